This is an optimization exercise on Yosys and OpenROAD, whose aim is small area, not a production implementation. At most, simulation tests tie the RTL to the original design; equivalence was not proved. Order is by start time. A run may have started before the one above it ended, and the first run may already hold edits. Some runs may be left out. An edit can pass the tests and still lose a function that they never use. Function not checked in run 2: the RTL went through the layout flow alone. Power figures rest on the tool's default switching activity, not on a simulated workload.

### flow/config.mk
export PLATFORM = sky130hd
export DESIGN_NAME = vdo_format_detect
export DESIGN_NICKNAME = vdo_format_detect
export VERILOG_FILES = /design/flow/design.v
export SDC_FILE = /design/flow/constraint.sdc
export NUM_CORES = 4
export LEC_CHECK = 0
export CAP_MARGIN = 20
export CORE_MARGIN = 2
export CORE_UTILIZATION = 40
export SLEW_MARGIN = 20
### flow/constraint.sdc
create_clock -name core_clock -period 5.0 [get_ports {aclk}]
set_input_delay 1.0000 -clock core_clock [delete_from_list [all_inputs] [get_ports {aclk}]]
set_output_delay 1.0000 -clock core_clock [all_outputs]
set_load 0.01 [all_outputs]
### flow/design.v
`timescale 1ns / 1ps
module vdo_format_detect (
  input         aclk,
  input         aresetn,
  input         s_axis_video_tlast,  
  input         s_axis_video_tuser,  
  input         s_axis_video_tvalid,
  output logic [11:0] pxlCnt,
  output logic [11:0] latchPxlCnt,
  output logic [11:0] lnCnt,
  output logic [11:0] latchLnCnt,
	output logic        oneSecPulse,
  output logic [5:0]  frameCnt,
	output logic [12:0] avgPxlCnt,
	output logic [12:0] avgLnCnt,
	output logic [1:0]  frameFormat  
);
enum bit [1:0] {NOVIDEO=2'd0,P60AT1080=2'd1,P30AT4K=2'd2,P60AT4K=2'd3} frameReslRate;
logic        rst;
logic [4:0]  primaryCnt;  
logic [12:0] secondaryCnt;
logic [02:0] secondsCnt;
assign rst = !aresetn;
always_ff @(posedge aclk) begin
  if(rst) begin
    pxlCnt <= 0;
    latchPxlCnt <= 0;
  end else if(s_axis_video_tlast & s_axis_video_tvalid) begin
    pxlCnt <= 0;
    latchPxlCnt <= pxlCnt;
  end else if(s_axis_video_tvalid) begin	
	  pxlCnt <= pxlCnt + 11'd1;
    latchPxlCnt <= latchPxlCnt;
  end
end
always_ff @(posedge aclk) begin
  if(rst) begin
    lnCnt <= 0;
    latchLnCnt <= 0;
  end else if(s_axis_video_tuser & s_axis_video_tvalid) begin
    lnCnt <= 0;
    latchLnCnt <= lnCnt;
  end else if(s_axis_video_tlast & s_axis_video_tvalid) begin	
	  lnCnt <= lnCnt + 11'd1;
    latchLnCnt <= latchLnCnt;
  end
end
always_ff @(posedge aclk) begin
  if(rst) begin
    primaryCnt <= 0;
  end else begin
	  primaryCnt <= primaryCnt + 5'd1;
  end
end
always_ff @(posedge aclk) begin
  if(rst) begin
    secondaryCnt <= 0;
  end else if(oneSecPulse) begin
    secondaryCnt <= 0;
  end else if(primaryCnt==5'h1f) begin
	  secondaryCnt <= secondaryCnt + 13'd1;
  end
end
always_ff @(posedge aclk) begin
  if(rst) begin
    oneSecPulse <= 0;
  end else if((secondaryCnt==13'd4578) & (!oneSecPulse)) begin
    oneSecPulse <= 1;
  end else begin
	  oneSecPulse <= 0;
  end
end
always_ff @(posedge aclk) begin
  if(rst) begin
    secondsCnt <= 0;
  end else if(oneSecPulse) begin
    secondsCnt <= secondsCnt + 3'd1;
  end
end
always_ff @(posedge aclk) begin
  if(rst) begin
    frameCnt <= 0;
	end else if(oneSecPulse) begin
    frameCnt <= 0;
  end else if(s_axis_video_tuser & s_axis_video_tvalid & (frameCnt<6'd63)) begin
	  frameCnt <= frameCnt + 6'd1;
  end
end
always_ff @(posedge aclk) begin
  if(rst) begin
    avgPxlCnt <= 0;
  end else if(lnCnt>11'd2) begin
    if(s_axis_video_tlast & s_axis_video_tvalid) begin	
	    avgPxlCnt <= (pxlCnt + latchPxlCnt)>>1;
		end
  end
end
always_ff @(posedge aclk) begin
  if(rst) begin
    avgLnCnt <= 0;
  end else if(frameCnt>6'd2) begin
    if(s_axis_video_tuser & s_axis_video_tvalid) begin	
	    avgLnCnt <= (lnCnt + latchLnCnt)>>1;
		end
  end
end
always_ff @(posedge aclk) begin
  if(rst) begin
    frameReslRate <= NOVIDEO;
  end else if(oneSecPulse & (secondsCnt>3'd1)) begin
    if((avgPxlCnt==13'd0) | (avgLnCnt==13'd0)) begin
      frameReslRate <= NOVIDEO;
		end else if((avgPxlCnt<=13'd1280) & (avgLnCnt<=13'd1600)) begin
	    frameReslRate <= P60AT1080;
		end else if((avgPxlCnt>13'd1900) & (avgLnCnt>13'd1600)) begin
	      frameReslRate <= P60AT4K;
		end else begin
	    frameReslRate <= frameReslRate;
		end
  end
end
assign frameFormat = frameReslRate;
endmodule
### flow/run.sh
#!/bin/bash
# synth_recipe.tcl (not shown) runs the flow's synth.tcl, then flattens the netlist and writes it again
# the make line also repeats each setting of config.mk as NAME=value (left out here)
make -C /OpenROAD-flow-scripts/flow DESIGN_CONFIG=/design/flow/config.mk WORK_HOME=/design/flow/orfs CLKGATE_MAP_FILE= SYNTH_SCRIPT=/design/flow/synth_recipe.tcl finish
==> results of run 1 <==
==> state kept, by name, indices dropped and copies added, names as in the netlist <==
name,count
avgLnCnt,12
avgPxlCnt,12
frameCnt,6
frameReslRate,2
latchLnCnt,12
latchPxlCnt,12
lnCnt,12
oneSecPulse,1
primaryCnt,5
pxlCnt,12
secondaryCnt,13
secondsCnt,3
==> how the worst max path moves through the flow <==
stage                                             to  depth (start not counted)
final                       avgLnCnt[8]$_SDFFE_PN0P_                          6
after global routing        avgLnCnt[8]$_SDFFE_PN0P_                          6
after CTS                 avgPxlCnt[10]$_SDFFE_PN0P_                          6
after detailed placement  avgPxlCnt[10]$_SDFFE_PN0P_                          6
after global placement    avgPxlCnt[10]$_SDFFE_PN0P_                          6
after floorplan               lnCnt[11]$_SDFFE_PP0P_                          7
==> cells by family after synthesis <==
logic type,synth area share [%]
other,0.0721
flip-flops,39.3
AO/OA/AOI/OAI,17.8
adder cells (fa/ha/maj),8.47
multiplexers,0.385
buffers and inverters,3.08
XOR/XNOR,6.91
AND/OR/NAND/NOR,24.0
==> power by group through the flow <==
stage | Combinational (mW) | Clock (mW) | Sequential (mW)
floorplan | 0.0454 | 0 | 0.848
finish | 0.0702 | 0.786 | 0.830
global placement | 0.0687 | 0 | 0.848
CTS | 0.0707 | 0.797 | 0.830
global route | 0.0773 | 0.833 | 0.831
detailed placement | 0.0706 | 0 | 0.849
==> through the flow <==
stage	cells	hold WS (ns)
finish	871	0.445
global route	871	0.466
CTS	871	0.452
detailed placement	855	0.440
global placement	855	0.427
floorplan	621	0.418
==> cells in the final DEF (no fill, tap or decap), types with 8 or more instances in the layout <==
| master | count |
|---|---|
| nand4_1 | 13 |
| and2_1 | 9 |
| and3_1 | 14 |
| a21oi_1 | 58 |
| xor2_1 | 28 |
| o211ai_1 | 8 |
| a211oi_1 | 8 |
| ha_1 | 32 |
| dfxtp_1 | 102 |
| nand2_1 | 90 |
| nand3_1 | 33 |
| o21ai_0 | 21 |
| clkdlybuf4s50_1 | 85 |
| nor2_1 | 58 |
| nor4_1 | 9 |
| inv_1 | 10 |
| xnor2_1 | 13 |
| or3_1 | 12 |
| clkbuf_16 | 9 |
==> final cells by class <==
| class | count | area [sq um] | area share (%) |
|---|---|---|---|
| multi-input cells | 483 | 3010 | 46.2 |
| flip-flops and latches | 102 | 2040 | 31.4 |
| repair buffers | 88 | 873 | 13.4 |
| clock buffers | 13 | 270 | 4.15 |
| well taps | 172 | 215 | 3.30 |
| clock inverters | 3 | 65.1 | 0.999 |
| inverters | 10 | 37.5 | 0.576 |
==> metal layers <==
layer / vias up / GRT usage [%] / share of wire [%] / wire [microns]
met5: - / 0 / 0 / 0
met1: 2250 / 24.4 / 45 / 6210
met3: 26 / 4.26 / 4.5 / 621
met4: 0 / 7.53 / 2.4 / 327
li1: 2362 / - / - / -
met2: 125 / 34.3 / 48 / 6600
==> qor.yml, run 1 <==
period_needed_ns: 3.03
ys_seq_area_share_pct: 39.3
yosysTopAreaCell: "dfxtp_1"
boundaryPins: 88
grt_usage_pct: 20.0
yosysWarningCount: 1
hpwl_microns: 10000
fillers: 1221
switchingPower_uw: 363
critPathBufInv: 1
path_max_fanout: 18
cts_setup_buffers: 0
drt_wl_total_microns: 13800
cp_data_required_time_ns: 5.25
synth-seq-cells: 102
fin_skew_ns: 0.00964
synth.most_common_cell: "dfxtp_1"
antenna_found_initial: 0
dieArea_sq_mm: 0.0139
placed_area_sq_mm: 0.00617
fin_ws_ns: 1.97
portBuffers: 85
cpLargestDelayFamily: "simple AND/OR/NAND/NOR gates"
htreeDepth: 3
coreArea_sq_mm: 0.0127
synth_edf_count: 0
setup_viol: 0
wire_per_inst_microns: 15.8
syn-mean-instance-area_sq_um: 8.39
startpoint_type: "primary input"
ant_nets: 0
place_ws_ns: 1.46
syn2layout_area_growth_pct: 25.2
drt_iter0_drc: 253
p_clk_share_pct: 46.6
peakVddDrop_mv: 0.141
cts_tree: "built"
period_share_pct: 60.5
path_class: "primary input to flop"
min_to: "primaryCnt[0]$_SDFF_PN0_"
holdBufCountCts: 0
cell_internal_pwr_mw: 1.32
slew_headroom_pct: 50.2
synth_cell_types: 61
num_rows: 41
initial_core_util_pct: 41.0
ff2ff_setup_slack_ns: 2.45
tightest_slew_ns: 0.747
critical_path.endpoint_type: "flop"
cts_sinks: 102
netlist_instances: 620
cts-root-buf: "clkbuf_16"
status: "finished clean"
cts_buffer_depth: 2
seqPwrFrac_pct: 49.2
gp_congestion: 0.814
die_w_microns: 118
clock_latency_ns: 0.36
holdCritStartpoint: "primaryCnt[0]$_SDFF_PN0_"
r2r_end: "avgLnCnt[11]$_SDFFE_PN0P_"
critPathLaunch: "s_axis_video_tvalid"
grt_pass1_wl_microns: 22500
diodes: 0
grt_overflow: 0
fin_area_sq_mm: 0.00651
hold_path_depth: 1
setup_tns_ns: 0
total_power_mw: 1.69
fmax_ghz: 0.330
clk_pin_slew_worst_paths_ns: 0.07
drive_gt1_share_pct: 3.86
yosys-top-cells-count: "dfxtp_1, nand2_1, a21oi_1, nor2_1, nand3_1"
critPathSlowestCell: "clkdlybuf4s50_1"
p_per_area_mw_per_mm2: 259
firstDrtPassIters: 4
swShare_pct: 21.5
vias_per_cell: 5.47
cts_resized: 0
leakage_nw: 2.42
nNetsFinal: 733
regToRegStartpoint: "lnCnt[0]$_SDFFE_PP0P_"
combPwrFrac_pct: 4.2
synth.area.top_cells: "dfxtp_1, ha_1, nand2_1"
vias: 4763
die_y_microns: 118
rsz0062_at_grt: "false"
cp.arrival_ns: 3.28
hold_violations: 0
maxCapViolCount: 0
synthArstFlopShare_pct: 0
cts_buffers: 9
syn_area_sq_mm: 0.00520
hp-class: "flop to flop"
timing.final.max_slew_violations: 0
ff2ff_path_depth: 7
synthFlopType: "dfxtp_1"
crit_chain: "clkdlybuf4s50_1, and2_1, o21ai_4, or3_1, a211o_1, o311ai_0"
final_util_pct: 51.4
grt_pass1_vias: 4551
drc: 0
slowest_delay_ns: 0.67
grt_start_max_net_pins: 49
synth_top_area_share_pct: 39.3
==> run 2, diff against run 1 <==
==> flow/design.v (replaced) <==
`timescale 1ns / 1ps
module vdo_format_detect (
  input         aclk,
  input         aresetn,
  input         s_axis_video_tlast,
  input         s_axis_video_tuser,
  input         s_axis_video_tvalid,
  output logic [11:0] pxlCnt,
  output logic [11:0] latchPxlCnt,
  output logic [11:0] lnCnt,
  output logic [11:0] latchLnCnt,
  output logic        oneSecPulse,
  output logic [5:0]  frameCnt,
  output logic [12:0] avgPxlCnt,
  output logic [12:0] avgLnCnt,
  output logic [1:0]  frameFormat
);
logic        eol, sof;
logic [4:0]  primaryCnt;
logic [12:0] secondaryCnt;
logic [2:0]  secondsCnt;
logic [11:0] avgPxl, avgLn;
logic [12:0] pxlSum, lnSum;
assign eol = s_axis_video_tlast & s_axis_video_tvalid;
assign sof = s_axis_video_tuser & s_axis_video_tvalid;
logic [12:0] pc, lc;
assign pc[0] = 1'b0;
assign lc[0] = 1'b0;
genvar gi;
generate
  for (gi = 0; gi < 12; gi++) begin : g_rca
    assign pxlSum[gi] = pxlCnt[gi] ^ latchPxlCnt[gi] ^ pc[gi];
    assign pc[gi+1]   = (pxlCnt[gi] & latchPxlCnt[gi]) | (pc[gi] & (pxlCnt[gi] ^ latchPxlCnt[gi]));
    assign lnSum[gi]  = lnCnt[gi] ^ latchLnCnt[gi] ^ lc[gi];
    assign lc[gi+1]   = (lnCnt[gi] & latchLnCnt[gi]) | (lc[gi] & (lnCnt[gi] ^ latchLnCnt[gi]));
  end
endgenerate
assign pxlSum[12] = pc[12];
assign lnSum[12]  = lc[12];
always_ff @(posedge aclk) begin
  if (!aresetn) begin
    pxlCnt <= 0;
    latchPxlCnt <= 0;
  end else if (eol) begin
    pxlCnt <= 0;
    latchPxlCnt <= pxlCnt;
  end else if (s_axis_video_tvalid) begin
    pxlCnt <= pxlCnt + 12'd1;
  end
end
always_ff @(posedge aclk) begin
  if (!aresetn) begin
    lnCnt <= 0;
    latchLnCnt <= 0;
  end else if (sof) begin
    lnCnt <= 0;
    latchLnCnt <= lnCnt;
  end else if (eol) begin
    lnCnt <= lnCnt + 12'd1;
  end
end
always_ff @(posedge aclk) begin
  if (!aresetn) primaryCnt <= 0;
  else          primaryCnt <= primaryCnt + 5'd1;
end
always_ff @(posedge aclk) begin
  if (!aresetn)                secondaryCnt <= 0;
  else if (oneSecPulse)        secondaryCnt <= 0;
  else if (primaryCnt == 5'h1f) secondaryCnt <= secondaryCnt + 13'd1;
end
always_ff @(posedge aclk) begin
  if (!aresetn) oneSecPulse <= 0;
  else          oneSecPulse <= (secondaryCnt == 13'd4578) & !oneSecPulse;
end
always_ff @(posedge aclk) begin
  if (!aresetn)         secondsCnt <= 0;
  else if (oneSecPulse) secondsCnt <= secondsCnt + 3'd1;
end
always_ff @(posedge aclk) begin
  if (!aresetn)         frameCnt <= 0;
  else if (oneSecPulse) frameCnt <= 0;
  else if (sof & (frameCnt != 6'd63)) frameCnt <= frameCnt + 6'd1;
end
always_ff @(posedge aclk) begin
  if (!aresetn) avgPxl <= 0;
  else if (eol & ((|lnCnt[11:2]) | (&lnCnt[1:0]))) avgPxl <= pxlSum[12:1];
end
always_ff @(posedge aclk) begin
  if (!aresetn) avgLn <= 0;
  else if (sof & ((|frameCnt[5:2]) | (&frameCnt[1:0]))) avgLn <= lnSum[12:1];
end
assign avgPxlCnt = {1'b0, avgPxl};
assign avgLnCnt  = {1'b0, avgLn};
always_ff @(posedge aclk) begin
  if (!aresetn) frameFormat <= 2'd0;
  else if (oneSecPulse & (secondsCnt[2] | secondsCnt[1])) begin
    if ((avgPxl == 12'd0) | (avgLn == 12'd0))
      frameFormat <= 2'd0;
    else if ((avgPxl <= 12'd1280) & (avgLn <= 12'd1600))
      frameFormat <= 2'd1;
    else if ((avgPxl > 12'd1900) & (avgLn > 12'd1600))
      frameFormat <= 2'd3;
  end
end
endmodule
==> flow/flow/run.sh (new file) <==
#!/bin/bash
# Standard ORFS layout, with small port buffers and a clock tree without dummy loads.
set -euo pipefail
bash standard.sh \
  BUFFER_PORTS_ARGS="-buffer_cell sky130_fd_sc_hd__buf_1" \
  CTS_ARGS="-sink_clustering_enable -repair_clock_nets -dont_use_dummy_load" \
  finish > standard.log 2>&1
==> flow/standard.sh (new file) <==
#!/bin/bash
# synth_recipe.tcl (not shown) runs the flow's synth.tcl, then flattens the netlist and writes it again
# the make line also repeats each setting of config.mk as NAME=value (left out here)
make -C /OpenROAD-flow-scripts/flow DESIGN_CONFIG=/design/flow/config.mk WORK_HOME=/design/flow/orfs CLKGATE_MAP_FILE= SYNTH_SCRIPT=/design/flow/synth_recipe.tcl "${@:-finish}"
removed: flow/run.sh
==> qor.yml, run 2 <==
wire_per_inst_microns: 14.5  # was 15.8 microns
cts_sinks: 102  # unchanged
hold_violations: 0  # unchanged
synth-seq-cells: 102  # unchanged
p_per_area_mw_per_mm2: 268  # was 259 mW/mm^2
grt_pass1_vias: 3440  # was 4551
synth_edf_count: 0  # unchanged
cp.arrival_ns: 5.07  # was 3.28 ns
synth_top_area_share_pct: 43.0  # was 39.3%
fin_skew_ns: 0.0116  # was 0.00964 ns
leakage_nw: 1.99  # was 2.42 nW
yosysWarningCount: 1  # unchanged
antenna_found_initial: 0  # unchanged
synth.most_common_cell: "dfxtp_1"  # unchanged
num_rows: 39  # was 41
fin_area_sq_mm: 0.00545  # was 0.00651 sq mm
fillers: 1157  # was 1221
hpwl_microns: 7760  # was 10000 microns
grt_overflow: 0  # unchanged
dr_wl_met3_microns: 505  # was 621 microns
register_area_sq_mm: 0.00204  # unchanged
synthFlopType: "dfxtp_1"  # unchanged
regMostFlops: "secondaryCnt"  # unchanged
period_needed_ns: 4.78  # was 3.03 ns
grt_usage_pct: 17.3  # was 20.0%
netlist_instances: 499  # was 620
critical_path.endpoint_type: "flop"  # unchanged
cp_data_required_time_ns: 5.29  # was 5.25 ns
placed_area_sq_mm: 0.00520  # was 0.00617 sq mm
synth.area.top_cells: "dfxtp_1, fa_1, nand2_1"  # was dfxtp_1, ha_1, nand2_1
peakVddDrop_mv: 0.167  # was 0.141 mV
met1_length_microns: 4990  # was 6210 microns
cts_buffers: 9  # unchanged
maxUsedRoutingLayer: "met4"  # unchanged
drc: 0  # unchanged
gp_congestion: 0.818  # was 0.814
firstDrtPassIters: 20  # was 4
drive_gt1_share_pct: 5.70  # was 3.86%
vias: 3604  # was 4763
boundaryPins: 88  # unchanged
final_common_cell: "dfxtp_1"  # unchanged
vias_per_cell: 4.99  # was 5.47
startpoint_type: "flop"  # was primary input
portBuffers: 85  # unchanged
maxCapViolCount: 0  # unchanged
diodes: 0  # unchanged
largest_reg_flops: 13  # unchanged
multi_input_area_sq_mm: 0.00257  # was 0.00301 sq mm
cts-root-buf: "clkbuf_16"  # unchanged
tightest_slew_ns: 0.918  # was 0.747 ns
setup_tns_ns: 0  # unchanged
clk_pin_slew_worst_paths_ns: 0.06  # was 0.07 ns
fin_ws_ns: 0.218  # was 1.97 ns
path_class: "flop to flop"  # was primary input to flop
dieArea_sq_mm: 0.0128  # was 0.0139 sq mm
drt_iter0_drc: 145  # was 253
place_ws_ns: 0.0663  # was 1.46 ns
status: "finished clean"  # unchanged
nNetsFinal: 616  # was 733
period_share_pct: 95.6  # was 60.5%
syn2layout_area_growth_pct: 14.7  # was 25.2%
wl_met2_microns: 4880  # was 6600 microns
htreeDepth: 3  # unchanged
yosysTopAreaCell: "dfxtp_1"  # unchanged
syn_area_sq_mm: 0.00475  # was 0.00520 sq mm
ant_nets: 0  # unchanged
hp-class: "flop to flop"  # unchanged
setup_viol: 0  # unchanged
cts_tree: "built"  # unchanged
die_y_microns: 113  # was 118 microns
fmax_ghz: 0.209  # was 0.330 GHz
die_w_microns: 113  # was 118 microns
rsz0062_at_grt: "false"  # unchanged
ys_seq_area_share_pct: 43.0  # was 39.3%
initial_core_util_pct: 41.3  # was 41.0%
synthArstFlopShare_pct: 0  # unchanged
path_max_fanout: 3  # was 18
yosys-top-cells-count: "dfxtp_1, nand2_1, nor2_1, xor2_1, fa_1"  # was dfxtp_1, nand2_1, a21oi_1, nor2_1, nand3_1
grt_start_max_net_pins: 41  # was 49
clock_latency_ns: 0.34  # was 0.36 ns
coreArea_sq_mm: 0.0115  # was 0.0127 sq mm
grt_pass1_wl_microns: 17500  # was 22500 microns
final_cell_mix: "dfxtp_1, buf_1, nand2_1, nor2_1, xor2_1"  # was dfxtp_1, nand2_1, clkdlybuf4s50_1, a21oi_1, nor2_1
synth_cell_types: 43  # was 61
drt_wl_total_microns: 10500  # was 13800 microns
cts_buffer_depth: 2  # unchanged
syn-mean-instance-area_sq_um: 9.52  # was 8.39 sq um
cts_setup_buffers: 0  # unchanged
timing.final.max_slew_violations: 0  # unchanged
slew_headroom_pct: 38.8  # was 50.2%
run 2: changes by cell type in the layout (fill, tap and decap cells not counted), sizes merged, moves of 10 or more:
cell / delta
nor2b: +18
nand3: -23
mux2i: +19
nand2: -10
a21oi: -47
ha: -24
a21boi: +21
clkdlybuf4s50: -85
fa: +20
buf: +87
o21ai: -15
nor2: -18
run 2: path summary, 6_finish.rpt:
| check | start | end | cells past startpoint | slack, ns |
|---|---|---|---|---|
| worst max register to register | latchPxlCnt[0]$_SDFFE_PN0P_ | avgPxl[10]$_SDFFE_PN0P_ | 17 | 0.22 |
| worst max-delay path | latchPxlCnt[0]$_SDFFE_PN0P_ | avgPxl[10]$_SDFFE_PN0P_ | 17 | 0.22 |
| worst min register to register | primaryCnt[0]$_SDFF_PN0_ | primaryCnt[0]$_SDFF_PN0_ | 1 | 0.46 |
| worst min-delay path | primaryCnt[0]$_SDFF_PN0_ | primaryCnt[0]$_SDFF_PN0_ | 1 | 0.46 |
run 2: through the flow:
stage / hold slack (ns) / util [%] / power (mW) / instances
after CTS: 0.466 / 47.1 / 1.48 / 722
final: 0.461 / 47.3 / 1.46 / 722
after global placement: 0.434 / 45.2 / 0.893 / 713
after detailed placement: 0.458 / 45.2 / 0.894 / 713
after global routing: 0.488 / 47.3 / 1.52 / 722
after floorplan: 0.421 / - / 0.879 / 500
run 2: kinds of logic (layout without fill, tap and decap cells):
kind of cell,after synthesis,after routing,share of synthesized area [%]
multiplexers,21,21,4.42
AO/OA/AOI/OAI,58,58,9.22
AND/OR/NAND/NOR,211,211,21.6
buffers and inverters,39,118,3.48
XOR/XNOR,37,37,6.82
flip-flops,102,102,43.0
other,1,2,0.0789
adder cells (fa/ha/maj),30,30,11.4
run 2: report_power, final:
group,switching (mW),total (mW),internal [mW]
logic,0.0353,0.0528,0.0175
registers,0.00452,0.823,0.818
clock network,0.270,0.588,0.318
total,0.310,1.46,1.15
run 2: metal layers:
metal,up-vias,GRT usage (%)
met1,1711,23.4
li1,1817,-
met4,0,4.72
met3,6,5.09
met5,-,0
met2,70,27.2
run 2: final cells by class:
type | instances | area share, %
clock buffer | 9 | 4.13
inverter | 18 | 1.24
multi-input combinational | 359 | 47.2
sequential | 102 | 37.5
tap | 143 | 3.28
timing repair buffer | 91 | 6.70
run 2: critical path: stages (launching register included):
cell     delay [ns]
dfxtp_1        0.32
and2_1         0.17
fa_1           0.38
fa_1           0.39
fa_2           0.35
fa_2           0.35
fa_1           0.40
fa_2           0.35
fa_2           0.35
fa_1           0.36
inv_1          0.07
fa_1           0.16
inv_1          0.05
fa_1           0.36
inv_1          0.07
fa_1           0.40
nand2_1        0.06
o211a_1        0.14
run 2: repair_timing:
action                                  in CTS  in global routing
resized for setup                            0                  9
endpoints found under the setup margin       0                  2
hold buffers                                 0                  0
==> run 3, diff against run 2 <==
==> flow/design.v (replaced) <==
`timescale 1ns / 1ps
module vdo_format_detect (
  input         aclk,
  input         aresetn,
  input         s_axis_video_tlast,
  input         s_axis_video_tuser,
  input         s_axis_video_tvalid,
  output logic [11:0] pxlCnt,
  output logic [11:0] latchPxlCnt,
  output logic [11:0] lnCnt,
  output logic [11:0] latchLnCnt,
  output logic        oneSecPulse,
  output logic [5:0]  frameCnt,
  output logic [12:0] avgPxlCnt,
  output logic [12:0] avgLnCnt,
  output logic [1:0]  frameFormat
);
logic        eol, sof;
logic [2:0]  secondsCnt;
logic [11:0] avgPxl, avgLn;
logic [12:0] pxlSum, lnSum;
logic [12:0] pc, lc;       
logic [12:0] pic, lic;     
logic        pk, lk;       
logic        pe1, pe0, le1, le0, ae1, ae0, be1, be0;
assign eol = s_axis_video_tlast & s_axis_video_tvalid;
assign sof = s_axis_video_tuser & s_axis_video_tvalid;
assign pc[0] = 1'b0;
assign lc[0] = 1'b0;
assign pic[0] = s_axis_video_tvalid;
assign lic[0] = eol;
genvar gi;
generate
  for (gi = 0; gi < 12; gi++) begin : g_bit
    assign pxlSum[gi] = pxlCnt[gi] ^ latchPxlCnt[gi] ^ pc[gi];
    assign pc[gi+1]   = (pxlCnt[gi] & latchPxlCnt[gi]) | (pc[gi] & (pxlCnt[gi] ^ latchPxlCnt[gi]));
    assign lnSum[gi]  = lnCnt[gi] ^ latchLnCnt[gi] ^ lc[gi];
    assign lc[gi+1]   = (lnCnt[gi] & latchLnCnt[gi]) | (lc[gi] & (lnCnt[gi] ^ latchLnCnt[gi]));
    assign pic[gi+1]  = pic[gi] & pxlCnt[gi];
    assign lic[gi+1]  = lic[gi] & lnCnt[gi];
  end
endgenerate
assign pxlSum[12] = pc[12];
assign lnSum[12]  = lc[12];
assign pk  = aresetn & !eol;
assign pe1 = aresetn & eol;
assign pe0 = aresetn & !eol;
always_ff @(posedge aclk) begin
  pxlCnt      <= {12{pk}} & (pxlCnt ^ pic[11:0]);
  latchPxlCnt <= ({12{pe1}} & pxlCnt) | ({12{pe0}} & latchPxlCnt);
end
assign lk  = aresetn & !sof;
assign le1 = aresetn & sof;
assign le0 = aresetn & !sof;
always_ff @(posedge aclk) begin
  lnCnt      <= {12{lk}} & (lnCnt ^ lic[11:0]);
  latchLnCnt <= ({12{le1}} & lnCnt) | ({12{le0}} & latchLnCnt);
end
localparam logic [17:0] TB_M = 18'd137625;
localparam logic [17:0] TB_Q = 18'd144179;
logic [17:0] tbReg, tbX;
logic        tbFb;
assign tbX = tbReg ^ TB_M;
assign oneSecPulse = (tbX == TB_Q);
assign tbFb = tbX[17] ^ tbX[10] ^ oneSecPulse;
always_ff @(posedge aclk) begin
  tbReg <= {18{aresetn}} & ({tbX[16:0], tbFb} ^ TB_M);
end
always_ff @(posedge aclk) begin
  if (!aresetn)         secondsCnt <= 0;
  else if (oneSecPulse) secondsCnt <= secondsCnt + 3'd1;
end
always_ff @(posedge aclk) begin
  if (!aresetn)         frameCnt <= 0;
  else if (oneSecPulse) frameCnt <= 0;
  else if (sof & (frameCnt != 6'd63)) frameCnt <= frameCnt + 6'd1;
end
assign ae1 = aresetn & eol & ((|lnCnt[11:2]) | (&lnCnt[1:0]));
assign ae0 = aresetn & !(eol & ((|lnCnt[11:2]) | (&lnCnt[1:0])));
assign be1 = aresetn & sof & ((|frameCnt[5:2]) | (&frameCnt[1:0]));
assign be0 = aresetn & !(sof & ((|frameCnt[5:2]) | (&frameCnt[1:0])));
always_ff @(posedge aclk) begin
  avgPxl <= ({12{ae1}} & pxlSum[12:1]) | ({12{ae0}} & avgPxl);
  avgLn  <= ({12{be1}} & lnSum[12:1])  | ({12{be0}} & avgLn);
end
assign avgPxlCnt = {1'b0, avgPxl};
assign avgLnCnt  = {1'b0, avgLn};
always_ff @(posedge aclk) begin
  if (!aresetn) frameFormat <= 2'd0;
  else if (oneSecPulse & (secondsCnt[2] | secondsCnt[1])) begin
    if ((avgPxl == 12'd0) | (avgLn == 12'd0))
      frameFormat <= 2'd0;
    else if ((avgPxl <= 12'd1280) & (avgLn <= 12'd1600))
      frameFormat <= 2'd1;
    else if ((avgPxl > 12'd1900) & (avgLn > 12'd1600))
      frameFormat <= 2'd3;
  end
end
endmodule
==> flow/flow/run.sh (replaced) <==
#!/bin/bash
# Layout flow: the standard synthesis, then the combinational logic between the
# registers is mapped again by ABC with an area-oriented script (registers and their
# names are kept as the standard synthesis made them), then the standard ORFS layout
# with sky130_fd_sc_hd__buf_1 port buffers and a clock tree without dummy loads.
set -euo pipefail
WORK=$(pwd)
RES=$WORK/orfs/results/$FLOW_PLATFORM/vdo_format_detect/base
LIB=$FLOW_HOME/platforms/sky130hd/lib/sky130_fd_sc_hd__tt_025C_1v80.lib
YOSYS=$FLOW_HOME/../tools/install/yosys/bin/yosys

bash standard.sh synth > synth.log 2>&1

cp $RES/1_2_yosys.v $WORK/std_synth.v
sed 's/sky130_fd_sc_hd__dfxtp_1 /KEEPDFF /; s/sky130_fd_sc_hd__conb_1 /KEEPTIE /' \
  $WORK/std_synth.v > $WORK/resyn_in.v
DU=""
for c in $(sed -n '/^export DONT_USE_CELLS/,/^$/p' $FLOW_HOME/platforms/sky130hd/config.mk | tr -d '\\' | grep -o 'sky130_fd_sc_hd__[a-z0-9_]*'); do
  DU="$DU -dont_use $c"
done
cat > $WORK/resyn.ys <<EOT
read_liberty -wb -ignore_miss_func $LIB
read_verilog $WORK/flow/keep.v
read_verilog $WORK/resyn_in.v
hierarchy -top $FLOW_TOP
flatten -wb
delete A:scopeinfo
opt_clean
abc -script $WORK/flow/resyn.abc -liberty $LIB $DU
opt_clean -purge
setundef -zero
splitnets
opt_clean -purge
stat -liberty $LIB
write_verilog -noattr -noexpr -nohex -nodec $WORK/resyn_out.v
EOT
$YOSYS -s $WORK/resyn.ys > resyn.log 2>&1
sed 's/KEEPDFF /sky130_fd_sc_hd__dfxtp_1 /; s/KEEPTIE /sky130_fd_sc_hd__conb_1 /' $WORK/resyn_out.v \
  | awk '/^module KEEP/{skip=1} !skip{print} /^endmodule/{skip=0}' > $RES/1_2_yosys.v
rm -f $RES/1_synth.odb

bash standard.sh \
  BUFFER_PORTS_ARGS="-buffer_cell sky130_fd_sc_hd__buf_1" \
  CTS_ARGS="-sink_clustering_enable -repair_clock_nets -dont_use_dummy_load" \
  finish > standard.log 2>&1
==> flow/flow/keep.v (new file) <==
(* blackbox *)
module KEEPDFF(input CLK, input D, output Q);
endmodule
(* blackbox *)
module KEEPTIE(output HI, output LO);
endmodule
==> flow/flow/resyn.abc (new file) <==
strash
&get -n
&st
&syn2
&dch -f
&nf -a
&put
mfs2 -a
strash
&get -n
&dch -f
&nf -a
&put
topo
==> qor.yml, run 3 <==
status: "finished clean"  # unchanged
grt_pass1_vias: 3077  # was 3440
largest_reg_flops: 18  # was 13
startpoint_type: "flop"  # unchanged
wire_per_inst_microns: 13.5  # was 14.5 microns
fmax_ghz: 0.222  # was 0.209 GHz
critPathBufInv: 0  # was 3
critPathSlowestCell: "dfxtp_1"  # was fa_1
tightest_slew_ns: 1.04  # was 0.918 ns
grt_pass1_wl_microns: 15200  # was 17500 microns
crit_chain: "xor2_1, a31oi_1, maj3_1, maj3_1, maj3_1, maj3_1, maj3_1, maj3_1, maj3_1, maj3_1, xnor2_1, a21oi_1"  # was and2_1, fa_1, fa_1, fa_2, fa_2, fa_1, fa_2, fa_2, fa_1, inv_1, fa_1, inv_1, fa_1, inv_1, fa_1, nand2_1, o211a_1
htreeDepth: 3  # unchanged
drive_gt1_share_pct: 2.23  # was 5.70%
hpwl_microns: 6470  # was 7760 microns
regMostFlops: "tbReg"  # was secondaryCnt
drt_wl_total_microns: 9020  # was 10500 microns
cts_buffer_depth: 2  # unchanged
ant_nets: 0  # unchanged
netlist_instances: 440  # was 499
grt_start_max_net_pins: 65  # was 41
drc: 0  # unchanged
timing.final.max_slew_violations: 0  # unchanged
fin_skew_ns: 0.0283  # was 0.0116 ns
syn-mean-instance-area_sq_um: 9.18  # was 9.52 sq um
slew_headroom_pct: 29.8  # was 38.8%
diodes: 0  # unchanged
cpLargestDelayFamily: "adder cells"  # unchanged
clk_pin_slew_worst_paths_ns: 0.09  # was 0.06 ns
grt_usage_pct: 17.1  # was 17.3%
cts_resized: 0  # unchanged
syn_area_sq_mm: 0.00404  # was 0.00475 sq mm
yosysWarningCount: 1  # unchanged
crit_top_cell: "maj3_1"  # was fa_1
grt_overflow: 0  # unchanged
antenna_found_initial: 0  # unchanged
hp-class: "flop to flop"  # unchanged
final_common_cell: "dfxtp_1"  # unchanged
rsz0062_at_grt: "false"  # unchanged
cts_setup_buffers: 0  # unchanged
drt_iter0_drc: 119  # was 145
holdBufCountCts: 0  # unchanged
critical_path.endpoint_type: "flop"  # unchanged
period_needed_ns: 4.51  # was 4.78 ns
die_w_microns: 105  # was 113 microns
dieArea_sq_mm: 0.0109  # was 0.0128 sq mm
maxCapViolCount: 0  # unchanged
cp.arrival_ns: 4.73  # was 5.07 ns
cts-root-buf: "clkbuf_8"  # was clkbuf_16
cts_sinks: 101  # was 102
boundaryPins: 88  # unchanged
peakVddDrop_mv: 0.162  # was 0.167 mV
path_class: "flop to flop"  # unchanged
leakage_nw: 1.77  # was 1.99 nW
num_rows: 36  # was 39
portBuffers: 85  # unchanged
firstDrtPassIters: 4  # was 20
vias_per_cell: 5.00  # was 4.99
coreArea_sq_mm: 0.00977  # was 0.0115 sq mm
total_power_mw: 1.31  # was 1.46 mW
setup_viol: 0  # unchanged
syn2layout_area_growth_pct: 15.6  # was 14.7%
clock_latency_ns: 0.37  # was 0.34 ns
vias: 3348  # was 3604
slowest_delay_ns: 0.47  # was 0.40 ns
period_share_pct: 90.2  # was 95.6%
gp_congestion: 0.754  # was 0.818
initial_core_util_pct: 41.3  # about the same
final_cell_mix: "dfxtp_1, buf_1, nor2_1, o21ai_0, a21oi_1"  # was dfxtp_1, buf_1, nand2_1, nor2_1, xor2_1
cts_buffers: 9  # unchanged
cts_tree: "built"  # unchanged
hold_violations: 0  # unchanged
path_max_fanout: 9  # was 3
cp_data_required_time_ns: 5.22  # was 5.29 ns
nNetsFinal: 544  # was 616
setup_tns_ns: 0  # unchanged
p_per_area_mw_per_mm2: 282  # was 268 mW/mm^2
die_y_microns: 105  # was 113 microns
run 3: layout make-up:
type	instances	area, sq um
flip-flops and latches	101	2020
repair buffers	87	335
clock buffers	9	124
multi-input cells	338	2010
fillers	981	5100
well taps	133	166
inverters	2	7.51
run 3: metrics by stage:
| step | hold slack, ns | cells | worst slack (ns) | utilization (%) | cell area (sq um) |
|---|---|---|---|---|---|
| 2_1_floorplan | 0.385 | 441 | 0.643 | - | 4040 |
| 3_3_place_gp | 0.398 | 661 | 0.585 | 46.5 | 4550 |
| 3_5_place_dp | 0.402 | 661 | 0.500 | 46.5 | 4550 |
| 4_1_cts | 0.393 | 670 | 0.478 | 47.8 | 4670 |
| 5_1_grt | 0.415 | 670 | 0.325 | 47.8 | 4670 |
| 6_report | 0.391 | 670 | 0.492 | 47.8 | 4670 |
run 3: final timing paths:
check / startpoint / end / slack (ns) / cells past startpoint
worst max register to register: lnCnt[2]$_DFF_P_ / avgLn[10]$_DFF_P_ / 0.49 / 12
worst max-delay path: lnCnt[2]$_DFF_P_ / avgLn[10]$_DFF_P_ / 0.49 / 12
worst min-delay path: tbReg[8]$_DFF_P_ / tbReg[9]$_DFF_P_ / 0.39 / 1
worst min register to register: tbReg[8]$_DFF_P_ / tbReg[9]$_DFF_P_ / 0.39 / 1
run 3: routing by layer:
layer | wire [microns] | GRT usage, % | vias to the layer above
met3 | 603 | 6.39 | 10
li1 | - | - | 1766
met1 | 4270 | 22.1 | 1505
met4 | 86 | 4.05 | 0
met5 | 0 | 0 | -
met2 | 4060 | 27.0 | 67
run 3: where the power goes:
group / total (mW) / switching, mW / internal [mW] / leakage (nW)
Clock: 0.404 / 0.242 / 0.162 / 0.0647
Combinational: 0.0716 / 0.0454 / 0.0262 / 0.880
Sequential: 0.840 / 0.0173 / 0.822 / 0.821
Total: 1.31 / 0.304 / 1.01 / 1.77
==> run 4, diff against run 3 <==
--- a/flow/design.v
+++ b/flow/design.v
@@ -57,13 +57,15 @@
   latchLnCnt <= ({12{le1}} & lnCnt) | ({12{le0}} & latchLnCnt);
 end
-localparam logic [17:0] TB_M = 18'd137625;
+localparam logic [17:0] TB_P = 18'd174762;
+localparam logic [17:0] TB_R = 18'd45875;
 localparam logic [17:0] TB_Q = 18'd144179;
 logic [17:0] tbReg, tbX;
 logic        tbFb;
-assign tbX = tbReg ^ TB_M;
+assign tbX = tbReg ^ TB_P;
 assign oneSecPulse = (tbX == TB_Q);
 assign tbFb = tbX[17] ^ tbX[10] ^ oneSecPulse;
 always_ff @(posedge aclk) begin
-  tbReg <= {18{aresetn}} & ({tbX[16:0], tbFb} ^ TB_M);
+  if (!aresetn) tbReg <= TB_R;
+  else          tbReg <= {tbX[16:0], tbFb} ^ TB_P;
 end
 always_ff @(posedge aclk) begin
==> flow/flow/run.sh (replaced) <==
#!/bin/bash
# Layout flow: the standard synthesis first (its register names are kept), then
# gen_netlist.py writes the design's gate-level netlist (datapath as cells, control
# logic mapped by ABC with an area script), which replaces the synthesized netlist;
# then the standard ORFS layout with sky130_fd_sc_hd__buf_1 port buffers and a
# clock tree of small buffers without dummy loads.
set -euo pipefail
WORK=$(pwd)
RES=$WORK/orfs/results/$FLOW_PLATFORM/vdo_format_detect/base
LIB=$FLOW_HOME/platforms/sky130hd/lib/sky130_fd_sc_hd__tt_025C_1v80.lib
YOSYS=$FLOW_HOME/../tools/install/yosys/bin/yosys

bash standard.sh synth > synth.log 2>&1
cp $RES/1_2_yosys.v $WORK/std_synth.v

python3 $WORK/flow/gen_netlist.py $WORK/std_synth.v $WORK/gen_netlist.v > gen_netlist.log 2>&1

DU=""
for c in $(sed -n '/^export DONT_USE_CELLS/,/^$/p' $FLOW_HOME/platforms/sky130hd/config.mk | tr -d '\\' | grep -o 'sky130_fd_sc_hd__[a-z0-9_]*'); do
  DU="$DU -dont_use $c"
done
cat > $WORK/map.ys <<EOT
read_liberty -lib $LIB
read_verilog $WORK/gen_netlist.v
hierarchy -check -top $FLOW_TOP
proc
opt -full
techmap
opt -fast
abc -script $WORK/flow/resyn.abc -liberty $LIB $DU
opt_clean -purge
splitnets
opt_clean -purge
hilomap -singleton -hicell sky130_fd_sc_hd__conb_1 HI -locell sky130_fd_sc_hd__conb_1 LO
opt_clean -purge
check -assert -mapped
stat -liberty $LIB
write_verilog -noattr -noexpr -nohex -nodec $WORK/map_out.v
EOT
$YOSYS -s $WORK/map.ys > map.log 2>&1
cp $WORK/map_out.v $RES/1_2_yosys.v
rm -f $RES/1_synth.odb

bash standard.sh \
  BUFFER_PORTS_ARGS="-buffer_cell sky130_fd_sc_hd__buf_1" \
  CTS_ARGS="-sink_clustering_enable -repair_clock_nets -dont_use_dummy_load" \
  finish > standard.log 2>&1
==> flow/flow/gen_netlist.py (new file) <==
#!/usr/bin/env python3
"""Write the gate-level netlist of vdo_format_detect used by this flow.

usage: gen_netlist.py STD_NETLIST OUT.v

The regular datapath (counter carry chains, the two averaging adders and the
load/hold selection of the latched and averaged registers) is written as
sky130_fd_sc_hd cell instances; the remaining control logic is written as
assign statements for Yosys/ABC to map. Each register is a
sky130_fd_sc_hd__dfxtp_1 carrying the instance name that the standard synthesis
(STD_NETLIST) gave the register driving the same net, so the registers pair by
name with the standard synthesis.
"""
import re, sys

std = open(sys.argv[1]).read()
# register instance names of the standard synthesis, keyed by the net on Q
names = {}
for m in re.finditer(r'sky130_fd_sc_hd__dfxtp_\d+\s+(\\\S+|\S+)\s*\((.*?)\);', std, re.S):
    q = re.search(r'\.Q\(\s*(\\\S+\s|[^)\s]+)\s*\)', m.group(2)).group(1).strip()
    names[q.lstrip('\\')] = m.group(1)

L = []          # body lines
W = set()       # declared wires
n = [0]

def wire(name):
    W.add(name)
    return name

def cell(typ, **pins):
    n[0] += 1
    conns = ", ".join(f".{p}({v})" for p, v in pins.items())
    L.append(f"  sky130_fd_sc_hd__{typ} g{n[0]} ({conns});")

def assign(lhs, rhs):
    L.append(f"  assign {lhs} = {rhs};")

def b(v, i):
    return f"{v}[{i}]"

used = set()
def ff(q, d):
    key = q.replace(' ', '')
    if key not in names:
        sys.exit(f"no standard register drives {key}")
    used.add(key)
    L.append(f"  sky130_fd_sc_hd__dfxtp_1 {names[key]} (.CLK(aclk), .D({d}), .Q({q}));")

# ---------------- control
assign(wire("eol"), "s_axis_video_tlast & s_axis_video_tvalid")
assign(wire("sof"), "s_axis_video_tuser & s_axis_video_tvalid")

# ---------------- pixel counter: pxlCnt <= (reset | eol) ? 0 : pxlCnt + tvalid
assign(wire("pk"), "aresetn & ~eol")
c = "s_axis_video_tvalid"
for i in range(12):
    s = wire(f"pxs{i}")
    if i < 11:
        co = wire(f"pxc{i+1}")
        cell("ha_1", A=b("pxlCnt", i), B=c, SUM=s, COUT=co)
        c = co
    else:
        assign(s, f"pxlCnt[11] ^ {c}")
    d = wire(f"pxd{i}")
    assign(d, f"pk & {s}")
    ff(b("pxlCnt", i), d)

# latchPxlCnt <= reset ? 0 : eol ? pxlCnt : latchPxlCnt
assign(wire("pe1"), "aresetn & eol")
assign(wire("pe0"), "aresetn & ~eol")
for i in range(12):
    d = wire(f"lpd{i}")
    cell("a22o_1", A1="pe1", A2=b("pxlCnt", i), B1="pe0", B2=b("latchPxlCnt", i), X=d)
    ff(b("latchPxlCnt", i), d)

# ---------------- line counter: lnCnt <= (reset | sof) ? 0 : lnCnt + eol
assign(wire("lk"), "aresetn & ~sof")
c = "eol"
for i in range(12):
    s = wire(f"lns{i}")
    if i < 11:
        co = wire(f"lnc{i+1}")
        cell("ha_1", A=b("lnCnt", i), B=c, SUM=s, COUT=co)
        c = co
    else:
        assign(s, f"lnCnt[11] ^ {c}")
    d = wire(f"lnd{i}")
    assign(d, f"lk & {s}")
    ff(b("lnCnt", i), d)

assign(wire("le1"), "aresetn & sof")
assign(wire("le0"), "aresetn & ~sof")
for i in range(12):
    d = wire(f"lld{i}")
    cell("a22o_1", A1="le1", A2=b("lnCnt", i), B1="le0", B2=b("latchLnCnt", i), X=d)
    ff(b("latchLnCnt", i), d)

# ---------------- averages: avg <= en ? (a + b) >> 1 : avg
def average(a, bb, q, en, tag):
    assign(wire(f"{tag}e1"), f"aresetn & {en}")
    assign(wire(f"{tag}e0"), f"aresetn & ~({en})")
    c = wire(f"{tag}c1")
    cell("and2_0", A=b(a, 0), B=b(bb, 0), X=c)
    for i in range(1, 12):
        s = wire(f"{tag}s{i}")
        co = wire(f"{tag}c{i+1}")
        cell("fa_1", A=b(a, i), B=b(bb, i), CIN=c, SUM=s, COUT=co)
        c = co
    for i in range(12):
        src = f"{tag}s{i+1}" if i < 11 else c
        d = wire(f"{tag}d{i}")
        cell("a22o_1", A1=f"{tag}e1", A2=src, B1=f"{tag}e0", B2=b(q, i), X=d)
        ff(b(q, i), d)

average("pxlCnt", "latchPxlCnt", "avgPxlCnt", "eol & ((|lnCnt[11:2]) | (&lnCnt[1:0]))", "ap")
average("lnCnt", "latchLnCnt", "avgLnCnt", "sof & ((|frameCnt[5:2]) | (&frameCnt[1:0]))", "al")
cell("conb_1", LO="avgPxlCnt[12]", HI=wire("unused_hi"))
assign("avgLnCnt[12]", "avgPxlCnt[12]")

# ---------------- timebase (see the RTL): 18-bit LFSR stored with alternating
# polarity, so each shift stage is one NOR2 (reset value 0) or NAND2 (reset value 1)
TB_P, TB_R, TB_Q = 174762, 45875, 144179
W.add("tbReg[17:0]"); W.add("tbX[17:0]")
assign(wire("rst"), "~aresetn")
assign("tbX", f"tbReg ^ 18'd{TB_P}")
assign("oneSecPulse", f"tbX == 18'd{TB_Q}")
assign(wire("tbN0"), f"aresetn ? (tbX[17] ^ tbX[10] ^ oneSecPulse ^ 1'b{TB_P & 1}) : 1'b{TB_R & 1}")
ff("tbReg[0]", "tbN0")
for i in range(1, 18):
    d = wire(f"tbN{i}")
    assert ((TB_P >> i) ^ (TB_P >> (i - 1))) & 1
    if (TB_R >> i) & 1:
        cell("nand2_1", A="aresetn", B=f"tbReg[{i-1}]", Y=d)
    else:
        cell("nor2_1", A="rst", B=f"tbReg[{i-1}]", Y=d)
    ff(f"tbReg[{i}]", d)

# ---------------- secondsCnt, frameCnt, frameFormat
W.add("secondsCnt[2:0]"); W.add("scN[2:0]")
assign("scN", "aresetn ? (oneSecPulse ? secondsCnt + 3'd1 : secondsCnt) : 3'd0")
for i in range(3):
    ff(f"secondsCnt[{i}]", f"scN[{i}]")
W.add("fcN[5:0]")
assign("fcN", "(aresetn & ~oneSecPulse) ? ((sof & ~(&frameCnt)) ? frameCnt + 6'd1 : frameCnt) : 6'd0")
for i in range(6):
    ff(f"frameCnt[{i}]", f"fcN[{i}]")
W.add("ffN[1:0]")
assign(wire("ffUpd"), "oneSecPulse & (secondsCnt[2] | secondsCnt[1])")
assign(wire("ffZ"), "(avgPxlCnt[11:0] == 12'd0) | (avgLnCnt[11:0] == 12'd0)")
assign(wire("ffA"), "(avgPxlCnt[11:0] <= 12'd1280) & (avgLnCnt[11:0] <= 12'd1600)")
assign(wire("ffB"), "(avgPxlCnt[11:0] > 12'd1900) & (avgLnCnt[11:0] > 12'd1600)")
assign("ffN", "~aresetn ? 2'd0 : ~ffUpd ? frameFormat : ffZ ? 2'd0 : ffA ? 2'd1 : ffB ? 2'd3 : frameFormat")
for i in range(2):
    ff(f"frameFormat[{i}]", f"ffN[{i}]")

missing = set(names) - used
if missing:
    sys.exit(f"standard registers not made here: {sorted(missing)}")

out = open(sys.argv[2], "w")
out.write("""module vdo_format_detect (aclk, aresetn, s_axis_video_tlast, s_axis_video_tuser,
  s_axis_video_tvalid, pxlCnt, latchPxlCnt, lnCnt, latchLnCnt, oneSecPulse, frameCnt,
  avgPxlCnt, avgLnCnt, frameFormat);
  input aclk, aresetn, s_axis_video_tlast, s_axis_video_tuser, s_axis_video_tvalid;
  output [11:0] pxlCnt, latchPxlCnt, lnCnt, latchLnCnt;
  output oneSecPulse;
  output [5:0] frameCnt;
  output [12:0] avgPxlCnt, avgLnCnt;
  output [1:0] frameFormat;
""")
for w in sorted(W):
    if "[" in w:
        nm, rng = w.split("[")
        out.write(f"  wire [{rng} {nm};\n")
    else:
        out.write(f"  wire {w};\n")
out.write("\n".join(L) + "\nendmodule\n")
removed: flow/flow/keep.v
==> qor.yml, run 4 <==
final_common_cell: "dfxtp_1"  # unchanged
slowest_delay_ns: 0.43  # was 0.47 ns
num_rows: 35  # was 36
cts_setup_buffers: 0  # unchanged
ant_nets: 0  # unchanged
syn_area_sq_mm: 0.00389  # was 0.00404 sq mm
period_share_pct: 96.9  # was 90.2%
crit_chain: "and2_0, fa_1, fa_2, fa_2, fa_2, fa_2, fa_2, fa_2, fa_2, fa_1, fa_2, fa_1, a22o_1"  # was xor2_1, a31oi_1, maj3_1, maj3_1, maj3_1, maj3_1, maj3_1, maj3_1, maj3_1, maj3_1, xnor2_1, a21oi_1
tightest_slew_ns: 0.943  # was 1.04 ns
fmax_ghz: 0.206  # was 0.222 GHz
gp_congestion: 0.814  # was 0.754
cts_tree: "built"  # unchanged
fin_skew_ns: 0.0249  # was 0.0283 ns
register_area_sq_mm: 0.00202  # about the same
hold_violations: 0  # unchanged
p_per_area_mw_per_mm2: 274  # was 282 mW/mm^2
slew_headroom_pct: 36.9  # was 29.8%
firstDrtPassIters: 4  # unchanged
htreeDepth: 3  # unchanged
largest_reg_flops: 18  # unchanged
holdBufCountCts: 0  # unchanged
final_cells: 556  # was 670
drt_iter0_drc: 92  # was 119
cts_buffers: 9  # unchanged
clk_pin_slew_worst_paths_ns: 0.10  # was 0.09 ns
yosysWarningCount: 1  # unchanged
dieArea_sq_mm: 0.0105  # was 0.0109 sq mm
cts_buffer_depth: 2  # unchanged
setup_viol: 0  # unchanged
portBuffers: 85  # unchanged
hpwl_microns: 6350  # was 6470 microns
rsz0062_at_grt: "false"  # unchanged
fillers: 876  # was 981
period_needed_ns: 4.84  # was 4.51 ns
cts-root-buf: "clkbuf_8"  # unchanged
maxCapViolCount: 0  # unchanged
dp.cells: 547  # was 661
die_w_microns: 103  # was 105 microns
regMostFlops: "tbReg"  # unchanged
drc: 0  # unchanged
syn2layout_area_growth_pct: 18.7  # was 15.6%
status: "finished clean"  # unchanged
antenna_found_initial: 0  # unchanged
vias: 2878  # was 3348
path_max_fanout: 2  # was 9
initial_core_util_pct: 41.7  # was 41.3%
diodes: 0  # unchanged
timing.final.max_slew_violations: 0  # unchanged
leakage_nw: 2.02  # was 1.77 nW
multi_input_area_sq_mm: 0.00189  # was 0.00201 sq mm
vias_per_cell: 5.18  # was 5.00
die_y_microns: 103  # was 105 microns
netlist_instances: 322  # was 440
grt_start_max_net_pins: 37  # was 65
final_cell_mix: "dfxtp_1, buf_1, a22o_1, and3_1, ha_1"  # was dfxtp_1, buf_1, nor2_1, o21ai_0, a21oi_1
hp-class: "flop to flop"  # unchanged
whs_ns: 0.387  # was 0.391 ns
grt_usage_pct: 17.0  # was 17.1%
nNetsFinal: 478  # was 544
clock_latency_ns: 0.35  # was 0.37 ns
drive_gt1_share_pct: 8.67  # was 2.23%
startpoint_type: "flop"  # unchanged
wire_per_inst_microns: 15.3  # was 13.5 microns
cts_sinks: 101  # unchanged
syn-mean-instance-area_sq_um: 12.1  # was 9.18 sq um
cp.arrival_ns: 5.10  # was 4.73 ns
drt_wl_total_microns: 8500  # was 9020 microns
grt_pass1_wl_microns: 13900  # was 15200 microns
critPathSlowestCell: "fa_1"  # was dfxtp_1
cp_data_required_time_ns: 5.26  # was 5.22 ns
crit_top_cell: "fa_2"  # was maj3_1
ff2ff_setup_slack_ns: 0.16  # was 0.49 ns
grt_pass1_vias: 2775  # was 3077
boundaryPins: 88  # unchanged
critical_path.endpoint_type: "flop"  # unchanged
path_class: "flop to flop"  # unchanged
grt_overflow: 0  # unchanged
peakVddDrop_mv: 0.152  # was 0.162 mV
coreArea_sq_mm: 0.00933  # was 0.00977 sq mm
==> run 4: critical path: cells and delay by family, from the launching register on <==
kind                     cells  cell delay, ns
AO/OA/AOI/OAI                1            0.23
AND/OR/NAND/NOR              1            0.16
flip-flops                   1            0.32
adder cells (fa/ha/maj)     11            4.03
==> run 4: timing repair <==
action,in CTS,in global routing
pin swaps,0,0
endpoints found under the hold margin,0,0
resized for setup,7,7
endpoints found under the setup margin,4,4
==> run 4: layout make-up <==
class                   instances  share of cell area [%]
flip-flops and latches        101                    43.8
inverters                       5                   0.407
repair buffers                 95                    8.54
clock buffers                   9                    2.68
well taps                     129                    3.50
multi-input cells             217                    41.0
==> run 4: per-stage QoR <==
| step | total power [mW] | area, sq um | utilization (%) | setup WS, ns | setup TNS (ns) |
|---|---|---|---|---|---|
| global placement | 0.889 | 4460 | 47.8 | -0.0938 | -0.188 |
| floorplan | 0.866 | 3900 | - | -0.00528 | -0.00528 |
| detailed placement | 0.889 | 4460 | 47.8 | -0.152 | -0.419 |
| global route | 1.32 | 4620 | 49.5 | 0.0118 | 0 |
| CTS | 1.28 | 4600 | 49.3 | 0.00677 | 0 |
| finish | 1.27 | 4620 | 49.5 | 0.157 | 0 |
==> run 4: path summary, 6_finish.rpt <==
check | endpoint | start | cells past startpoint
worst min register to register | tbReg[8]$_SDFF_PN1_ | tbReg[7]$_SDFF_PN0_ | 1
worst min-delay path | tbReg[8]$_SDFF_PN1_ | tbReg[7]$_SDFF_PN0_ | 1
worst max-delay path | avgLn[10]$_DFF_P_ | latchLnCnt[0]$_DFF_P_ | 13
worst max register to register | avgLn[10]$_DFF_P_ | latchLnCnt[0]$_DFF_P_ | 13
==> run 4: routing by layer <==
layer  wire [microns]  vias to the layer above  global-route usage, %
met5                0                        -                      0
met4               76                        0                   4.82
met3              505                        6                   4.41
met2             3830                       72                   25.6
met1             4090                     1396                   24.4
li1                 -                     1404                      -
==> run 4: power by group <==
group	internal [mW]	leakage (nW)	switching [mW]
clock	0.162	0.0647	0.234
combinational	0.0141	1.13	0.0324
sequential	0.816	0.820	0.00701
total	0.992	2.02	0.274
==> run 5, diff against run 4 <==
--- a/flow/flow/gen_netlist.py
+++ b/flow/flow/gen_netlist.py
@@ -48,4 +48,26 @@
     L.append(f"  sky130_fd_sc_hd__dfxtp_1 {names[key]} (.CLK(aclk), .D({d}), .Q({q}));")
 
+
+def counter(q, width, cin, clr, tag):
+    """q <= clr ? 0 : q + cin, as an XNOR/XOR and a NOR2 per bit; the carry chain
+    alternates NAND2 (inverted carry) and NOR2B (true carry)."""
+    c, true = cin, True
+    for i in range(width):
+        ns = wire(f"{tag}ns{i}")      # ~(q[i] ^ carry)
+        if true:
+            cell("xnor2_1", A=b(q, i), B=c, Y=ns)
+        else:
+            cell("xor2_1", A=b(q, i), B=c, X=ns)
+        d = wire(f"{tag}d{i}")
+        cell("nor2_1", A=ns, B=clr, Y=d)
+        ff(b(q, i), d)
+        if i < width - 1:
+            nc = wire(f"{tag}c{i+1}")
+            if true:
+                cell("nand2_1", A=b(q, i), B=c, Y=nc)
+            else:
+                cell("nor2b_1", A=c, B_N=b(q, i), Y=nc)
+            c, true = nc, not true
+
 # ---------------- control
 assign(wire("eol"), "s_axis_video_tlast & s_axis_video_tvalid")
@@ -53,17 +75,6 @@
 
 # ---------------- pixel counter: pxlCnt <= (reset | eol) ? 0 : pxlCnt + tvalid
-assign(wire("pk"), "aresetn & ~eol")
-c = "s_axis_video_tvalid"
-for i in range(12):
-    s = wire(f"pxs{i}")
-    if i < 11:
-        co = wire(f"pxc{i+1}")
-        cell("ha_1", A=b("pxlCnt", i), B=c, SUM=s, COUT=co)
-        c = co
-    else:
-        assign(s, f"pxlCnt[11] ^ {c}")
-    d = wire(f"pxd{i}")
-    assign(d, f"pk & {s}")
-    ff(b("pxlCnt", i), d)
+assign(wire("pclr"), "~aresetn | eol")
+counter("pxlCnt", 12, "s_axis_video_tvalid", "pclr", "px")
 
 # latchPxlCnt <= reset ? 0 : eol ? pxlCnt : latchPxlCnt
@@ -76,17 +87,6 @@
 
 # ---------------- line counter: lnCnt <= (reset | sof) ? 0 : lnCnt + eol
-assign(wire("lk"), "aresetn & ~sof")
-c = "eol"
-for i in range(12):
-    s = wire(f"lns{i}")
-    if i < 11:
-        co = wire(f"lnc{i+1}")
-        cell("ha_1", A=b("lnCnt", i), B=c, SUM=s, COUT=co)
-        c = co
-    else:
-        assign(s, f"lnCnt[11] ^ {c}")
-    d = wire(f"lnd{i}")
-    assign(d, f"lk & {s}")
-    ff(b("lnCnt", i), d)
+assign(wire("lclr"), "~aresetn | sof")
+counter("lnCnt", 12, "eol", "lclr", "ln")
 
 assign(wire("le1"), "aresetn & sof")
@@ -138,12 +138,9 @@
 
 # ---------------- secondsCnt, frameCnt, frameFormat
-W.add("secondsCnt[2:0]"); W.add("scN[2:0]")
-assign("scN", "aresetn ? (oneSecPulse ? secondsCnt + 3'd1 : secondsCnt) : 3'd0")
-for i in range(3):
-    ff(f"secondsCnt[{i}]", f"scN[{i}]")
-W.add("fcN[5:0]")
-assign("fcN", "(aresetn & ~oneSecPulse) ? ((sof & ~(&frameCnt)) ? frameCnt + 6'd1 : frameCnt) : 6'd0")
-for i in range(6):
-    ff(f"frameCnt[{i}]", f"fcN[{i}]")
+W.add("secondsCnt[2:0]")
+counter("secondsCnt", 3, "oneSecPulse", "rst", "sc")
+assign(wire("fcInc"), "sof & ~(&frameCnt)")
+assign(wire("fclr"), "~aresetn | oneSecPulse")
+counter("frameCnt", 6, "fcInc", "fclr", "fc")
 W.add("ffN[1:0]")
 assign(wire("ffUpd"), "oneSecPulse & (secondsCnt[2] | secondsCnt[1])")
--- a/flow/config.mk
+++ b/flow/config.mk
@@ -9,3 +9,4 @@
 export CORE_MARGIN = 2
 export CORE_UTILIZATION = 40
+export GPL_TIMING_DRIVEN = 0
 export SLEW_MARGIN = 20
==> qor.yml, run 5 <==
path_class: "flop to flop"  # unchanged
whs_ns: 0.388  # was 0.387 ns
diodes: 0  # unchanged
coreArea_sq_mm: 0.00933  # unchanged
drt_iter0_drc: 44  # was 92
final_common_cell: "dfxtp_1"  # unchanged
swShare_pct: 21.9  # was 21.6%
rsz0062_at_grt: "false"  # unchanged
cell_internal_pwr_uw: 990  # was 992 uW
holdBufCountCts: 0  # unchanged
clk_pin_slew_worst_paths_ns: 0.07  # was 0.10 ns
seqPwrFrac_pct: 65.2  # was 65.0%
placed_area_sq_mm: 0.00439  # was 0.00446 sq mm
crit_top_cell: "fa_2"  # unchanged
fin_skew_ns: 0.0398  # was 0.0249 ns
cp.arrival_ns: 5.12  # was 5.10 ns
path_max_fanout: 3  # was 2
hpwl_microns: 6060  # was 6350 microns
tightest_slew_ns: 0.877  # was 0.943 ns
grt_pass1_wl_microns: 13900  # about the same
startpoint_type: "flop"  # unchanged
met2_usage_pct: 26.8  # was 25.6%
ant_nets: 0  # unchanged
grt_pass1_vias: 2841  # was 2775
final_cell_mix: "dfxtp_1, buf_1, nor2_1, a22o_1, nand2_1"  # was dfxtp_1, buf_1, a22o_1, and3_1, ha_1
firstDrtPassIters: 4  # unchanged
hold_violations: 0  # unchanged
status: "finished clean"  # unchanged
syn2layout_area_growth_pct: 17.3  # was 18.7%
htreeDepth: 3  # unchanged
final_cells: 579  # was 556
cts_sinks: 101  # unchanged
syn-mean-instance-area_sq_um: 11.0  # was 12.1 sq um
initial_core_util_pct: 41.6  # was 41.7%
gp_congestion: 0.805  # was 0.814
dieArea_sq_mm: 0.0105  # about the same
grt_util_met1_pct: 22.4  # was 24.4%
peakVddDrop_mv: 0.140  # was 0.152 mV
p_per_area_mw_per_mm2: 279  # was 274 mW/mm^2
fmax_ghz: 0.205  # was 0.206 GHz
switchingPower_uw: 277  # was 274 uW
largest_reg_flops: 18  # unchanged
combPwrFrac_pct: 3.4  # was 3.7%
syn_area_sq_mm: 0.00388  # was 0.00389 sq mm
slew_headroom_pct: 41.3  # was 36.9%
nNetsFinal: 479  # was 478
yosysWarningCount: 1  # unchanged
maxCapViolCount: 0  # unchanged
num_rows: 35  # unchanged
fin_area_sq_mm: 0.00455  # was 0.00462 sq mm
slowest_delay_ns: 0.44  # was 0.43 ns
grt_usage_pct: 17.2  # was 17.0%
boundaryPins: 88  # unchanged
p_clk_share_pct: 31.4  # was 31.3%
grt.busiest_layer: "met2"  # unchanged
clock_latency_ns: 0.37  # was 0.35 ns
critPathBufInv: 0  # unchanged
period_share_pct: 97.5  # was 96.9%
critPathSlowestCell: "fa_1"  # unchanged
vias_per_cell: 4.92  # was 5.18
die_w_microns: 102  # was 103 microns
cts-root-buf: "clkbuf_8"  # unchanged
drt_wl_total_microns: 8240  # was 8500 microns
grt_overflow: 0  # unchanged
timing.final.max_slew_violations: 0  # unchanged
final_util_pct: 48.8  # was 49.5%
die_y_microns: 102  # was 103 microns
hp-class: "flop to flop"  # unchanged
cts_buffers: 9  # unchanged
antenna_found_initial: 0  # unchanged
drive_gt1_share_pct: 6.67  # was 8.67%
leakage_nw: 1.66  # was 2.02 nW
use_met3_pct: 6.36  # was 4.41%
grt_start_max_net_pins: 19  # was 37
regMostFlops: "tbReg"  # unchanged
dp.cells: 570  # was 547
wire_per_inst_microns: 14.2  # was 15.3 microns
portBuffers: 85  # unchanged
cts_tree: "built"  # unchanged
total_power_mw: 1.27  # about the same
period_needed_ns: 4.87  # was 4.84 ns
setup_viol: 0  # unchanged
cp_data_required_time_ns: 5.24  # was 5.26 ns
drc: 0  # unchanged
cpLargestDelayFamily: "adder cells"  # unchanged
vias: 2846  # was 2878
critical_path.endpoint_type: "flop"  # unchanged
netlist_instances: 354  # was 322
cts_buffer_depth: 2  # unchanged
crit_chain: "and2_0, fa_2, fa_1, fa_1, fa_2, fa_2, fa_1, fa_2, fa_2, fa_2, fa_2, fa_1, a22o_1"  # was and2_0, fa_1, fa_2, fa_2, fa_2, fa_2, fa_2, fa_2, fa_2, fa_1, fa_2, fa_1, a22o_1
-- run 5: cell count changes in the layout (fill, tap and decap cells not counted), sizes merged, moves of 5 or more --
cell   change
nor2      +36
and3      -23
ha        -22
nand2     +19
xor2      +16
xnor2     +13
nor2b     +12
buf        -9
a21oi      -6
nor3       -5
-- run 5: routing by layer --
metal  share of wire (%)  vias up
met3                 5.9       12
met4                 1.7        0
met1                  47     1348
li1                    -     1410
met5                   0        -
met2                  45       76
-- run 5: power by group through the flow --
stage                     combinational, mW  clock [mW]  sequential (mW)
after CTS                            0.0438       0.420            0.827
after global routing                 0.0492       0.450            0.828
after global placement               0.0423           0            0.845
after detailed placement             0.0436           0            0.845
after floorplan                      0.0263           0            0.844
final                                0.0429       0.398            0.826
-- run 5: what timing repair did --
action	CTS	global route
resized for setup	8	6
setup buffers	0	0
hold endpoints to repair	0	0
setup endpoints to repair	4	4
-- run 5: path summary, 6_finish.rpt --
path	startpoint	endpoint	slack [ns]	depth (start not counted)
max reg2reg	latchPxlCnt[0]$_DFF_P_	avgPxl[10]$_DFF_P_	0.13	13
min reg2reg	tbReg[6]$_SDFF_PN0_	tbReg[7]$_SDFF_PN0_	0.39	1
min	tbReg[6]$_SDFF_PN0_	tbReg[7]$_SDFF_PN0_	0.39	1
max	latchPxlCnt[0]$_DFF_P_	avgPxl[10]$_DFF_P_	0.13	13
-- run 5: final cells by class --
class | count | area [sq um]
timing repair buffer | 86 | 327
multi-input combinational | 247 | 1880
inverter | 7 | 26.3
sequential | 101 | 2030
clock buffer | 9 | 124
fill | 916 | 4780
tap | 129 | 161
-- run 5: metrics by stage --
step	worst slack, ns	TNS (ns)
6_report	0.125	0
5_1_grt	0.00833	0
4_1_cts	0.00920	0
3_5_place_dp	-0.225	-0.540
3_3_place_gp	-0.188	-0.438
2_1_floorplan	-0.00670	-0.00670
==> run 6, diff against run 5 <==
--- a/flow/design.v
+++ b/flow/design.v
@@ -60,8 +60,9 @@
 localparam logic [17:0] TB_R = 18'd45875;
 localparam logic [17:0] TB_Q = 18'd144179;
+localparam logic [17:0] TB_D = 18'd262106;
 logic [17:0] tbReg, tbX;
 logic        tbFb;
 assign tbX = tbReg ^ TB_P;
-assign oneSecPulse = (tbX == TB_Q);
+assign oneSecPulse = ((tbX ^ TB_Q) & TB_D) == 18'd0;
 assign tbFb = tbX[17] ^ tbX[10] ^ oneSecPulse;
 always_ff @(posedge aclk) begin
--- a/flow/flow/run.sh
+++ b/flow/flow/run.sh
@@ -2,5 +2,6 @@
 # Layout flow: the standard synthesis first (its register names are kept), then
 # gen_netlist.py writes the design's gate-level netlist (datapath as cells, control
-# logic mapped by ABC with an area script), which replaces the synthesized netlist;
+# logic mapped by ABC: each flow/abc_*.abc script is tried and the smallest result
+# kept), which replaces the synthesized netlist;
 # then the standard ORFS layout with sky130_fd_sc_hd__buf_1 port buffers and a
 # clock tree of small buffers without dummy loads.
@@ -20,5 +21,9 @@
   DU="$DU -dont_use $c"
 done
-cat > $WORK/map.ys <<EOT
+# map the control logic with each ABC script in flow/ and keep the smallest netlist
+best=""; best_area=""
+for scr in $WORK/flow/abc_*.abc; do
+  k=$(basename $scr .abc)
+  cat > $WORK/map_$k.ys <<EOT
 read_liberty -lib $LIB
 read_verilog $WORK/gen_netlist.v
@@ -28,5 +33,5 @@
 techmap
 opt -fast
-abc -script $WORK/flow/resyn.abc -liberty $LIB $DU
+abc -script $scr -liberty $LIB $DU
 opt_clean -purge
 splitnets
@@ -35,9 +40,14 @@
 opt_clean -purge
 check -assert -mapped
-stat -liberty $LIB
-write_verilog -noattr -noexpr -nohex -nodec $WORK/map_out.v
+tee -o $WORK/map_$k.stat stat -liberty $LIB
+write_verilog -noattr -noexpr -nohex -nodec $WORK/map_$k.v
 EOT
-$YOSYS -s $WORK/map.ys > map.log 2>&1
-cp $WORK/map_out.v $RES/1_2_yosys.v
+  $YOSYS -s $WORK/map_$k.ys > map_$k.log 2>&1
+  area=$(grep -o "Chip area for module.*: [0-9.]*" $WORK/map_$k.stat | grep -o "[0-9.]*$")
+  echo "$k $area" >> map_areas.txt
+  if [[ -z "$best" ]] || awk "BEGIN{exit !($area < $best_area)}"; then best=$k; best_area=$area; fi
+done
+echo "chosen $best $best_area" >> map_areas.txt
+cp $WORK/map_$best.v $RES/1_2_yosys.v
 rm -f $RES/1_synth.odb
 
==> flow/flow/abc_1.abc (new file) <==
strash
&get -n
&st
&syn2
&dch -f
&nf -a
&put
mfs2 -a
strash
&get -n
&dch -f
&nf -a
&put
topo
==> flow/flow/abc_2.abc (new file) <==
strash
&get -n
&st
&syn2
&dch -f
&nf -a
&put
mfs2 -a
strash
&get -n
&dch -f
&nf -a
&put
mfs2 -a
strash
&get -n
&dch -f
&nf -a
&put
==> flow/flow/abc_3.abc (new file) <==
strash
&get -n
&st
&syn2
&dch -f
&nf -a
&put
mfs2 -a
strash
&get -n
&dch -f
&nf -a
&put
mfs2 -a
strash
&get -n
&dch -f
&nf -a
&put
mfs2 -a
strash
&get -n
&dch -f
&nf -a
&put
mfs2 -a
strash
&get -n
&dch -f
&nf -a
&put
==> flow/flow/abc_4.abc (new file) <==
strash
&get -n
&st
&syn2
&dch -f
&nf -a
&put
mfs2 -a
strash
&get -n
&dch -f
&nf -a
&put
mfs2 -a
strash
&get -n
&dch -f
&nf -a
&put
 mfs2 -a
strash
&get -n
&st
&syn2
&dch -f
&nf -a
&put
--- a/flow/flow/gen_netlist.py
+++ b/flow/flow/gen_netlist.py
@@ -125,5 +125,5 @@
 assign(wire("rst"), "~aresetn")
 assign("tbX", f"tbReg ^ 18'd{TB_P}")
-assign("oneSecPulse", f"tbX == 18'd{TB_Q}")
+assign("oneSecPulse", f"((tbX ^ 18'd{TB_Q}) & 18'd262106) == 18'd0")
 assign(wire("tbN0"), f"aresetn ? (tbX[17] ^ tbX[10] ^ oneSecPulse ^ 1'b{TB_P & 1}) : 1'b{TB_R & 1}")
 ff("tbReg[0]", "tbN0")
removed: flow/flow/resyn.abc
==> qor.yml, run 6 <==
r2r_end: "avgLn[10]$_DFF_P_"  # was avgPxl[10]$_DFF_P_
fmax_ghz: 0.205  # about the same
period_share_pct: 97.4  # was 97.5%
portBuffers: 85  # unchanged
largest_reg_flops: 18  # unchanged
syn-mean-instance-area_sq_um: 11.2  # was 11.0 sq um
dp.cells: 557  # was 570
clock_latency_ns: 0.36  # was 0.37 ns
netlist_instances: 342  # was 354
htreeDepth: 3  # unchanged
drc: 0  # unchanged
cts_buffer_depth: 2  # unchanged
met1_length_microns: 3800  # was 3880 microns
die_y_microns: 102  # about the same
grt_pass1_vias: 2732  # was 2841
vias: 2824  # was 2846
slew_headroom_pct: 31.3  # was 41.3%
peakVddDrop_mv: 0.143  # was 0.140 mV
clk_pin_slew_worst_paths_ns: 0.09  # was 0.07 ns
status: "finished clean"  # unchanged
cp.arrival_ns: 5.12  # about the same
wire_per_inst_microns: 14.4  # was 14.2 microns
regToRegStartpoint: "lnCnt[0]$_DFF_P_"  # was latchPxlCnt[0]$_DFF_P_
path_max_fanout: 6  # was 3
slowest_delay_ns: 0.44  # about the same
crit_chain: "and2_0, fa_1, fa_2, fa_2, fa_2, fa_2, fa_2, fa_1, fa_2, fa_2, fa_2, fa_1, a22o_1"  # was and2_0, fa_2, fa_1, fa_1, fa_2, fa_2, fa_1, fa_2, fa_2, fa_2, fa_2, fa_1, a22o_1
period_needed_ns: 4.87  # about the same
crit_top_cell: "fa_2"  # unchanged
antenna_found_initial: 0  # unchanged
critPathSlowestCell: "fa_1"  # unchanged
cts_buffers: 9  # unchanged
setup_viol: 0  # unchanged
switchingPower_uw: 281  # was 277 uW
firstDrtPassIters: 4  # unchanged
regMostFlops: "tbReg"  # unchanged
total_power_mw: 1.27  # about the same
yosysWarningCount: 1  # unchanged
min_to: "tbReg[14]$_SDFF_PN0_"  # was tbReg[7]$_SDFF_PN0_
cp_data_required_time_ns: 5.25  # was 5.24 ns
maxUsedRoutingLayer: "met4"  # unchanged
drt_iter0_drc: 37  # was 44
cts_sinks: 101  # unchanged
startpoint_type: "flop"  # unchanged
initial_core_util_pct: 41.4  # was 41.6%
seqPwrFrac_pct: 64.9  # was 65.2%
final_cells: 566  # was 579
syn_area_sq_mm: 0.00385  # was 0.00388 sq mm
cts_tree: "built"  # unchanged
setup_tns_ns: 0  # unchanged
holdCritStartpoint: "tbReg[13]$_SDFF_PN1_"  # was tbReg[6]$_SDFF_PN0_
dr_wl_met3_microns: 516  # was 486 microns
grt_usage_pct: 16.2  # was 17.2%
holdBufCountCts: 0  # unchanged
drive_gt1_share_pct: 6.86  # was 6.67%
path_class: "flop to flop"  # unchanged
cell_internal_pwr_uw: 991  # was 990 uW
grt_start_max_net_pins: 18  # was 19
critical_path.endpoint_type: "flop"  # unchanged
gp_congestion: 0.796  # was 0.805
fin_skew_ns: 0.0292  # was 0.0398 ns
ff2ff_path_depth: 13  # unchanged
p_clk_share_pct: 31.8  # was 31.4%
hpwl_microns: 6060  # about the same
p_per_area_mw_per_mm2: 282  # was 279 mW/mm^2
die_w_microns: 102  # about the same
vias_per_cell: 4.99  # was 4.92
swShare_pct: 22.1  # was 21.9%
grt_overflow: 0  # unchanged
timing.final.max_slew_violations: 0  # unchanged
hold_violations: 0  # unchanged
rsz0062_at_grt: "false"  # unchanged
hold_path_depth: 1  # unchanged
num_rows: 35  # unchanged
syn2layout_area_growth_pct: 17.2  # was 17.3%
combPwrFrac_pct: 3.3  # was 3.4%
ant_nets: 0  # unchanged
final_cell_mix: "dfxtp_1, buf_1, nor2_1, a22o_1, nand2_1"  # unchanged
ff2ff_setup_slack_ns: 0.13  # about the same
diodes: 0  # unchanged
fillers: 910  # was 916
tightest_slew_ns: 1.03  # was 0.877 ns
hp-class: "flop to flop"  # unchanged
cts-root-buf: "clkbuf_8"  # unchanged
leakage_nw: 1.66  # about the same
maxCapViolCount: 0  # unchanged
boundaryPins: 88  # unchanged
wl_met2_microns: 3800  # was 3740 microns
grt_pass1_wl_microns: 13200  # was 13900 microns
nNetsFinal: 466  # was 479
final_common_cell: "dfxtp_1"  # unchanged
dieArea_sq_mm: 0.0104  # was 0.0105 sq mm
drt_wl_total_microns: 8180  # was 8240 microns
coreArea_sq_mm: 0.00928  # was 0.00933 sq mm
-- run 6: how the worst max path moves through the flow --
| stage | slack, ns | endpoint | startpoint |
|---|---|---|---|
| finish | 0.13 | avgLn[10]$_DFF_P_ | lnCnt[0]$_DFF_P_ |
| global route | 0.02 | avgPxl[10]$_DFF_P_ | pxlCnt[0]$_DFF_P_ |
| CTS | 0.007 | avgLn[10]$_DFF_P_ | lnCnt[0]$_DFF_P_ |
| detailed placement | -0.17 | avgLn[10]$_DFF_P_ | lnCnt[0]$_DFF_P_ |
| global placement | -0.16 | avgLn[10]$_DFF_P_ | lnCnt[0]$_DFF_P_ |
| floorplan | -0.005 | avgLn[10]$_DFF_P_ | latchLnCnt[0]$_DFF_P_ |
-- run 6: layer usage --
metal	track usage (%)	vias up
met2	26.1	75
met1	21.1	1360
met3	5.61	5
met5	0	-
met4	3.69	0
li1	-	1384
-- run 6: worst max-delay path: cells and delay by family (launching register included) --
kind | cells | cell delay, ns
simple gates | 1 | 0.16
fa+ha+maj | 11 | 4.02
compound gates | 1 | 0.23
flops | 1 | 0.36
-- run 6: what timing repair did --
item                                    CTS  global route
buffers inserted                          0             0
endpoints found under the hold margin     0             0
gates cloned                              0             0
endpoints found under the setup margin    4             4
resized for setup                         8             8
pin swaps                                 0             1
-- run 6: area by class of cell --
class                   instances  area (sq um)  share of cell area [%]
clock buffers                   9           124                    2.75
well taps                     129           161                    3.58
repair buffers                 85           319                    7.08
multi-input cells             239          1860                    41.4
inverters                       3          11.3                   0.250
flip-flops and latches        101          2030                    45.0
-- run 6: metrics by stage --
| step | hold slack (ns) | setup slack, ns | instance area (sq um) | util (%) |
|---|---|---|---|---|
| detailed placement | 0.367 | -0.175 | 4350 | 46.8 |
| global route | 0.381 | 0.0218 | 4510 | 48.6 |
| finish | 0.379 | 0.129 | 4510 | 48.6 |
| global placement | 0.358 | -0.158 | 4340 | 46.8 |
| CTS | 0.378 | 0.00657 | 4490 | 48.4 |
| floorplan | 0.350 | -0.00527 | 3860 | - |
-- run 6: power groups by stage --
stage                     combinational (mW)  clock [mW]  sequential [mW]
after floorplan                       0.0260           0            0.844
after global placement                0.0413           0            0.844
after detailed placement              0.0423           0            0.845
after CTS                             0.0424       0.414            0.826
after global routing                  0.0472       0.452            0.828
final                                 0.0415       0.405            0.826

[port drivers added, routing unchanged]
The flow's constraints put no driver on any port. The routed layouts listed below were extracted and timed again, unchanged, in two steps. Step 1, drivers: a clkbuf_16 drives aclk and a buf_2 each remaining input, both assumed. Step 2 times the ports against the registers' clock, not the clock port: input delays grow and output delays shrink by t, the midpoint of the rising clock arrivals with the driver on. Slacks: ideal ports / drivers / drivers and shift; pairs: ideal ports / drivers.
run | t (ns) | setup WS [ns] | slew at the worst register clock pin (ns) | worst data-port slew with drivers (ns)
run 1 | 0.389 | 1.974 / 1.990 / 1.601 | 0.07 / 0.07 | 0.03
run 2 | 0.379 | 0.218 / 0.218 / 0.218 | 0.07 / 0.07 | 0.03
run 3 | 0.386 | 0.492 / 0.492 / 0.492 | 0.10 / 0.10 | 0.03
run 4 | 0.370 | 0.157 / 0.157 / 0.157 | 0.10 / 0.10 | 0.03
run 5 | 0.382 | 0.125 / 0.125 / 0.125 | 0.11 / 0.11 | 0.04
run 6 | 0.374 | 0.129 / 0.129 / 0.129 | 0.10 / 0.10 | 0.03
After both steps every run listed still meets setup and hold. For run 1, which loses most, drivers alone change the setup slack by +0.016 ns; drivers and shift together by -0.373 ns.
